What follows belongs to an exercise in optimizing a design on an open flow for small area; a production flow would make more cautious choices. Function was checked by simulation only, so behaviour that the tests miss may differ from the original. Runs are listed by start time; runs that overlapped did not see each other's results, and the first one shown may already differ from the original design. Some runs may be left out. An edit can pass the tests and still lose a function that they never use. No activity file was given, so power comes from the tool's default toggle rates.

$ cat flow/run.sh
#!/bin/bash
# synth_recipe.tcl (not shown) runs the flow's synth.tcl, then flattens the netlist and writes it again
# the make line also repeats each setting of config.mk as NAME=value (left out here)
make -C /OpenROAD-flow-scripts/flow DESIGN_CONFIG=/design/flow/config.mk WORK_HOME=/design/flow/orfs CLKGATE_MAP_FILE= SYNTH_SCRIPT=/design/flow/synth_recipe.tcl finish
$ cat flow/config.mk
export PLATFORM = sky130hd
export DESIGN_NAME = uart_box
export DESIGN_NICKNAME = uart_box
export VERILOG_FILES = /design/flow/design.v
export SDC_FILE = /design/flow/constraint.sdc
export NUM_CORES = 4
export LEC_CHECK = 0
export CAP_MARGIN = 20
export CORE_MARGIN = 2
export CORE_UTILIZATION = 50
export SLEW_MARGIN = 20
$ cat flow/constraint.sdc
create_clock -name core_clock -period 10.0 [get_ports {CLK}]
set_input_delay 2.0000 -clock core_clock [delete_from_list [all_inputs] [get_ports {CLK}]]
set_output_delay 2.0000 -clock core_clock [all_outputs]
set_load 0.01 [all_outputs]
$ cat flow/design.v
module serial_tx_box
(
input  wire       CLK,
input  wire       RST,
input  wire       I_STB,
input  wire [7:0] I_DATA,
output wire       I_ACK,
output wire       O_TxD,
input  wire       TICK,
input  wire [4:0] PH
);
reg  [255:0] rg;
reg  [5:0]   wp;
reg  [5:0]   rp;
wire [7:0]   tap    = rg[255:248];
wire         wmatch = (wp[4:0] == PH);
wire         rmatch = (rp[4:0] == PH);
wire         empty  = (wp == rp);
wire         full   = (wp[5] != rp[5]) && (wp[4:0] == rp[4:0]);
reg  [9:0]   sh;
reg          txd;
reg  [2:0]   sub;
wire         bnd    = TICK && (sub == 3'd7);
wire         shfree = (sh == 10'd0);
wire         ld     = shfree && rmatch && !empty;
wire         wr     = I_STB && wmatch && (!full || ld);
always@(posedge CLK)
 rg <= {rg[247:0], wr ? I_DATA : tap};
always@(posedge CLK or posedge RST)
 if(RST)        wp <= 6'd0;
 else if(wr)    wp <= wp + 6'd1;
always@(posedge CLK or posedge RST)
 if(RST)        rp <= 6'd0;
 else if(ld)    rp <= rp + 6'd1;
always@(posedge CLK or posedge RST)
 if(RST)        sub <= 3'd0;
 else if(TICK)  sub <= sub + 3'd1;
always@(posedge CLK or posedge RST)
 if(RST)                sh <= 10'd0;
 else if(bnd && !shfree) sh <= {1'b0, sh[9:1]};
 else if(ld)            sh <= {1'b1, tap, 1'b0};
always@(posedge CLK or posedge RST)
 if(RST)                txd <= 1'b1;
 else if(bnd && !shfree) txd <= sh[0];
assign I_ACK = wr;
assign O_TxD = txd;
endmodule
module serial_rx_box
(
input  wire       CLK,
input  wire       RST,
input  wire       I_RxD,
output wire       O_STB,
output wire [7:0] O_DATA,
input  wire       O_ACK,
input  wire       TICK,
input  wire [4:0] PH
);
reg          act;
reg  [6:0]   cnt;
reg  [7:0]   sh;
reg          pend;
wire         smp    = TICK && act && (cnt[2:0] == 3'd3);
wire         dbit   = (cnt[6:3] != 4'd0) && (cnt[6:3] != 4'd9);
reg  [255:0] rg;
reg  [5:0]   wp;
reg  [5:0]   rp;
wire [7:0]   tap    = rg[255:248];
wire         empty  = (wp == rp);
wire         full   = (wp[5] != rp[5]) && (wp[4:0] == rp[4:0]);
wire         wr     = pend && !full && (wp[3:0] == PH[3:0]);
wire         wr0    = wr && (wp[4] == PH[4]);
wire         wr16   = wr && (wp[4] != PH[4]);
reg  [7:0]   od;
reg          ostb;
wire         take   = ostb && O_ACK;
wire         rd     = (rp[4:0] == PH) && !empty && (!ostb || take);
always@(posedge CLK or posedge RST)
 if(RST)                       act <= 1'b0;
 else if(!act && TICK && !I_RxD) act <= 1'b1;
 else if(smp && cnt[6:3] == 4'd9) act <= 1'b0;
always@(posedge CLK or posedge RST)
 if(RST)                       cnt <= 7'd0;
 else if(!act)                 cnt <= 7'd0;
 else if(TICK)                 cnt <= cnt + 7'd1;
always@(posedge CLK)
 if(smp && dbit)               sh <= {I_RxD, sh[7:1]};
always@(posedge CLK or posedge RST)
 if(RST)                       pend <= 1'b0;
 else if(smp && cnt[6:3] == 4'd8) pend <= 1'b1;
 else if(wr)                   pend <= 1'b0;
always@(posedge CLK)
 rg <= {rg[247:128], wr16 ? sh : rg[127:120], rg[119:0], wr0 ? sh : tap};
always@(posedge CLK or posedge RST)
 if(RST)        wp <= 6'd0;
 else if(wr)    wp <= wp + 6'd1;
always@(posedge CLK or posedge RST)
 if(RST)        rp <= 6'd0;
 else if(rd)    rp <= rp + 6'd1;
always@(posedge CLK)
 if(rd)         od <= tap;
always@(posedge CLK or posedge RST)
 if(RST)        ostb <= 1'b0;
 else if(rd)    ostb <= 1'b1;
 else if(take)  ostb <= 1'b0;
assign O_STB  = ostb;
assign O_DATA = od;
endmodule
module uart_box
(
input  wire        CLK,
input  wire        RST,
input  wire        I_STB,
input  wire [7:0]  I_DATA,
output wire        I_ACK,
output wire        O_TxD,
input  wire        I_RxD,
output wire        O_STB,
output wire [7:0]  O_DATA,
input  wire        O_ACK,
input  wire [15:0] CFG_CLK_DIV
);
reg  [15:0] pc;
wire        tick = (pc == 16'd1);
always@(posedge CLK or posedge RST)
 if(RST)        pc <= 16'd1;
 else if(tick)  pc <= CFG_CLK_DIV;
 else           pc <= pc - 16'd1;
reg  [4:0]  ph;
always@(posedge CLK or posedge RST)
 if(RST)        ph <= 5'd0;
 else           ph <= ph + 5'd1;
serial_tx_box tx
(
.CLK        (CLK),
.RST        (RST),
.I_STB      (I_STB),
.I_DATA     (I_DATA),
.I_ACK      (I_ACK),
.O_TxD      (O_TxD),
.TICK       (tick),
.PH         (ph)
);
serial_rx_box rx
(
.CLK        (CLK),
.RST        (RST),
.I_RxD      (I_RxD),
.O_STB      (O_STB),
.O_DATA     (O_DATA),
.O_ACK      (O_ACK),
.TICK       (tick),
.PH         (ph)
);
endmodule
==> results of run 1 <==
[path summary, 6_finish.rpt]
| check | end | cells past startpoint |
|---|---|---|
| min in group asynchronous | pc[4] | 3 |
| max reg2reg | rx.sh[5] | 4 |
| min reg2reg | rx.rg[253] | 0 |
| max in group asynchronous | tx.sh[3] | 3 |
| max | I_ACK | 6 |
| min | rx.rg[253] | 0 |
[power groups by stage]
stage                     Combinational, mW  Sequential [mW]  Clock, mW
after floorplan                      0.0914             2.52          0
after global placement                0.116             2.53          0
after CTS                             0.119             2.48       2.10
final                                 0.116             2.48       2.04
after global routing                  0.132             2.49       2.20
after detailed placement              0.118             2.53          0
[logic make-up after synthesis]
logic type      count (synthesis)  synth area share
flops                         597            0.8529
simple gates                  122           0.04359
xor+xnor                       72           0.04317
compound gates                 47           0.01918
buf+inv                        30          0.008650
mux                            30           0.02312
fa+ha+maj                      11          0.009421
[critical path, delay by kind of cell]
kind                   cells  cell delay [ps]
buffers and inverters      4             1360
AND/OR/NAND/NOR            1              160
AO/OA/AOI/OAI              1               60
[per-layer routing]
metal | vias up | GRT usage | part of all wire
met5 | - | 0 | 0
met3 | 29 | 0.02981 | 0.037
met1 | 2848 | 0.1817 | 0.54
met4 | 0 | 0.04549 | 0.021
met2 | 89 | 0.1637 | 0.40
li1 | 3103 | - | -
[cell type report]
| class | instances | share of cell area |
|---|---|---|
| clock buffer | 86 | 0.09560 |
| tap | 384 | 0.02789 |
| sequential | 597 | 0.7234 |
| timing repair buffer | 41 | 0.02354 |
| clock inverter | 13 | 0.01010 |
| inverter | 8 | 0.001743 |
| multi-input combinational | 282 | 0.1178 |
[placed cells by master, fill, tap and decap left out, types with 3 or more instances in the layout]
master / netlist / routed
dfrtp_1: 67 / 67
nand2_1: 22 / 22
dfxtp_1: 512 / 512
nand4_1: 5 / 5
or3_1: 4 / 4
edfxtp_1: 16 / 16
nand3_1: 18 / 18
and3_1: 5 / 5
xor2_1: 27 / 27
inv_1: 8 / 7
clkbuf_16: 0 / 58
clkinv_2: 0 / 6
clkbuf_8: 0 / 9
nor3_1: 6 / 6
and2_1: 5 / 5
ha_1: 11 / 11
mux2_2: 30 / 30
bufinv_16: 0 / 4
o21a_1: 4 / 4
clkbuf_1: 14 / 19
nor2_1: 34 / 34
clkdlybuf4s50_1: 0 / 39
nor4_1: 9 / 9
a21oi_1: 31 / 31
xnor2_1: 45 / 45
nand3b_1: 3 / 3
[flip-flops by register name, indices dropped and copies added, names as in the netlist, 3 cells and up]
signal,cells
tx.sh,10
rx.rp,6
rx.wp,6
ph,5
tx.rg,256
tx.sub,3
tx.wp,6
rx.sh,8
rx.od,8
tx.rp,6
rx.cnt,7
pc,16
rx.rg,256
==> results.tsv, run 1 <==
metric	value	unit
status	finished clean	
gp_congestion	0.7400	
fmax	178.8	MHz
async_flop_share	0.1156	
nNetsFinal	1024	
io_buffers	39	
avgRoutedWirePerCell	12.64	um
grt_use_total	0.1193	
worstMarginPinSlew	922.9	ps
fillers	2234	
core	0.02870	mm^2
slew_violations	0	
grt_max_degree	70	
synth_common_cells	512 x dfxtp_1, 67 x dfrtp_1, 45 x xnor2_1, 34 x nor2_1, 31 x a21oi_1	
grt_pass1_wl	29600	um
hold_slack	313.4	ps
arrival	3590	ps
setup_violations	0	
period_minus_slack	5593	ps
ioPinCount	40	
worst_path_most_repeated_cell	clkdlybuf4s50_1	
path_clk_slew	60	ps
yosysTopAreaCell	dfxtp_1	
utilization	0.6001	
fin_skew	25.79	ps
area_growth	17.90	%
seqCellArea	0.01246	mm^2
dr.pass1.iters	4	
clk_latency	550	ps
grt_pass1_vias	5858	
grt_antenna_before_repair	0	
ys.flop_type	dfxtp_1	
synth_seq_area_share	0.8529	
syn_area_per_cell	16.07	um^2
powerDensity	269.3	mW/mm^2
hp-class	reg -> reg	
min_from	rx.rg[245]	
clock-sinks	597	
cts_max_path_buffers	3	
worstPathMaxFanout	12	
ys_ff_latch	597	
p_sw	903.7	uW
pre_cts_slack	4398	ps
netlist_top_cells_area	dfxtp_1 70%, dfrtp_1 11%, edfxtp_1 3.3%, xnor2_1 2.7%, mux2_2 2.3%	
synth_area	0.01461	mm^2
hold_violations	0	
tns	0	ps
pwr-share-clk	0.440	
sw_frac_of_total	0.1948	
stdcell_area	0.01722	mm^2
overflow	0	
drt_iter0_markers	308	
synth_top_area_share	0.7016	
sequentialPowerShare	0.535	
end_kind	primary output	
ant_nets	0	
dieWidth	174.9	um
placed_area	0.01540	mm^2
cpMaxStageDelayCell	clkdlybuf4s50_1	
cts.repair.resized	0	
critPathLaunch	I_STB	
drv_cap	0	
leakage	7.159	nW
r2r-start	pc[7]	
combPwrFrac	0.025	
setup_ws	4407	ps
synth_cells	909	
ir_worst_vdd	0.0001534	V
power.total	4.638	mW
place_inst	1312	
dieArea	0.03060	mm^2
crit_path_start_kind	input port	
hpwl	9970	um
htreeDepth	2	
crit_required	8000	ps
cts_setup_buffers	0	
crit_type	in -> out	
final_cells	1411	
syn-num-nets	949	
vias_per_cell	4.301	
initial_core_util	0.5090	
yosys_warnings	3	
period_share	0.5593	
fp.dieH	174.9	um
clockRootBuffer	clkbuf_16	
cts_tree	yes	
num_rows	62	
p_int	3.735	mW
synth_cell_types	43	
synth_most_common_cell	dfxtp_1	
layout-drive-gt1-share	0.1207	
cts_buffers	54	
diodes	0	
path_cells	clkdlybuf4s50_1, and3_1, o31ai_2, buf_4, inv_1, clkdlybuf4s50_1	
wl	17830	um
multi_input_area	0.002028	mm^2
rsz0062_at_grt	no	
cp_slowest_stage_delay	550	ps
maxSlewHeadroom	0.3847	
synth_edf_count	16	
reg2reg_setup_slack	7340	ps
hold_buffers	0	
dr_total_vias	6069	
drc_errors	0	
==> run 2: changes to the inputs <==
==> flow/design.v (replaced) <==
module serial_tx_box
(
input  wire       CLK,
input  wire       RST,
input  wire       I_STB,
input  wire [7:0] I_DATA,
output wire       I_ACK,
output wire       O_TxD,
input  wire       TICK
);
reg  [255:0] rg;
reg  [4:0]   dw;
reg  [4:0]   dr;
reg          fl;
wire [7:0]   tap    = rg[255:248];
wire         zw     = (dw == 5'd0);
wire         zr     = (dr == 5'd0);
reg  [9:0]   sh;
reg          txd;
reg  [2:0]   sub;
wire         bnd    = TICK && (sub == 3'd7);
wire         shfree = (sh == 10'd0);
wire         ld     = shfree && zr && !(zw && !fl);
wire         wr     = I_STB && zw && !(zr && fl && !ld);
always@(posedge CLK)
 rg <= {rg[247:0], wr ? I_DATA : tap};
always@(posedge CLK or posedge RST)
 if(RST)        dw <= 5'd0;
 else if(!wr)   dw <= dw - 5'd1;
always@(posedge CLK or posedge RST)
 if(RST)        dr <= 5'd0;
 else if(!ld)   dr <= dr - 5'd1;
always@(posedge CLK or posedge RST)
 if(RST)        fl <= 1'b0;
 else if(wr)    fl <= 1'b1;
 else if(ld)    fl <= 1'b0;
always@(posedge CLK)
 if(TICK)       sub <= sub + 3'd1;
always@(posedge CLK or posedge RST)
 if(RST)                 sh <= 10'd0;
 else if(bnd && !shfree) sh <= {1'b0, sh[9:1]};
 else if(ld)             sh <= {1'b1, tap, 1'b0};
always@(posedge CLK or posedge RST)
 if(RST)                 txd <= 1'b1;
 else if(bnd && !shfree) txd <= sh[0];
assign I_ACK = wr;
assign O_TxD = txd;
endmodule
module serial_rx_box
(
input  wire       CLK,
input  wire       RST,
input  wire       I_RxD,
output wire       O_STB,
output wire [7:0] O_DATA,
input  wire       O_ACK,
input  wire       TICK
);
reg          act;
reg  [6:0]   cnt;
reg  [7:0]   sh;
reg          pend;
wire         smp    = TICK && act && (cnt[2:0] == 3'd3);
wire         dbit   = (cnt[6:3] != 4'd0) && (cnt[6:3] != 4'd9);
reg  [255:0] rg;
reg  [4:0]   dw;
reg  [4:0]   dr;
reg          fl;
wire [7:0]   tap    = rg[255:248];
wire         zr4    = (dr[3:0] == 4'd0);
wire         zw4    = (dw[3:0] == 4'd0);
wire         zr     = zr4 && !dr[4];
wire         zw     = zw4 && !dw[4];
wire         full   = fl && zr4 && (dr[4] == dw[4]);
wire         wr     = pend && zw4 && !full;
wire         wr0    = wr && !dw[4];
wire         wr16   = wr &&  dw[4];
reg  [7:0]   od;
reg          ostb;
wire         take   = ostb && O_ACK;
wire         rd     = zr && !(zw && !fl) && (!ostb || take);
always@(posedge CLK or posedge RST)
 if(RST)                         act <= 1'b0;
 else if(!act && TICK && !I_RxD) act <= 1'b1;
 else if(smp && cnt[6:3] == 4'd9) act <= 1'b0;
always@(posedge CLK)
 if(!act)                       cnt <= 7'd0;
 else if(TICK)                  cnt <= cnt + 7'd1;
always@(posedge CLK)
 if(smp && dbit)                sh <= {I_RxD, sh[7:1]};
always@(posedge CLK or posedge RST)
 if(RST)                          pend <= 1'b0;
 else if(smp && cnt[6:3] == 4'd8) pend <= 1'b1;
 else if(wr)                      pend <= 1'b0;
always@(posedge CLK)
 rg <= {rg[247:128], wr16 ? sh : rg[127:120], rg[119:0], wr0 ? sh : tap};
always@(posedge CLK or posedge RST)
 if(RST)        dw <= 5'd0;
 else if(!wr)   dw <= dw - 5'd1;
always@(posedge CLK or posedge RST)
 if(RST)        dr <= 5'd0;
 else if(!rd)   dr <= dr - 5'd1;
always@(posedge CLK or posedge RST)
 if(RST)        fl <= 1'b0;
 else if(wr)    fl <= 1'b1;
 else if(rd)    fl <= 1'b0;
always@(posedge CLK)
 if(rd)         od <= tap;
always@(posedge CLK or posedge RST)
 if(RST)        ostb <= 1'b0;
 else if(rd)    ostb <= 1'b1;
 else if(take)  ostb <= 1'b0;
assign O_STB  = ostb;
assign O_DATA = od;
endmodule
module uart_box
(
input  wire        CLK,
input  wire        RST,
input  wire        I_STB,
input  wire [7:0]  I_DATA,
output wire        I_ACK,
output wire        O_TxD,
input  wire        I_RxD,
output wire        O_STB,
output wire [7:0]  O_DATA,
input  wire        O_ACK,
input  wire [15:0] CFG_CLK_DIV
);
reg  [15:0] pc;
wire        tick = (pc == 16'd1);
always@(posedge CLK or posedge RST)
 if(RST)        pc <= 16'd1;
 else if(tick)  pc <= CFG_CLK_DIV;
 else           pc <= pc - 16'd1;
serial_tx_box tx
(
.CLK        (CLK),
.RST        (RST),
.I_STB      (I_STB),
.I_DATA     (I_DATA),
.I_ACK      (I_ACK),
.O_TxD      (O_TxD),
.TICK       (tick)
);
serial_rx_box rx
(
.CLK        (CLK),
.RST        (RST),
.I_RxD      (I_RxD),
.O_STB      (O_STB),
.O_DATA     (O_DATA),
.O_ACK      (O_ACK),
.TICK       (tick)
);
endmodule
==> run 2 against run 1 <==
Flip-flop and latch count shrank 7. Design area shrank 2.7%. Clock-buffer cell count shrank 6. Sequential share of layout area grew 0.83 points. First-iteration DRC count grew 0.32%. Routed wire length shrank 1.3%. Combinational power grew 22%. Setup slack lost 28 ps. Global-route usage grew 0.70 points. Die area shrank 3.2%. Critical endpoint unchanged. Largest cell class unchanged. Highest routed layer unchanged.
==> results.tsv, run 2 <==
metric	value	unit	change
status	finished clean		unchanged
reg2reg_setup_slack	7120	ps	was 7340 ps
synth_edf_count	19		was 16
gp_congestion	0.7238		was 0.7400
stdcell_area	0.01676	mm^2	was 0.01722 mm^2
critPathLaunch	I_STB		unchanged
dieWidth	172.1	um	was 174.9 um
clock-sinks	590		was 597
worstPathMaxFanout	14		was 12
ys.flop_type	dfxtp_1		unchanged
cts_tree	yes		unchanged
synth_top_area_share	0.7353		was 0.7016
r2r-start	pc[0]		was pc[7]
rsz0062_at_grt	no		unchanged
core	0.02778	mm^2	was 0.02870 mm^2
period_minus_slack	5621	ps	was 5593 ps
avgRoutedWirePerCell	12.86	um	was 12.64 um
slew_violations	0		unchanged
clk_latency	570	ps	was 550 ps
cp_slowest_stage_delay	650	ps	was 550 ps
hp-class	reg -> reg		unchanged
cts.repair.resized	0		unchanged
worstSetupEndpoint	I_ACK		unchanged
syn_area_per_cell	16.43	um^2	was 16.07 um^2
clockRootBuffer	clkbuf_16		unchanged
dr_total_vias	5908		was 6069
num_rows	61		was 62
p_int	3.662	mW	was 3.735 mW
dieArea	0.02962	mm^2	was 0.03060 mm^2
end_kind	primary output		unchanged
hold_violations	0		unchanged
cts_max_path_buffers	3		unchanged
io_buffers	39		unchanged
synth_cell_types	50		was 43
drv_cap	0		unchanged
nNetsFinal	990		was 1024
synth_common_cells	519 x dfxtp_1, 50 x dfrtp_1, 31 x nand2_1, 27 x mux2_2, 25 x inv_1		was 512 x dfxtp_1, 67 x dfrtp_1, 45 x xnor2_1, 34 x nor2_1, 31 x a21oi_1
place_inst	1270		was 1312
layout-drive-gt1-share	0.1253		was 0.1207
async_flop_share	0.08814		was 0.1156
powerDensity	274.3	mW/mm^2	was 269.3 mW/mm^2
hold_buffers	0		unchanged
cpMaxStageDelayCell	clkdlybuf4s50_1		unchanged
worst_path_most_repeated_cell	clkdlybuf4s50_1		unchanged
r2r.worst_path.cells	5		was 4
ys_ff_latch	590		was 597
grt_pass1_wl	29570	um	was 29600 um
tns	0	ps	unchanged
grt_antenna_before_repair	0		unchanged
p_sw	936.1	uW	was 903.7 uW
fin_skew	20.93	ps	was 25.79 ps
path_clk_slew	60	ps	about the same
yosys_warnings	3		unchanged
synth_cells	860		was 909
grt_use_total	0.1264		was 0.1193
hold_slack	308.2	ps	was 313.4 ps
drc_errors	0		unchanged
crit_required	8000	ps	about the same
period_share	0.5621		was 0.5593
grt_max_degree	53		was 70
path_cells	clkdlybuf4s50_1, o211a_1, clkdlybuf4s50_1		was clkdlybuf4s50_1, and3_1, o31ai_2, buf_4, inv_1, clkdlybuf4s50_1
largest_registers	rx.rg: 256 flops, tx.rg: 256 flops, pc: 16 flops		unchanged
hpwl	9971	um	was 9970 um
grt_pass1_vias	5999		was 5858
crit_type	in -> out		unchanged
leakage	6.719	nW	was 7.159 nW
seqCellArea	0.01226	mm^2	was 0.01246 mm^2
pwr-share-clk	0.428		was 0.440
rr_endpoint	tx.sh[1]		was rx.sh[5]
ir_worst_vdd	0.0001844	V	was 0.0001534 V
syn-num-nets	903		was 949
final_cells	1368		was 1411
synth_seq_area_share	0.8680		was 0.8529
ioPinCount	40		unchanged
yosysTopAreaCell	dfxtp_1		unchanged
synth_area	0.01413	mm^2	was 0.01461 mm^2
fp.dieH	172.1	um	was 174.9 um
sw_frac_of_total	0.2036		was 0.1948
worstMarginPinSlew	1054	ps	was 922.9 ps
synth_most_common_cell	dfxtp_1		unchanged
sequentialPowerShare	0.541		was 0.535
cts_buffers	53		was 54
final_cell_mix	519 x dfxtp_1, 53 x clkbuf_16, 50 x dfrtp_1, 39 x clkdlybuf4s50_1, 31 x nand2_1		was 512 x dfxtp_1, 67 x dfrtp_1, 58 x clkbuf_16, 45 x xnor2_1, 39 x clkdlybuf4s50_1
fillers	2141		was 2234
ant_nets	0		unchanged
cts_setup_buffers	0		unchanged
maxSlewHeadroom	0.2974		was 0.3847
combPwrFrac	0.031		was 0.025
arrival	3620	ps	was 3590 ps
netlist_top_cells_area	dfxtp_1 74%, dfrtp_1 8.9%, edfxtp_1 4.0%, mux2_2 2.2%, ha_1 1.2%		was dfxtp_1 70%, dfrtp_1 11%, edfxtp_1 3.3%, xnor2_1 2.7%, mux2_2 2.3%
crit_path_start_kind	input port		unchanged
vias_per_cell	4.319		was 4.301
htreeDepth	2		unchanged
drt_iter0_markers	309		was 308
wl	17600	um	was 17830 um
diodes	0		unchanged
multi_input_area	0.001745	mm^2	was 0.002028 mm^2
placed_area	0.01498	mm^2	was 0.01540 mm^2
overflow	0		unchanged
initial_core_util	0.5086		was 0.5090
fmax	177.9	MHz	was 178.8 MHz
dr.pass1.iters	4		unchanged
setup_violations	0		unchanged
area_growth	18.63	%	was 17.90%
final_common_cell	dfxtp_1		unchanged
## run 2: cell types whose count changed after synthesis, sizes merged, moves of 17 or more
cell   before  now
a21oi      31    8
xnor2      45   10
o21ai       2   19
inv         8   25
dfrtp      67   50
## run 2: layout make-up
cell class	instances	area share
clock buffer	80	0.09174
inverter	25	0.005598
timing repair buffer	42	0.02463
tap	378	0.02822
clock inverter	18	0.01403
sequential	590	0.7317
multi-input combinational	235	0.1041
## run 2: logic make-up (layout without fill, tap and decap cells)
| group | after synthesis | after routing | synth area share |
|---|---|---|---|
| AOI/OAI and AO/OA | 53 | 53 | 0.02435 |
| muxes | 40 | 40 | 0.03073 |
| and+or+nand+nor | 103 | 103 | 0.03879 |
| xor gates and xnor gates | 25 | 25 | 0.01550 |
| buffers and inverters | 35 | 165 | 0.01027 |
| DFF | 590 | 590 | 0.8680 |
| adders and majority gates | 14 | 14 | 0.01240 |
## run 2: per-layer routing
metal  GRT usage  share of wire  vias up  wire [um]
li1            -              -     2994          -
met1      0.1749           0.51     2779       8986
met2      0.1926           0.42       89       7390
met3     0.03273          0.044       46        772
met4     0.04713          0.025        0        445
met5           0              0        -          0
## run 2: stage by stage
stage / power [mW] / worst slack, ps / util
CTS: 4.661 / 4357 / 0.6031
global placement: 2.674 / 4384 / 0.5393
detailed placement: 2.681 / 4354 / 0.5393
global route: 4.786 / 4303 / 0.6034
finish: 4.598 / 4379 / 0.6034
floorplan: 2.624 / 5553 / -
## run 2: worst min-delay path by stage
stage            endpoint  slack, ps       start  depth (start not counted)
2_1_floorplan  rx.rg[100]        310   rx.rg[92]                          0
3_3_place_gp    tx.rg[50]        310   tx.rg[42]                          0
3_5_place_dp    rx.rg[14]        310    rx.rg[6]                          0
4_1_cts        rx.rg[158]        300  rx.rg[150]                          0
5_1_grt        tx.rg[147]        300  tx.rg[139]                          0
6_report       rx.rg[158]        310  rx.rg[150]                          0
## run 2: power groups by stage
stage	sequential (mW)	combinational, mW	clock, mW
3_3_place_gp	2.53	0.139	0
6_report	2.49	0.142	1.97
2_1_floorplan	2.53	0.0986	0
4_1_cts	2.49	0.145	2.03
5_1_grt	2.49	0.162	2.13
3_5_place_dp	2.54	0.145	0
## run 2: worst max-delay path: cells and delay by family
family	cells	cell delay, ps
buffers and inverters	2	1130
AOI/OAI and AO/OA	1	490
==> run 3: changes to the inputs <==
==> flow/flow/run.sh (new file) <==
#!/bin/bash
# Layout flow: the standard ORFS flow (standard.sh), with a clock tree of clkbuf_8 leaf
# clusters and no dummy clock loads, and buf_1 port buffers.
set -euo pipefail
export CTS_ARGS="-sink_clustering_enable -repair_clock_nets -dont_use_dummy_load -buf_list sky130_fd_sc_hd__clkbuf_8 -sink_clustering_size 20 -sink_clustering_max_diameter 60"
export BUFFER_PORTS_ARGS="-buffer_cell sky130_fd_sc_hd__buf_1"
bash standard.sh > standard.log 2>&1
==> flow/standard.sh (new file) <==
#!/bin/bash
# synth_recipe.tcl (not shown) runs the flow's synth.tcl, then flattens the netlist and writes it again
# the make line also repeats each setting of config.mk as NAME=value (left out here)
make -C /OpenROAD-flow-scripts/flow DESIGN_CONFIG=/design/flow/config.mk WORK_HOME=/design/flow/orfs CLKGATE_MAP_FILE= SYNTH_SCRIPT=/design/flow/synth_recipe.tcl "${@:-finish}"
removed: flow/run.sh
==> run 3 against run 2 <==
Still clean. Sequential power is essentially flat. First-iteration DRC count is 19% higher. Area after synthesis unchanged. Sequential share of layout area increased by 7.2 points. Largest power group unchanged.
==> results.tsv, run 3 <==
metric	value	unit	change
status	finished clean		unchanged
fmax	208.7	MHz	was 177.9 MHz
clockRootBuffer	clkbuf_8		was clkbuf_16
largest_registers	rx.rg: 256 flops, tx.rg: 256 flops, pc: 16 flops		unchanged
dieArea	0.02962	mm^2	unchanged
clk_latency	550	ps	was 570 ps
wl	16710	um	was 17600 um
htreeDepth	2		unchanged
worst_path_most_repeated_cell	buf_1		was clkdlybuf4s50_1
grt_max_degree	53		unchanged
rr_endpoint	pc[14]		was tx.sh[1]
dr.pass1.iters	6		was 4
setup_violations	0		unchanged
fin_skew	41.33	ps	was 20.93 ps
grt_antenna_before_repair	0		unchanged
avgRoutedWirePerCell	12.78	um	was 12.86 um
synth_most_common_cell	dfxtp_1		unchanged
cts_max_path_buffers	3		unchanged
cts_buffers	36		was 53
ant_nets	0		unchanged
hp-class	reg -> reg		unchanged
area_growth	7.943	%	was 18.63%
cp_top_family	compound AO/OA/AOI/OAI gates		was buffers and inverters
async_flop_share	0.08814		unchanged
worstMarginPinSlew	912.3	ps	was 1054 ps
drv_cap	0		unchanged
multi_input_area	0.001745	mm^2	unchanged
leakage	6.022	nW	was 6.719 nW
dieWidth	172.1	um	unchanged
io_buffers	39		unchanged
dr_total_vias	5726		was 5908
grt_pass1_vias	5594		was 5999
synth_cell_types	50		unchanged
final_cell_mix	519 x dfxtp_1, 50 x dfrtp_1, 39 x buf_1, 36 x clkbuf_8, 31 x nand2_1		was 519 x dfxtp_1, 53 x clkbuf_16, 50 x dfrtp_1, 39 x clkdlybuf4s50_1, 31 x nand2_1
tns	0	ps	unchanged
cts.repair.resized	0		unchanged
cts_tree	yes		unchanged
syn-num-nets	903		unchanged
nNetsFinal	974		was 990
grt_use_total	0.1185		was 0.1264
fillers	2277		was 2141
r2r.worst_path.cells	6		was 5
hold_violations	0		unchanged
seqCellArea	0.01226	mm^2	unchanged
period_share	0.4792		was 0.5621
vias_per_cell	4.381		was 4.319
end_kind	primary output		unchanged
hold_buffers	0		unchanged
synth_area	0.01413	mm^2	unchanged
synth_cells	860		unchanged
powerDensity	233.9	mW/mm^2	was 274.3 mW/mm^2
reg2reg_setup_slack	7090	ps	was 7120 ps
yosys_warnings	3		unchanged
num_rows	61		unchanged
maxSlewHeadroom	0.3895		was 0.2974
arrival	2790	ps	was 3620 ps
cp_slowest_stage_delay	490	ps	was 650 ps
netlist_top_cells_area	dfxtp_1 74%, dfrtp_1 8.9%, edfxtp_1 4.0%, mux2_2 2.2%, ha_1 1.2%		unchanged
hpwl	9681	um	was 9971 um
synth_seq_area_share	0.8680		unchanged
yosysTopAreaCell	dfxtp_1		unchanged
syn_area_per_cell	16.43	um^2	unchanged
r2r-start	pc[0]		unchanged
rsz0062_at_grt	no		unchanged
ys.flop_type	dfxtp_1		unchanged
path_clk_slew	110	ps	was 60 ps
worst-path-stages	3		unchanged
ys_ff_latch	590		unchanged
drt_iter0_markers	367		was 309
min_from	tx.rg[152]		was rx.rg[150]
core	0.02778	mm^2	unchanged
cts_setup_buffers	0		unchanged
path_cells	buf_1, o211a_1, buf_1		was clkdlybuf4s50_1, o211a_1, clkdlybuf4s50_1
diodes	0		unchanged
crit_required	8000	ps	about the same
ioPinCount	40		unchanged
synth_edf_count	19		unchanged
critPathBufInv	2		unchanged
clock-sinks	590		unchanged
synth_common_cells	519 x dfxtp_1, 50 x dfrtp_1, 31 x nand2_1, 27 x mux2_2, 25 x inv_1		unchanged
initial_core_util	0.5086		unchanged
crit_path_start_kind	input port		unchanged
layout-drive-gt1-share	0.08504		was 0.1253
fp.dieH	172.1	um	unchanged
cpMaxStageDelayCell	o211a_1		was clkdlybuf4s50_1
grt_pass1_wl	27900	um	was 29570 um
final_common_cell	dfxtp_1		unchanged
period_minus_slack	4792	ps	was 5621 ps
power.total	3.567	mW	was 4.598 mW
synth_top_area_share	0.7353		unchanged
critPathLaunch	I_STB		unchanged
ir_worst_vdd	0.0001214	V	was 0.0001844 V
gp_congestion	0.7289		was 0.7238
worstSetupEndpoint	I_ACK		unchanged
slew_violations	0		unchanged
worstPathMaxFanout	14		unchanged
overflow	0		unchanged
drc_errors	0		unchanged
crit_type	in -> out		unchanged
run 3: metal layers:
| metal | track usage | part of all wire | vias to the layer above |
|---|---|---|---|
| li1 | - | - | 2921 |
| met1 | 0.1756 | 0.54 | 2700 |
| met2 | 0.1687 | 0.40 | 61 |
| met3 | 0.02770 | 0.035 | 44 |
| met4 | 0.04604 | 0.031 | 0 |
| met5 | 0 | 0 | - |
run 3: per-stage QoR:
stage / setup WS, ps / cell area, um^2 / util / hold WS (ps) / instances
after global placement: 5203 / 14740 / 0.5305 / 310.1 / 1270
after CTS: 5189 / 15230 / 0.5484 / 301.1 / 1306
final: 5208 / 15250 / 0.5490 / 300.5 / 1307
after floorplan: 5553 / 14130 / - / 309.6 / 860
after global routing: 5096 / 15250 / 0.5490 / 296.6 / 1307
after detailed placement: 5191 / 14740 / 0.5305 / 312.1 / 1270
run 3: cell families after synthesis:
logic type | after synthesis | synth area share
mux | 40 | 0.03073
flops | 590 | 0.8680
compound gates | 53 | 0.02435
simple gates | 103 | 0.03879
xor+xnor | 25 | 0.01550
fa+ha+maj | 14 | 0.01240
buf+inv | 35 | 0.01027
run 3: worst min-delay path by stage:
stage / to / slack [ps] / cells past startpoint
2_1_floorplan: rx.rg[100] / 310 / 0
3_3_place_gp: rx.rg[60] / 310 / 0
3_5_place_dp: rx.rg[236] / 310 / 0
4_1_cts: tx.rg[160] / 300 / 0
5_1_grt: rx.rg[241] / 300 / 0
6_report: tx.rg[160] / 300 / 0
run 3: where the power goes:
| part | leakage (nW) | internal (mW) | switching [mW] |
|---|---|---|---|
| Clock | 0.259 | 0.328 | 0.626 |
| Sequential | 4.97 | 2.43 | 0.0495 |
| Combinational | 0.791 | 0.0629 | 0.0666 |
run 3: layout make-up:
class / count / area share
Multi-Input combinational cell: 235 / 0.1144
Timing Repair Buffer: 43 / 0.01181
Inverter: 25 / 0.006153
Sequential cell: 590 / 0.8041
Clock buffer: 36 / 0.03249
Tap cell: 378 / 0.03101
==> run 4: changes to the inputs <==
--- a/flow/design.v
+++ b/flow/design.v
@@ -129,10 +129,9 @@
 );
 reg  [15:0] pc;
 wire        tick = (pc == 16'd1);
-always@(posedge CLK or posedge RST)
- if(RST)        pc <= 16'd1;
- else if(tick)  pc <= CFG_CLK_DIV;
- else           pc <= pc - 16'd1;
+always@(posedge CLK)
+ if(RST || tick) pc <= CFG_CLK_DIV;
+ else            pc <= pc - 16'd1;
 serial_tx_box tx
 (
 .CLK        (CLK),
==> flow/flow/run.sh (replaced) <==
#!/bin/bash
# Layout flow: the standard ORFS flow (standard.sh, standard synthesis unchanged) with
#  - combinational cells swapped to their smallest drive strength after floorplan (downsize.tcl);
#    repair_design upsizes again where slew or capacitance needs it
#  - buf_1 port buffers
#  - a clock tree of clkbuf_8 leaf clusters without dummy loads
#  - power recovery (downsizing on paths with slack) after global routing
set -euo pipefail
here=$(cd "$(dirname "$0")" && pwd)
export POST_FLOORPLAN_TCL="$here/downsize.tcl"
export BUFFER_PORTS_ARGS="-buffer_cell sky130_fd_sc_hd__buf_1"
export CTS_ARGS="-sink_clustering_enable -repair_clock_nets -dont_use_dummy_load -buf_list sky130_fd_sc_hd__clkbuf_8 -sink_clustering_size 20 -sink_clustering_max_diameter 60"
export RECOVER_POWER=100
bash standard.sh > standard.log 2>&1
==> flow/flow/downsize.tcl (new file) <==
# Swap every combinational cell to the smallest cell of the same function family
# (same name but for the drive-strength suffix); repair_design upsizes where needed later.
set n 0
foreach inst [[ord::get_db_block] getInsts] {
  set m [$inst getMaster]
  set name [$m getName]
  if {![regexp {^(sky130_fd_sc_hd__[a-z0-9]+)_([0-9]+)$} $name -> base drive]} { continue }
  if {[regexp {^sky130_fd_sc_hd__(df|edf|sdf|dl|tap|fill|decap|conb|clk|diode)} $name]} { continue }
  set best $m
  set barea [expr {[$m getWidth] * [$m getHeight]}]
  foreach d {0 1 2 4} {
    set c [[ord::get_db] findMaster ${base}_$d]
    if {$c eq "NULL" || $c eq ""} { continue }
    set a [expr {[$c getWidth] * [$c getHeight]}]
    if {$a < $barea} { set best $c; set barea $a }
  }
  if {$best ne $m} { $inst swapMaster $best; incr n }
}
puts "downsize: swapped $n cells"
==> run 4 against run 3 <==
Utilization down 0.62 points. Combinational power down 16%. Worst hold slack better by 6.0 ps. Maximum frequency down 15%. Final cell count up 0.15%. Highest routed layer unchanged. First-iteration DRC count down 12%. Sequential power about the same. Clock skew up 11 ps. Design area down 1.4%. Critical path depth up 1. Now fails the layout checks on max-capacitance violations, max-slew violations.
==> results.tsv, run 4 <==
metric	value	unit	change
cp_slowest_stage_delay	1220	ps	was 490 ps
stdcell_area	0.01504	mm^2	was 0.01525 mm^2
dr.pass1.iters	4		was 6
gp_congestion	0.7609		was 0.7289
netlist_top_cells_area	dfxtp_1 76%, dfrtp_1 6.2%, edfxtp_1 4.1%, mux2_2 1.9%, nand2_1 1.3%		was dfxtp_1 74%, dfrtp_1 8.9%, edfxtp_1 4.0%, mux2_2 2.2%, ha_1 1.2%
ant_nets	0		unchanged
slew_violations	53		was 0
synth_cells	861		was 860
place_inst	1273		was 1270
ir_worst_vdd	0.0001235	V	was 0.0001214 V
arrival	3630	ps	was 2790 ps
async_flop_share	0.06102		was 0.08814
final_cell_mix	535 x dfxtp_1, 51 x nand2_1, 39 x buf_1, 36 x clkbuf_8, 35 x dfrtp_1		was 519 x dfxtp_1, 50 x dfrtp_1, 39 x buf_1, 36 x clkbuf_8, 31 x nand2_1
leakage	6.007	nW	was 6.022 nW
path_cells	buf_1, nand2_1, a31oi_1, buf_1		was buf_1, o211a_1, buf_1
synth_top_area_share	0.7629		was 0.7353
synth_seq_area_share	0.8678		was 0.8680
nNetsFinal	976		was 974
drt_iter0_markers	322		was 367
initial_core_util	0.5067		was 0.5086
status	failed layout checks		was finished clean
check.faults	max-capacitance violations, max-slew violations		
hold_buffers	0		unchanged
pre_cts_slack	4752	ps	was 5191 ps
path_clk_slew	110	ps	about the same
clockRootBuffer	clkbuf_8		unchanged
hp-class	reg -> reg		unchanged
hold_slack	306.4	ps	was 300.5 ps
cp_top_family	compound AO/OA/AOI/OAI gates		unchanged
hold_violations	0		unchanged
synth_cell_types	56		was 50
placed_area	0.01456	mm^2	was 0.01474 mm^2
synth-adder-area-share	0.01248		was 0.01240
cts.repair.resized	0		unchanged
drv_cap	2		was 0
grt_pass1_wl	27250	um	was 27900 um
syn-num-nets	904		was 903
synth_top_family_by_area	simple AND/OR/NAND/NOR gates		unchanged
wl	15970	um	was 16710 um
yosysTopAreaCell	dfxtp_1		unchanged
critPathBufInv	2		unchanged
reg2reg_setup_slack	7120	ps	was 7090 ps
synth-xor-area-share	0.01872		was 0.01550
rsz0062_at_grt	no		unchanged
tns	0	ps	unchanged
final_common_cell	dfxtp_1		unchanged
overflow	0		unchanged
layout-drive-gt1-share	0.06337		was 0.08504
period_minus_slack	5632	ps	was 4792 ps
num_rows	61		unchanged
synth_compound_area_frac	0.02255		was 0.02435
final_cells	1309		was 1307
cts_max_path_buffers	3		unchanged
crit_required	8000	ps	about the same
cts_buffers	36		unchanged
synthMuxAreaShare	0.02219		was 0.03073
worstPathMaxFanout	14		unchanged
fillers	2269		was 2277
vias_per_cell	4.330		was 4.381
cpMaxStageDelayCell	a31oi_1		was o211a_1
syn_area_per_cell	16.30	um^2	was 16.43 um^2
worst_path_most_repeated_cell	buf_1		unchanged
synth_edf_count	19		unchanged
synth_most_common_cell	dfxtp_1		unchanged
drc_errors	0		unchanged
end_kind	primary output		unchanged
fp.dieH	171.6	um	was 172.1 um
io_buffers	39		unchanged
ys_ff_latch	590		unchanged
dieArea	0.02943	mm^2	was 0.02962 mm^2
ioPinCount	40		unchanged
core	0.02771	mm^2	was 0.02778 mm^2
grt_max_degree	38		was 53
dr_total_vias	5668		was 5726
dieWidth	171.6	um	was 172.1 um
diodes	0		unchanged
grt_use_total	0.1164		was 0.1185
yosys_warnings	3		unchanged
cts_setup_buffers	0		unchanged
worstMarginPinSlew	2026	ps	was 912.3 ps
synthSimpleGateAreaFrac	0.04822		was 0.03879
fmax	177.6	MHz	was 208.7 MHz
setup_violations	0		unchanged
maxSlewHeadroom	-0.3505		was 0.3895
area_growth	7.130	%	was 7.943%
utilization	0.5428		was 0.5490
largest_registers	rx.rg: 256 flops, tx.rg: 256 flops, pc: 16 flops		unchanged
hpwl	9307	um	was 9681 um
grt_antenna_before_repair	0		unchanged
powerDensity	234.4	mW/mm^2	was 233.9 mW/mm^2
synth_area	0.01404	mm^2	was 0.01413 mm^2
period_share	0.5632		was 0.4792
setup_ws	4368	ps	was 5208 ps
power.total	3.525	mW	was 3.567 mW
crit_type	in -> out		unchanged
htreeDepth	2		unchanged
crit_path_start_kind	input port		unchanged
grt_pass1_vias	5529		was 5594
clk_latency	560	ps	was 550 ps
cts_tree	yes		unchanged
fin_skew	51.91	ps	was 41.33 ps
ys.flop_type	dfxtp_1		unchanged
synth_common_cells	535 x dfxtp_1, 48 x nand2_1, 35 x dfrtp_1, 24 x mux2_2, 24 x nor2_1		was 519 x dfxtp_1, 50 x dfrtp_1, 31 x nand2_1, 27 x mux2_2, 25 x inv_1
avgRoutedWirePerCell	12.20	um	was 12.78 um
clock-sinks	590		unchanged
-- run 4: changes by cell type after synthesis, moves of 10 or more --
cell	previous run	this run
xnor2_1	10	20
dfrtp_1	50	35
dfxtp_1	519	535
nand2_1	31	48
mux2i_1	13	3
-- run 4: routing by layer --
metal	routed length [um]	track usage
met5	0	0
met4	496	0.04753
met3	706	0.02830
met2	6170	0.1631
met1	8601	0.1727
-- run 4: path summary, 6_finish.rpt --
| path | start | to | cells after the start |
|---|---|---|---|
| worst max-delay path | I_STB | I_ACK | 4 |
| worst min-delay path | rx.rg[241] | rx.rg[249] | 0 |
| worst max register to register | tx.dw[0] | tx.rg[3] | 6 |
| worst min register to register | rx.rg[241] | rx.rg[249] | 0 |
| max in group asynchronous | RST | tx.dr[1] | 3 |
| min in group asynchronous | RST | rx.ostb | 3 |
-- run 4: logic make-up (layout without fill, tap and decap cells) --
group	count (synthesis)	after routing
buffers and inverters	27	97
and+or+nand+nor	125	125
DFF	590	590
adders and majority gates	14	14
xor gates and xnor gates	30	30
muxes	28	28
AOI/OAI and AO/OA	47	47
-- run 4: power breakdown --
group          switching (mW)  internal (mW)
Sequential             0.0360           2.43
Combinational          0.0566         0.0528
Clock                   0.624          0.327
Total                   0.716           2.81
-- run 4: layout make-up --
cell class,instances,area (um^2),share of cell area
clock buffers,36,495.5,0.03295
well taps,378,473.0,0.03145
repair buffers,42,161.4,0.01073
multi-input cells,244,1655,0.1101
flip-flops and latches,590,12180,0.8101
inverters,19,71.32,0.004742
==> run 5: changes to the inputs <==
--- a/flow/flow/run.sh
+++ b/flow/flow/run.sh
@@ -4,11 +4,9 @@
 #    repair_design upsizes again where slew or capacitance needs it
 #  - buf_1 port buffers
 #  - a clock tree of clkbuf_8 leaf clusters without dummy loads
-#  - power recovery (downsizing on paths with slack) after global routing
 set -euo pipefail
 here=$(cd "$(dirname "$0")" && pwd)
 export POST_FLOORPLAN_TCL="$here/downsize.tcl"
 export BUFFER_PORTS_ARGS="-buffer_cell sky130_fd_sc_hd__buf_1"
 export CTS_ARGS="-sink_clustering_enable -repair_clock_nets -dont_use_dummy_load -buf_list sky130_fd_sc_hd__clkbuf_8 -sink_clustering_size 20 -sink_clustering_max_diameter 60"
-export RECOVER_POWER=100
 bash standard.sh > standard.log 2>&1
==> run 5 against run 4 <==
Total power hardly changed. The run now finishes clean. Non-clock buffer count stayed put. First-iteration DRC count fell by 9.3%.
==> results.tsv, run 5 <==
metric	value	unit	change
synth_edf_count	19		unchanged
worstMarginPinSlew	984.0	ps	was 2026 ps
sw_frac_of_total	0.2032		about the same
htreeDepth	2		unchanged
synth_cell_types	56		unchanged
synth_top_area_share	0.7629		unchanged
synth-xor-area-share	0.01872		unchanged
layout-drive-gt1-share	0.07197		was 0.06337
hp-class	reg -> reg		unchanged
num_rows	61		unchanged
async_flop_share	0.06102		unchanged
avgRoutedWirePerCell	12.20	um	unchanged
yosysTopAreaCell	dfxtp_1		unchanged
cts_buffers	36		unchanged
drc_errors	0		unchanged
fin_skew	53.51	ps	was 51.91 ps
r2r.worst_path.cells	6		unchanged
synth_seq_area_share	0.8678		unchanged
gp_congestion	0.7609		unchanged
tns	0	ps	unchanged
drt_iter0_markers	292		was 322
hpwl	9307	um	unchanged
arrival	3190	ps	was 3630 ps
dr.pass1.iters	4		unchanged
crit_path_start_kind	input port		unchanged
grt_pass1_vias	5529		unchanged
fp.dieH	171.6	um	unchanged
cts_tree	yes		unchanged
synth_area	0.01404	mm^2	unchanged
dr_total_vias	5675		was 5668
initial_core_util	0.5067		unchanged
end_kind	primary output		unchanged
hold_depth	0		unchanged
diodes	0		unchanged
hold_buffers	0		unchanged
min_from	rx.rg[241]		unchanged
utilization	0.5433		was 0.5428
wl	15970	um	unchanged
clk_latency	560	ps	about the same
leakage	6.015	nW	was 6.007 nW
cp_top_family	compound AO/OA/AOI/OAI gates		unchanged
critPathBufInv	2		unchanged
dieWidth	171.6	um	unchanged
ir_worst_vdd	0.0001235	V	about the same
final_common_cell	dfxtp_1		unchanged
synth_compound_area_frac	0.02255		unchanged
ys.flop_type	dfxtp_1		unchanged
period_share	0.5193		was 0.5632
syn-num-nets	904		unchanged
netlist_top_cells_area	dfxtp_1 76%, dfrtp_1 6.2%, edfxtp_1 4.1%, mux2_2 1.9%, nand2_1 1.3%		unchanged
vias_per_cell	4.335		was 4.330
yosys_warnings	3		unchanged
synth_cells	861		unchanged
grt_pass1_wl	27250	um	unchanged
ioPinCount	40		unchanged
cts_setup_buffers	0		unchanged
period_minus_slack	5193	ps	was 5632 ps
cp_slowest_stage_delay	790	ps	was 1220 ps
core	0.02771	mm^2	unchanged
synthMuxAreaShare	0.02219		unchanged
met3_wirelength	707	um	was 706 um
ys_ff_latch	590		unchanged
path_cells	buf_1, nand2_1, a31oi_2, buf_1		was buf_1, nand2_1, a31oi_1, buf_1
drv_cap	0		was 2
overflow	0		unchanged
fmax	192.6	MHz	was 177.6 MHz
cts.repair.resized	0		unchanged
crit_type	in -> out		unchanged
sequentialPowerShare	0.699		about the same
pwr-share-clk	0.270		about the same
min_to	rx.rg[249]		unchanged
io_buffers	39		unchanged
rsz0062_at_grt	no		unchanged
grt_antenna_before_repair	0		unchanged
path_clk_slew	110	ps	about the same
dieArea	0.02943	mm^2	unchanged
synth_common_cells	535 x dfxtp_1, 48 x nand2_1, 35 x dfrtp_1, 24 x mux2_2, 24 x nor2_1		unchanged
slew_violations	0		was 53
synth-adder-area-share	0.01248		unchanged
nNetsFinal	976		unchanged
synth_top_family_by_area	simple AND/OR/NAND/NOR gates		unchanged
p_int	2.809	mW	about the same
ant_nets	0		unchanged
synthSimpleGateAreaFrac	0.04822		unchanged
rr_endpoint	pc[6]		was tx.rg[3]
powerDensity	234.2	mW/mm^2	was 234.4 mW/mm^2
p_sw	716.5	uW	was 716.4 uW
reg2reg_setup_slack	7230	ps	was 7120 ps
crit_required	8000	ps	about the same
top_layer	met4		unchanged
status	finished clean		was failed layout checks
final_cell_mix	535 x dfxtp_1, 51 x nand2_1, 39 x buf_1, 36 x clkbuf_8, 35 x dfrtp_1		unchanged
synth_most_common_cell	dfxtp_1		unchanged
grt_max_degree	38		unchanged
r2r-start	pc[0]		was tx.dw[0]
hold_violations	0		unchanged
clock-sinks	590		unchanged
largest_registers	rx.rg: 256 flops, tx.rg: 256 flops, pc: 16 flops		unchanged
wl_met2	6149	um	was 6170 um
worstPathMaxFanout	14		unchanged
cts_max_path_buffers	3		unchanged
clockRootBuffer	clkbuf_8		unchanged
worst_path_most_repeated_cell	buf_1		unchanged
setup_violations	0		unchanged
maxSlewHeadroom	0.3419		was -0.3505
syn_area_per_cell	16.30	um^2	unchanged
area_growth	7.228	%	was 7.130%
grt_use_total	0.1164		unchanged
combPwrFrac	0.031		about the same
power.total	3.526	mW	was 3.525 mW
wl_met1	8621	um	was 8601 um
cpMaxStageDelayCell	a31oi_2		was a31oi_1
[run 5: metrics by stage]
stage,std cells,area (um^2),worst slack (ps),hold slack (ps)
detailed placement,1273,14560,4752,312.1
floorplan,861,14040,5362,309.6
CTS,1309,15050,4749,311.9
global placement,1273,14560,4784,310.0
global route,1309,15050,4652,329.7
finish,1309,15050,4807,306.0
[run 5: cell families after synthesis]
kind of cell / count (synthesis)
xor+xnor: 30
fa+ha+maj: 14
buf+inv: 27
compound gates: 47
mux: 28
simple gates: 125
flops: 590
[run 5: routing by layer]
layer	up-vias	GRT usage
li1	2893	-
met4	0	0.04753
met5	-	0
met3	43	0.02830
met2	81	0.1631
met1	2658	0.1727
[run 5: cell type report]
cell class | count | area, um^2
tap | 378 | 473.0
multi-input combinational | 244 | 1662
clock buffer | 36 | 495.5
sequential | 590 | 12180
fill | 2267 | 12650
timing repair buffer | 42 | 168.9
inverter | 19 | 71.32
[run 5: worst max-delay path by stage]
stage,depth (start not counted),slack [ps],start,endpoint
2_1_floorplan,3,5360,I_STB,I_ACK
3_3_place_gp,4,4780,I_STB,I_ACK
3_5_place_dp,4,4750,I_STB,I_ACK
4_1_cts,4,4750,I_STB,I_ACK
5_1_grt,4,4650,I_STB,I_ACK
6_report,4,4810,I_STB,I_ACK
[run 5: power groups by stage]
| stage | clock network [mW] | registers [mW] | logic [mW] |
|---|---|---|---|
| final | 0.951 | 2.47 | 0.109 |
| after global routing | 1.09 | 2.48 | 0.129 |
| after CTS | 1.00 | 2.47 | 0.112 |
| after detailed placement | 0 | 2.52 | 0.113 |
| after global placement | 0 | 2.52 | 0.109 |
| after floorplan | 0 | 2.51 | 0.0869 |
==> run 6: changes to the inputs <==
==> flow/flow/run.sh (replaced) <==
#!/bin/bash
# Layout flow: the standard ORFS flow (standard.sh, standard synthesis unchanged) with
#  - combinational cells swapped to their smallest drive strength after floorplan (downsize.tcl);
#    repair_design upsizes again where slew or capacitance needs it
#  - buf_1 port buffers
#  - a clock tree of clkbuf_8 leaf clusters under clkbuf_4 branch and root buffers, without
#    dummy loads; placement density 0.85 to keep the leaf clusters small
set -euo pipefail
here=$(cd "$(dirname "$0")" && pwd)
export POST_FLOORPLAN_TCL="$here/downsize.tcl"
export BUFFER_PORTS_ARGS="-buffer_cell sky130_fd_sc_hd__buf_1"
export CTS_ARGS="-sink_clustering_enable -repair_clock_nets -dont_use_dummy_load -buf_list sky130_fd_sc_hd__clkbuf_8 -tree_buf sky130_fd_sc_hd__clkbuf_4 -root_buf sky130_fd_sc_hd__clkbuf_4 -sink_clustering_size 22 -sink_clustering_max_diameter 60"
bash standard.sh > standard.log 2>&1
--- a/flow/config.mk
+++ b/flow/config.mk
@@ -8,4 +8,5 @@
 export CAP_MARGIN = 20
 export CORE_MARGIN = 2
 export CORE_UTILIZATION = 50
+export PLACE_DENSITY = 0.85
 export SLEW_MARGIN = 20
==> run 6 against run 5 <==
Critical path type unchanged. Critical endpoint unchanged. Register-to-register slack lost 280 ps. Setup slack improved by 430 ps. Flip-flop and latch count unchanged. Maximum frequency rose by 9.1%.
==> results.tsv, run 6 <==
metric	value	unit	change
synthSimpleGateAreaFrac	0.04822		unchanged
layout-drive-gt1-share	0.06486		was 0.07197
io_buffers	39		unchanged
grt_antenna_before_repair	0		unchanged
drv_cap	0		unchanged
worst-path-stages	5		was 4
stdcell_area	0.01495	mm^2	was 0.01505 mm^2
dieArea	0.02943	mm^2	unchanged
synth_compound_area_frac	0.02255		unchanged
synth_seq_area_share	0.8678		unchanged
period_minus_slack	4759	ps	was 5193 ps
drt_iter0_markers	260		was 292
cp_top_family	buffers and inverters		was compound AO/OA/AOI/OAI gates
yosys_warnings	3		unchanged
synth_common_cells	535 x dfxtp_1, 48 x nand2_1, 35 x dfrtp_1, 24 x mux2_2, 24 x nor2_1		unchanged
rsz0062_at_grt	no		unchanged
period_share	0.4759		was 0.5193
leakage	5.964	nW	was 6.015 nW
status	finished clean		unchanged
critPathBufInv	3		was 2
maxSlewHeadroom	0.3874		was 0.3419
setup_violations	0		unchanged
worst_path_most_repeated_cell	buf_1		unchanged
cts_max_path_buffers	3		unchanged
synth_most_common_cell	dfxtp_1		unchanged
synth_top_family_by_area	simple AND/OR/NAND/NOR gates		unchanged
avgRoutedWirePerCell	12.86	um	was 12.20 um
htreeDepth	1		was 2
synth_cell_types	56		unchanged
synth_cells	861		unchanged
path_clk_slew	120	ps	was 110 ps
crit_required	8000	ps	about the same
placed_area	0.01455	mm^2	was 0.01456 mm^2
vias_per_cell	4.398		was 4.335
grt_max_degree	38		unchanged
initial_core_util	0.5067		unchanged
cts_tree	yes		unchanged
clk_latency	740	ps	was 560 ps
core	0.02771	mm^2	unchanged
nNetsFinal	970		was 976
wl	16760	um	was 15970 um
grt_pass1_wl	27990	um	was 27250 um
cts_buffers	30		was 36
yosysTopAreaCell	dfxtp_1		unchanged
cpMaxStageDelayCell	buf_4		was a31oi_2
synth_edf_count	19		unchanged
slew_violations	0		unchanged
ant_nets	0		unchanged
synth-adder-area-share	0.01248		unchanged
ys_ff_latch	590		unchanged
cts.repair.resized	0		unchanged
synth_top_area_share	0.7629		unchanged
synth_area	0.01404	mm^2	unchanged
fp.dieH	171.6	um	unchanged
arrival	2760	ps	was 3190 ps
syn-num-nets	904		unchanged
grt_pass1_vias	5868		was 5529
cp_slowest_stage_delay	250	ps	was 790 ps
ys.flop_type	dfxtp_1		unchanged
final_cell_mix	535 x dfxtp_1, 51 x nand2_1, 39 x buf_1, 35 x dfrtp_1, 27 x clkbuf_8		was 535 x dfxtp_1, 51 x nand2_1, 39 x buf_1, 36 x clkbuf_8, 35 x dfrtp_1
hold_buffers	0		unchanged
ioPinCount	40		unchanged
async_flop_share	0.06102		unchanged
num_rows	61		unchanged
fin_skew	17.77	ps	was 53.51 ps
tns	0	ps	unchanged
overflow	0		unchanged
hold_depth	0		unchanged
ir_worst_vdd	0.0001560	V	was 0.0001235 V
hpwl	10600	um	was 9307 um
cts_setup_buffers	0		unchanged
clockRootBuffer	clkbuf_4		was clkbuf_8
netlist_top_cells_area	dfxtp_1 76%, dfrtp_1 6.2%, edfxtp_1 4.1%, mux2_2 1.9%, nand2_1 1.3%		unchanged
worstPathMaxFanout	14		unchanged
path_cells	buf_1, nand2_1, a31oi_1, buf_4, buf_1		was buf_1, nand2_1, a31oi_2, buf_1
crit_type	in -> out		unchanged
area_growth	6.462	%	was 7.228%
largest_registers	rx.rg: 256 flops, tx.rg: 256 flops, pc: 16 flops		unchanged
dr_total_vias	5730		was 5675
r2r.worst_path.cells	4		was 6
dr.pass1.iters	4		unchanged
diodes	0		unchanged
powerDensity	229.7	mW/mm^2	was 234.2 mW/mm^2
crit_path_start_kind	input port		unchanged
synth-xor-area-share	0.01872		unchanged
synthMuxAreaShare	0.02219		unchanged
clock-sinks	590		unchanged
grt_use_total	0.1185		was 0.1164
fmax	210.1	MHz	was 192.6 MHz
syn_area_per_cell	16.30	um^2	unchanged
dieWidth	171.6	um	unchanged
drc_errors	0		unchanged
end_kind	primary output		unchanged
power.total	3.433	mW	was 3.526 mW
hold_violations	0		unchanged
final_common_cell	dfxtp_1		unchanged
hp-class	reg -> reg		unchanged
gp_congestion	0.7722		was 0.7609
worstMarginPinSlew	910.5	ps	was 984.0 ps
==> run 6: cell counts after synthesis <==
No cell type changed its count.
==> run 6: worst register-to-register path, delay by kind of cell (launching register included) <==
kind / cells / cell delay, ps
AOI/OAI and AO/OA: 1 / 220
and+or+nand+nor: 3 / 2320
DFF: 1 / 370
==> run 6: cells by family after synthesis <==
family          count (synthesis)
flops                         590
simple gates                  125
compound gates                 47
xor+xnor                       30
mux                            28
buf+inv                        27
fa+ha+maj                      14
==> run 6: metrics by stage <==
stage,hold slack (ps),util,worst slack (ps),cells
finish,327.1,0.5394,5241,1303
CTS,316.3,0.5394,5210,1303
global placement,309.8,0.5252,5201,1273
global route,336.1,0.5394,5095,1303
detailed placement,312.1,0.5252,5211,1273
floorplan,309.6,-,5362,861
==> run 6: final timing paths <==
path	startpoint	endpoint	slack (ps)
min in group asynchronous	RST	rx.act	1330
setup / recovery	I_STB	I_ACK	5240
hold / removal	tx.rg[153]	tx.rg[161]	330
setup reg to reg	pc[7]	pc[7]	6950
max in group asynchronous	RST	tx.txd	8300
hold reg to reg	tx.rg[153]	tx.rg[161]	330
==> run 6: per-layer routing <==
metal | part of all wire | vias up | wire [um] | GRT usage
li1 | - | 2887 | - | -
met1 | 0.50 | 2721 | 8431 | 0.1695
met2 | 0.43 | 92 | 7243 | 0.1853
met3 | 0.039 | 30 | 662 | 0.02255
met4 | 0.025 | 0 | 423 | 0.03316
met5 | 0 | - | 0 | 0
==> run 6: cell type report <==
cell class / instances / area [um^2]
fill: 2127 / 12760
sequential: 590 / 12180
multi-input combinational: 244 / 1655
tap: 378 / 473.0
clock buffer: 30 / 394.1
timing repair buffer: 42 / 168.9
inverter: 19 / 71.32
==> run 6: power by group <==
| group | switching, mW | leakage, nW | internal [mW] |
|---|---|---|---|
| Combinational | 0.0593 | 0.817 | 0.0532 |
| Clock | 0.599 | 0.208 | 0.254 |
| Sequential | 0.0377 | 4.94 | 2.43 |
| Total | 0.696 | 5.96 | 2.74 |
==> run 7: changes to the inputs <==
--- a/flow/flow/run.sh
+++ b/flow/flow/run.sh
@@ -9,5 +9,5 @@
 here=$(cd "$(dirname "$0")" && pwd)
 export POST_FLOORPLAN_TCL="$here/downsize.tcl"
 export BUFFER_PORTS_ARGS="-buffer_cell sky130_fd_sc_hd__buf_1"
-export CTS_ARGS="-sink_clustering_enable -repair_clock_nets -dont_use_dummy_load -buf_list sky130_fd_sc_hd__clkbuf_8 -tree_buf sky130_fd_sc_hd__clkbuf_4 -root_buf sky130_fd_sc_hd__clkbuf_4 -sink_clustering_size 22 -sink_clustering_max_diameter 60"
+export CTS_ARGS="-sink_clustering_enable -repair_clock_nets -dont_use_dummy_load -buf_list sky130_fd_sc_hd__clkbuf_8 -tree_buf sky130_fd_sc_hd__clkbuf_4 -root_buf sky130_fd_sc_hd__clkbuf_4 -sink_clustering_size 20 -sink_clustering_max_diameter 60"
 bash standard.sh > standard.log 2>&1
==> run 7 against run 6 <==
Global-route usage rose by 0.14 points. Synthesized cell count did not move. Register-to-register slack got worse by 30 ps. Largest cell class unchanged. Critical endpoint unchanged. Final cell count rose by 0.38%.
==> results.tsv, run 7 <==
metric	value	unit	change
status	finished clean		unchanged
initial_core_util	0.5067		unchanged
ys.flop_type	dfxtp_1		unchanged
dieArea	0.02943	mm^2	unchanged
clockRootBuffer	clkbuf_4		unchanged
critPathBufInv	3		unchanged
hpwl	10600	um	unchanged
top_layer	met4		unchanged
worst_path_most_repeated_cell	buf_1		unchanged
hold_violations	0		unchanged
wl	16850	um	was 16760 um
pwr-share-clk	0.260		was 0.249
setup_violations	0		unchanged
fin_skew	64.35	ps	was 17.77 ps
sw_frac_of_total	0.2038		was 0.2028
dr_total_vias	5763		was 5730
synth_seq_area_share	0.8678		unchanged
drv_cap	0		unchanged
core	0.02771	mm^2	unchanged
nNetsFinal	975		was 970
place_inst	1273		unchanged
leakage	5.995	nW	was 5.964 nW
clk_latency	670	ps	was 740 ps
synth_area	0.01404	mm^2	unchanged
synth_top_area_share	0.7629		unchanged
area_growth	6.863	%	was 6.462%
r2r.worst_path.cells	4		unchanged
yosys_warnings	3		unchanged
worstMarginPinSlew	917.1	ps	was 910.5 ps
htreeDepth	2		was 1
yosysTopAreaCell	dfxtp_1		unchanged
reg2reg_setup_slack	6920	ps	was 6950 ps
end_kind	primary output		unchanged
hold_buffers	0		unchanged
syn_area_per_cell	16.30	um^2	unchanged
period_minus_slack	4767	ps	was 4759 ps
cts_tree	yes		unchanged
drt_iter0_markers	250		was 260
slew_violations	0		unchanged
crit_required	8000	ps	about the same
gp_congestion	0.7722		unchanged
cts_max_path_buffers	3		unchanged
combPwrFrac	0.032		was 0.033
rr_endpoint	pc[7]		unchanged
crit_path_start_kind	input port		unchanged
min_to	rx.rg[122]		was tx.rg[161]
hp-class	reg -> reg		unchanged
worstPathMaxFanout	14		unchanged
sequentialPowerShare	0.708		was 0.719
crit_type	in -> out		unchanged
cpMaxStageDelayCell	buf_4		unchanged
dr.pass1.iters	4		unchanged
synth_cells	861		unchanged
grt_antenna_before_repair	0		unchanged
drc_errors	0		unchanged
cts_buffers	35		was 30
avgRoutedWirePerCell	12.88	um	was 12.86 um
min_from	rx.rg[114]		was tx.rg[153]
syn-num-nets	904		unchanged
r2r-start	pc[7]		unchanged
p_int	2.775	mW	was 2.737 mW
netlist_top_cells_area	dfxtp_1 76%, dfrtp_1 6.2%, edfxtp_1 4.1%, mux2_2 1.9%, nand2_1 1.3%		unchanged
dieWidth	171.6	um	unchanged
grt_max_degree	38		unchanged
grt_pass1_vias	5838		was 5868
synth_edf_count	19		unchanged
fp.dieH	171.6	um	unchanged
ir_worst_vdd	0.0001514	V	was 0.0001560 V
cts_setup_buffers	0		unchanged
ys_ff_latch	590		unchanged
final_common_cell	dfxtp_1		unchanged
synth_cell_types	56		unchanged
maxSlewHeadroom	0.3830		was 0.3874
io_buffers	39		unchanged
cp_top_family	buffers and inverters		unchanged
rsz0062_at_grt	no		unchanged
final_cell_mix	535 x dfxtp_1, 51 x nand2_1, 39 x buf_1, 35 x dfrtp_1, 30 x clkbuf_8		was 535 x dfxtp_1, 51 x nand2_1, 39 x buf_1, 35 x dfrtp_1, 27 x clkbuf_8
hold_depth	0		unchanged
synth_common_cells	535 x dfxtp_1, 48 x nand2_1, 35 x dfrtp_1, 24 x mux2_2, 24 x nor2_1		unchanged
period_share	0.4767		was 0.4759
wl_met2	7190	um	was 7243 um
fmax	209.8	MHz	was 210.1 MHz
clock-sinks	590		unchanged
vias_per_cell	4.406		was 4.398
cts.repair.resized	0		unchanged
ant_nets	0		unchanged
arrival	2770	ps	was 2760 ps
async_flop_share	0.06102		unchanged
p_sw	710.3	uW	was 696.4 uW
diodes	0		unchanged
powerDensity	232.3	mW/mm^2	was 229.7 mW/mm^2
overflow	0		unchanged
grt_pass1_wl	28070	um	was 27990 um
path_clk_slew	110	ps	was 120 ps
path_cells	buf_1, nand2_1, a31oi_1, buf_4, buf_1		unchanged
largest_registers	rx.rg: 256 flops, tx.rg: 256 flops, pc: 16 flops		unchanged
layout-drive-gt1-share	0.06989		was 0.06486
num_rows	61		unchanged
wl_met1	8513	um	was 8431 um
cp_slowest_stage_delay	250	ps	about the same
grt_use_total	0.1198		was 0.1185
met3_wirelength	794	um	was 662 um
final_cells	1308		was 1303
tns	0	ps	unchanged
synth_most_common_cell	dfxtp_1		unchanged
ioPinCount	40		unchanged
[run 7: stage by stage]
stage	hold slack, ps	total power [mW]	instance area (um^2)	util	setup slack [ps]
floorplan	309.6	2.600	14040	-	5362
global placement	309.8	2.620	14550	0.5252	5201
detailed placement	312.1	2.635	14550	0.5252	5211
CTS	275.3	3.520	15000	0.5415	5210
global route	277.4	3.631	15000	0.5415	5095
finish	281.0	3.486	15000	0.5415	5233
[run 7: cell type report]
cell class	count	area, um^2
tap	378	473.0
fill	2132	12700
inverter	19	71.32
clock buffer	35	450.4
multi-input combinational	244	1655
sequential	590	12180
timing repair buffer	42	168.9
[run 7: kinds of logic (layout without fill, tap and decap cells)]
group                      after synthesis  after routing  share of synthesized area
AOI/OAI and AO/OA                       47             47                    0.02255
xor gates and xnor gates                30             30                    0.01872
adders and majority gates               14             14                    0.01248
buffers and inverters                   27             96                   0.008021
DFF                                    590            590                     0.8678
muxes                                   28             28                    0.02219
and+or+nand+nor                        125            125                    0.04822
[run 7: worst max-delay path by stage]
stage	start	to	slack, ps	cells after the start
2_1_floorplan	I_STB	I_ACK	5360	3
3_3_place_gp	I_STB	I_ACK	5200	5
3_5_place_dp	I_STB	I_ACK	5210	5
4_1_cts	I_STB	I_ACK	5210	5
5_1_grt	I_STB	I_ACK	5100	5
6_report	I_STB	I_ACK	5230	5
[run 7: power by group through the flow]
stage	registers, mW	logic (mW)	clock network [mW]
global route	2.48	0.131	1.02
global placement	2.52	0.105	0
floorplan	2.51	0.0869	0
CTS	2.47	0.115	0.938
detailed placement	2.52	0.114	0
finish	2.47	0.113	0.906
[run 7: metal layers]
layer	vias up	GRT usage
met1	2734	0.1693
met5	-	0
met2	101	0.1847
met4	0	0.03242
met3	34	0.03014
li1	2894	-
==> run 8: changes to the inputs <==
--- a/flow/design.v
+++ b/flow/design.v
@@ -35,7 +35,8 @@
  else if(wr)    fl <= 1'b1;
  else if(ld)    fl <= 1'b0;
 always@(posedge CLK)
- if(TICK)       sub <= sub + 3'd1;
+ if(shfree)     sub <= 3'd0;                
+ else if(TICK)  sub <= sub + 3'd1;
 always@(posedge CLK or posedge RST)
  if(RST)                 sh <= 10'd0;
  else if(bnd && !shfree) sh <= {1'b0, sh[9:1]};
--- a/flow/flow/run.sh
+++ b/flow/flow/run.sh
@@ -9,5 +9,5 @@
 here=$(cd "$(dirname "$0")" && pwd)
 export POST_FLOORPLAN_TCL="$here/downsize.tcl"
 export BUFFER_PORTS_ARGS="-buffer_cell sky130_fd_sc_hd__buf_1"
-export CTS_ARGS="-sink_clustering_enable -repair_clock_nets -dont_use_dummy_load -buf_list sky130_fd_sc_hd__clkbuf_8 -tree_buf sky130_fd_sc_hd__clkbuf_4 -root_buf sky130_fd_sc_hd__clkbuf_4 -sink_clustering_size 20 -sink_clustering_max_diameter 60"
+export CTS_ARGS="-sink_clustering_enable -repair_clock_nets -dont_use_dummy_load -buf_list sky130_fd_sc_hd__clkbuf_8 -tree_buf sky130_fd_sc_hd__clkbuf_4 -root_buf sky130_fd_sc_hd__clkbuf_4 -sink_clustering_size 21 -sink_clustering_max_diameter 60"
 bash standard.sh > standard.log 2>&1
==> run 8 against run 7 <==
Critical path type unchanged. Flip-flop and latch count is the same. Non-clock buffer count shrank 2. Die area grew 0.72%. Global-route usage grew 0.33 points. Routed wire length grew 2.5%. Worst hold slack is essentially flat. Sequential share of layout area shrank 0.62 points. Combinational power is essentially flat.
==> results.tsv, run 8 <==
metric	value	unit	change
clk_latency	680	ps	was 670 ps
utilization	0.5428		was 0.5415
clockRootBuffer	clkbuf_4		unchanged
slew_violations	0		unchanged
ir_worst_vdd	0.0001990	V	was 0.0001514 V
cts_buffers	34		was 35
netlist_top_cells_area	dfxtp_1 76%, dfrtp_1 6.2%, edfxtp_1 3.4%, mux2_2 2.0%, nand2_1 1.4%		was dfxtp_1 76%, dfrtp_1 6.2%, edfxtp_1 4.1%, mux2_2 1.9%, nand2_1 1.3%
crit_path_start_kind	input port		unchanged
hold_buffers	0		unchanged
dr.pass1.iters	5		was 4
async_flop_share	0.06102		unchanged
powerDensity	230.0	mW/mm^2	was 232.3 mW/mm^2
fmax	196.9	MHz	was 209.8 MHz
setup_violations	0		unchanged
path_cells	buf_1, nand2_1, a31oi_2, buf_1		was buf_1, nand2_1, a31oi_1, buf_4, buf_1
arrival	3080	ps	was 2770 ps
yosys_warnings	3		unchanged
path_clk_slew	110	ps	about the same
synth_common_cells	538 x dfxtp_1, 51 x nand2_1, 35 x dfrtp_1, 33 x nor2_1, 25 x mux2_2		was 535 x dfxtp_1, 48 x nand2_1, 35 x dfrtp_1, 24 x mux2_2, 24 x nor2_1
leakage	5.978	nW	was 5.995 nW
worstMarginPinSlew	902.9	ps	was 917.1 ps
grt_pass1_vias	6128		was 5838
ys_ff_latch	590		unchanged
cp_slowest_stage_delay	680	ps	was 250 ps
sequentialPowerShare	0.711		was 0.708
hp-class	reg -> reg		unchanged
fp.dieH	172.2	um	was 171.6 um
grt_max_degree	37		was 38
p_int	2.765	mW	was 2.775 mW
fillers	2136		was 2132
area_growth	6.635	%	was 6.863%
dieWidth	172.2	um	was 171.6 um
yosysTopAreaCell	dfxtp_1		unchanged
period_minus_slack	5078	ps	was 4767 ps
grt_pass1_wl	28990	um	was 28070 um
crit_required	8000	ps	about the same
ant_nets	0		unchanged
wl	17270	um	was 16850 um
core	0.02778	mm^2	was 0.02771 mm^2
synth_seq_area_share	0.8593		was 0.8678
p_sw	703.3	uW	was 710.3 uW
pwr-share-clk	0.256		was 0.260
cp_top_family	compound AO/OA/AOI/OAI gates		was buffers and inverters
cts_setup_buffers	0		unchanged
maxSlewHeadroom	0.3934		was 0.3830
worstPathMaxFanout	14		unchanged
drt_iter0_markers	275		was 250
ys.flop_type	dfxtp_1		unchanged
pre_cts_slack	4910	ps	was 5211 ps
cts_tree	yes		unchanged
initial_core_util	0.5091		was 0.5067
hold_violations	0		unchanged
dr_total_vias	5890		was 5763
synth_cells	883		was 861
synth_top_area_share	0.7616		was 0.7629
syn-num-nets	926		was 904
htreeDepth	2		unchanged
setup_ws	4922	ps	was 5233 ps
final_common_cell	dfxtp_1		unchanged
syn_area_per_cell	16.02	um^2	was 16.30 um^2
dieArea	0.02965	mm^2	was 0.02943 mm^2
grt_antenna_before_repair	0		unchanged
end_kind	primary output		unchanged
crit_type	in -> out		unchanged
fin_skew	75.09	ps	was 64.35 ps
gp_congestion	0.7508		was 0.7722
synth_cell_types	54		was 56
rsz0062_at_grt	no		unchanged
combPwrFrac	0.033		was 0.032
tns	0	ps	unchanged
diodes	0		unchanged
worst_path_most_repeated_cell	buf_1		unchanged
io_buffers	39		unchanged
sw_frac_of_total	0.2028		was 0.2038
nNetsFinal	991		was 975
synth_edf_count	16		was 19
power.total	3.469	mW	was 3.486 mW
cpMaxStageDelayCell	a31oi_2		was buf_4
cts.repair.resized	0		unchanged
critPathBufInv	2		was 3
avgRoutedWirePerCell	13.04	um	was 12.88 um
largest_registers	rx.rg: 256 flops, tx.rg: 256 flops, pc: 16 flops		unchanged
synth_most_common_cell	dfxtp_1		unchanged
hpwl	11120	um	was 10600 um
cts_max_path_buffers	3		unchanged
synth_area	0.01414	mm^2	was 0.01404 mm^2
hold_slack	281.0	ps	about the same
vias_per_cell	4.449		was 4.406
ioPinCount	40		unchanged
drc_errors	0		unchanged
final_cell_mix	538 x dfxtp_1, 52 x nand2_1, 39 x buf_1, 35 x dfrtp_1, 34 x nor2_1		was 535 x dfxtp_1, 51 x nand2_1, 39 x buf_1, 35 x dfrtp_1, 30 x clkbuf_8
drv_cap	0		unchanged
layout-drive-gt1-share	0.06977		was 0.06989
overflow	0		unchanged
grt_use_total	0.1231		was 0.1198
num_rows	61		unchanged
clock-sinks	590		unchanged
status	finished clean		unchanged
period_share	0.5078		was 0.4767
-- run 8: changes by cell type after synthesis, moves of 4 or more --
cell and delta:
o21ai_0 -16, a21oi_1 +14, nor2_1 +9, mux2i_1 +6
xor2_1 +6, nand2b_1 +4, nor3_1 +4, xnor2_1 -4
-- run 8: cell families (layout without fill, tap and decap cells) --
family                     Yosys count  after routing  synth area share
xor gates and xnor gates            32             32           0.01982
buffers and inverters               27             90          0.009554
DFF                                590            590            0.8593
AOI/OAI and AO/OA                   35             35           0.01566
muxes                               34             34           0.02628
and+or+nand+nor                    151            151           0.05698
adders and majority gates           14             14           0.01239
-- run 8: stage by stage --
stage,instances,instance area (um^2)
global route,1324,15080
global placement,1290,14620
finish,1324,15080
CTS,1324,15060
floorplan,883,14140
detailed placement,1290,14620
-- run 8: layer usage --
metal / up-vias / track usage / wire length, um
li1: 2954 / - / -
met1: 2804 / 0.1680 / 8506
met2: 97 / 0.1966 / 7727
met3: 35 / 0.02632 / 616
met4: 0 / 0.04165 / 420
met5: - / 0 / 0
-- run 8: power groups by stage --
stage	Clock, mW	Combinational (mW)	Sequential (mW)
final	0.887	0.114	2.47
after global routing	1.00	0.132	2.48
after CTS	0.921	0.115	2.47
after detailed placement	0	0.115	2.52
after global placement	0	0.106	2.52
after floorplan	0	0.0867	2.51
-- run 8: area by class of cell --
type                            instances  area (um^2)  share of cell area
Clock buffer                           34        436.7             0.02896
Inverter                               16        60.06            0.003982
Multi-Input combinational cell        266         1804              0.1196
Sequential cell                       590        12150              0.8059
Tap cell                              378        473.0             0.03136
Timing Repair Buffer                   40        153.9             0.01020
-- run 8: path summary, 6_finish.rpt --
path / slack, ps / from / end / depth (start not counted)
min: 280 / tx.rg[147] / tx.rg[155] / 0
min reg2reg: 280 / tx.rg[147] / tx.rg[155] / 0
max in group asynchronous: 8100 / RST / tx.txd / 3
max: 4920 / I_STB / I_ACK / 4
min in group asynchronous: 1500 / RST / tx.dr[3] / 3
max reg2reg: 7170 / pc[0] / rx.cnt[3] / 6
==> run 9: changes to the inputs <==
==> flow/flow/run.sh (replaced) <==
#!/bin/bash
# Layout flow: the standard ORFS flow (standard.sh, standard synthesis unchanged) with
#  - combinational cells swapped to their smallest drive strength after floorplan (downsize.tcl);
#    repair_design upsizes again where slew or capacitance needs it
#  - buf_1 port buffers
#  - a clock tree of clkbuf_8 leaf clusters under clkbuf_4 branch and root buffers, without
#    dummy loads; placement density 0.9 to keep the leaf clusters small
set -euo pipefail
here=$(cd "$(dirname "$0")" && pwd)
export POST_FLOORPLAN_TCL="$here/downsize.tcl"
export BUFFER_PORTS_ARGS="-buffer_cell sky130_fd_sc_hd__buf_1"
export CTS_ARGS="-sink_clustering_enable -repair_clock_nets -dont_use_dummy_load -buf_list sky130_fd_sc_hd__clkbuf_8 -tree_buf sky130_fd_sc_hd__clkbuf_4 -root_buf sky130_fd_sc_hd__clkbuf_4 -sink_clustering_size 22 -sink_clustering_max_diameter 60"
bash standard.sh > standard.log 2>&1
--- a/flow/config.mk
+++ b/flow/config.mk
@@ -8,5 +8,5 @@
 export CAP_MARGIN = 20
 export CORE_MARGIN = 2
 export CORE_UTILIZATION = 50
-export PLACE_DENSITY = 0.85
+export PLACE_DENSITY = 0.9
 export SLEW_MARGIN = 20
==> run 9 against run 8 <==
Still clean. Utilization decreased by 0.099 points. Combinational power about the same. Worst hold slack got worse by 28 ps. Register-to-register slack got worse by 50 ps. Sequential power about the same. First-iteration DRC count decreased by 14%. Clock-buffer cell count decreased by 3. Largest power group unchanged. Highest routed layer unchanged.
==> results.tsv, run 9 <==
metric	value	unit	change
dr.pass1.iters	4		was 5
r2r-start	rx.dw[0]		was pc[0]
dr_total_vias	5903		was 5890
dieArea	0.02965	mm^2	unchanged
io_buffers	39		unchanged
maxSlewHeadroom	0.3528		was 0.3934
fin_skew	61.34	ps	was 75.09 ps
ant_nets	0		unchanged
fmax	208.0	MHz	was 196.9 MHz
gp_congestion	0.7645		was 0.7508
cts.repair.resized	0		unchanged
avgRoutedWirePerCell	13.67	um	was 13.04 um
drt_iter0_markers	237		was 275
path_cells	buf_1, nand2_1, a31oi_1, buf_4, buf_1		was buf_1, nand2_1, a31oi_2, buf_1
worstMarginPinSlew	963.4	ps	was 902.9 ps
overflow	0		unchanged
grt_antenna_before_repair	0		unchanged
fillers	2153		was 2136
drv_cap	0		unchanged
htreeDepth	1		was 2
worstPathMaxFanout	14		unchanged
pwr-share-clk	0.250		was 0.256
nNetsFinal	989		was 991
min_from	tx.rg[93]		was tx.rg[147]
leakage	5.967	nW	was 5.978 nW
utilization	0.5418		was 0.5428
rsz0062_at_grt	no		unchanged
final_cell_mix	538 x dfxtp_1, 52 x nand2_1, 39 x buf_1, 35 x dfrtp_1, 34 x nor2_1		unchanged
async_flop_share	0.06102		unchanged
cts_tree	yes		unchanged
core	0.02778	mm^2	unchanged
hold_buffers	0		unchanged
ir_worst_vdd	0.0001890	V	was 0.0001990 V
reg2reg_setup_slack	7120	ps	was 7170 ps
netlist_top_cells_area	dfxtp_1 76%, dfrtp_1 6.2%, edfxtp_1 3.4%, mux2_2 2.0%, nand2_1 1.4%		unchanged
area_growth	6.441	%	was 6.635%
hp-class	reg -> reg		unchanged
synth_most_common_cell	dfxtp_1		unchanged
setup_violations	0		unchanged
yosys_warnings	3		unchanged
cts_setup_buffers	0		unchanged
status	finished clean		unchanged
largest_registers	rx.rg: 256 flops, tx.rg: 256 flops, pc: 16 flops		unchanged
final_cells	1322		was 1324
fp.dieH	172.2	um	unchanged
powerDensity	229.1	mW/mm^2	was 230.0 mW/mm^2
vias_per_cell	4.465		was 4.449
combPwrFrac	0.034		was 0.033
synth_seq_area_share	0.8593		unchanged
end_kind	primary output		unchanged
sequentialPowerShare	0.716		was 0.711
ioPinCount	40		unchanged
hpwl	11920	um	was 11120 um
num_rows	61		unchanged
cts_buffers	31		was 34
layout-drive-gt1-share	0.06674		was 0.06977
clock-sinks	590		unchanged
cp_slowest_stage_delay	260	ps	was 680 ps
rr_endpoint	rx.rg[4]		was rx.cnt[3]
initial_core_util	0.5091		unchanged
arrival	2810	ps	was 3080 ps
period_share	0.4808		was 0.5078
synth_common_cells	538 x dfxtp_1, 51 x nand2_1, 35 x dfrtp_1, 33 x nor2_1, 25 x mux2_2		unchanged
place_inst	1291		was 1290
yosysTopAreaCell	dfxtp_1		unchanged
ys_ff_latch	590		unchanged
path_clk_slew	120	ps	was 110 ps
p_sw	704.4	uW	was 703.3 uW
tns	0	ps	unchanged
syn-num-nets	926		unchanged
dieWidth	172.2	um	unchanged
grt_use_total	0.1251		was 0.1231
syn_area_per_cell	16.02	um^2	unchanged
r2r.worst_path.cells	7		was 6
drc_errors	0		unchanged
ys.flop_type	dfxtp_1		unchanged
min_to	tx.rg[101]		was tx.rg[155]
crit_type	in -> out		unchanged
sw_frac_of_total	0.2043		was 0.2028
crit_required	8000	ps	about the same
diodes	0		unchanged
hold_depth	0		unchanged
grt_pass1_vias	6106		was 6128
crit_path_start_kind	input port		unchanged
synth_cells	883		unchanged
hold_violations	0		unchanged
p_int	2.744	mW	was 2.765 mW
cpMaxStageDelayCell	buf_4		was a31oi_2
synth_edf_count	16		unchanged
synth_cell_types	54		unchanged
grt_max_degree	37		unchanged
worst_path_most_repeated_cell	buf_1		unchanged
clk_latency	740	ps	was 680 ps
synth_top_area_share	0.7616		unchanged
slew_violations	0		unchanged
clockRootBuffer	clkbuf_4		unchanged
final_common_cell	dfxtp_1		unchanged
wl	18070	um	was 17270 um
synth_area	0.01414	mm^2	unchanged
cts_max_path_buffers	3		unchanged
grt_pass1_wl	29290	um	was 28990 um
period_minus_slack	4808	ps	was 5078 ps
## run 9: cell counts after synthesis
No cell type changed its count.
## run 9: stage by stage
stage	total power [mW]	hold WS, ps	setup WS (ps)	area (um^2)
after detailed placement	2.638	312.1	5190	14630
after floorplan	2.600	309.6	5396	14140
after global routing	3.585	250.2	5063	15050
final	3.449	253.4	5192	15050
after CTS	3.484	252.1	5194	15030
after global placement	2.621	310.5	5251	14620
## run 9: layout make-up
cell class                      count  area [um^2]  share of cell area
Tap cell                          378        473.0             0.03142
Timing Repair Buffer               41        161.4             0.01072
Clock buffer                       31        407.9             0.02710
Multi-Input combinational cell    266         1798              0.1194
Sequential cell                   590        12150              0.8073
Inverter                           16        60.06            0.003990
## run 9: cells by family (layout without fill, tap and decap cells)
kind of cell,Yosys count,count (layout),share of synthesized area
XOR/XNOR,32,32,0.01982
flip-flops,590,590,0.8593
adder cells (fa/ha/maj),14,14,0.01239
multiplexers,34,34,0.02628
buffers and inverters,27,88,0.009554
AND/OR/NAND/NOR,151,151,0.05698
AO/OA/AOI/OAI,35,35,0.01566
## run 9: worst max-delay path by stage
stage                      from     to  depth (start not counted)  slack (ps)
after floorplan           I_STB  I_ACK                          3        5400
after global placement    I_STB  I_ACK                          5        5250
after detailed placement  I_STB  I_ACK                          5        5190
after CTS                 I_STB  I_ACK                          5        5190
after global routing      I_STB  I_ACK                          5        5060
final                     I_STB  I_ACK                          5        5190
## run 9: worst max-delay path: cells and delay by family
kind	cells	cell delay, ps
compound gates	1	180
buf+inv	3	550
simple gates	1	70
## run 9: layer usage
metal	up-vias	routed length, um	GRT usage
met5	-	0	0
met4	0	391	0.03361
met2	89	8641	0.2160
met3	36	695	0.02426
li1	2936	-	-
met1	2842	8342	0.1621
## run 9: power by group through the flow
stage / clock, mW / combinational, mW / sequential (mW)
after floorplan: 0 / 0.0867 / 2.51
after global placement: 0 / 0.105 / 2.52
after detailed placement: 0 / 0.118 / 2.52
after CTS: 0.897 / 0.119 / 2.47
after global routing: 0.973 / 0.134 / 2.48
final: 0.864 / 0.117 / 2.47

-- static timing again, ports no longer ideal --
In the flow no input, the clock included, has a driving cell. The finished layouts below were timed again as built, in two steps.
Step 1: set_driving_cell puts a clkbuf_16 on CLK and a buf_2 on each other input, an assumption about the parent block.
Step 2 times the ports against the registers' clock, not the clock port: input delays grow and output delays shrink by t, the midpoint of the rising clock arrivals with the driver on.
Three values: ideal ports, drivers, drivers and shift; two values: the first two.
run	t (ns)	setup WS [ns]	latest minus earliest clock arrival (ns)
run 1	0.587	4.407 / 4.381 / 4.381	0.026 / 0.027
run 2	0.601	4.379 / 4.354 / 4.354	0.021 / 0.022
run 3	0.573	5.208 / 5.186 / 5.186	0.044 / 0.044
run 4	0.573	4.368 / 4.346 / 4.346	0.052 / 0.052
run 5	0.573	4.807 / 4.785 / 4.785	0.054 / 0.054
run 6	0.770	5.241 / 5.219 / 5.219	0.020 / 0.020
run 7	0.665	5.233 / 5.211 / 5.211	0.083 / 0.083
run 8	0.667	4.922 / 4.894 / 4.894	0.105 / 0.105
run 9	0.752	5.192 / 5.165 / 5.165	0.074 / 0.074
The setup slack of run 8, which loses most, moves by -0.028 ns with the drivers and by -0.028 ns with both steps.
